From an optimization exercise on the open Yosys and OpenROAD flow, aimed at small area and a short achievable clock period; shortcuts taken in it are not production practice.
The RTL was checked by simulation tests, not by an equivalence proof against the original design.
Runs are listed by start time; runs that overlapped did not see each other's results, and the first one shown may already differ from the original design.
The series may have gaps, and a smaller design here may also do less where the tests do not look.
Power and IR drop assume default switching activity.

[flow/config.mk]
export PLATFORM = sky130hd
export DESIGN_NAME = processador_pipeline_modular
export DESIGN_NICKNAME = processador_pipeline_modular
export VERILOG_FILES = /design/flow/design.v
export SDC_FILE = /design/flow/constraint.sdc
export NUM_CORES = 4
export LEC_CHECK = 0
export CAP_MARGIN = 20
export CORE_MARGIN = 2
export CORE_UTILIZATION = 40
export SLEW_MARGIN = 20
[flow/constraint.sdc]
create_clock -name core_clock -period 13.0 [get_ports {clock}]
set_input_delay 2.6000 -clock core_clock [delete_from_list [all_inputs] [get_ports {clock}]]
set_output_delay 2.6000 -clock core_clock [all_outputs]
set_load 0.01 [all_outputs]
[flow/design.v]
module mux2_1 #(
    parameter WIDTH = 32  
)(
    input      [WIDTH-1:0] in0,  
    input      [WIDTH-1:0] in1,  
    input                  sel,  
    output reg [WIDTH-1:0] out  
);
    always @(*) begin 
        case (sel) 
            1'b0: out = in0; 
            1'b1: out = in1;
            default: out = {WIDTH{1'b0}};  
        endcase
    end
endmodule
module mux3_1 #(
    parameter WIDTH = 32  
)(
    input      [WIDTH-1:0] in0,  
    input      [WIDTH-1:0] in1,  
    input      [WIDTH-1:0] in2,  
    input      [1:0]         sel,
    output reg [WIDTH-1:0] out
);
    always @(*) begin
        case (sel)
            2'b00:   out = in0;
            2'b01:   out = in1;
            2'b10:   out = in2;
            default: out = {WIDTH{1'b0}};  
        endcase
    end
endmodule
module Unidade_Controle_Principal (
    input  [6:0] opcode,     
    output reg    RegWrite,  
    output reg    ALUSrc,    
    output reg    MemToReg,  
    output reg    MemRead,   
    output reg    MemWrite,  
    output reg    Branch,    
    output reg [1:0] ALUOp
);
    always @(*) begin
        RegWrite = 1'b0; ALUSrc = 1'b0; MemToReg = 1'b0; MemRead  = 1'b0;
        MemWrite = 1'b0; Branch = 1'b0; ALUOp    = 2'b00;  
        case (opcode)
            7'b0110011: begin
                RegWrite = 1'b1; ALUSrc = 1'b0; MemToReg = 1'b0; MemRead = 1'b0;
                MemWrite = 1'b0; Branch = 1'b0; ALUOp    = 2'b10;  
            end
            7'b0000011: begin
                RegWrite = 1'b1; ALUSrc = 1'b1; MemToReg = 1'b1; MemRead = 1'b1;
                MemWrite = 1'b0; Branch = 1'b0; ALUOp    = 2'b00;  
            end
            7'b0010011: begin
                RegWrite = 1'b1; ALUSrc = 1'b1; MemToReg = 1'b0; MemRead = 1'b0;
                MemWrite = 1'b0; Branch = 1'b0; ALUOp    = 2'b11;  
            end
            7'b0100011: begin
                RegWrite = 1'b0; ALUSrc = 1'b1; MemToReg = 1'b0;  
                MemRead  = 1'b0; MemWrite = 1'b1; Branch = 1'b0; ALUOp    = 2'b00;  
            end
            7'b1100011: begin
                RegWrite = 1'b0; ALUSrc = 1'b0; MemToReg = 1'b0;  
                MemRead  = 1'b0; MemWrite = 1'b0; Branch = 1'b1; ALUOp    = 2'b01;  
            end
        endcase
    end
endmodule
module Unidade_Controle_ULA (
    input  [1:0]  ALUOp,                 
    input  [6:0]  funct7,                
    input  [2:0]  funct3,                
    output reg [3:0]  alu_control_out    
);
    localparam ALU_AND = 4'b0000, ALU_OR  = 4'b0001, ALU_ADD = 4'b0010, ALU_SUB = 4'b0100, ALU_SRL = 4'b0101;
    always @(*) begin
        case (ALUOp)
            2'b00: alu_control_out = ALU_ADD;  
            2'b01: alu_control_out = ALU_SUB;  
            2'b11: alu_control_out = ALU_AND;  
            2'b10: begin                       
                case (funct3)
                    3'b000: if (funct7 == 7'b0100000) alu_control_out = ALU_SUB; else alu_control_out = ALU_ADD;  
                    3'b110: alu_control_out = ALU_OR;
                    3'b101: if (funct7 == 7'b0000000) alu_control_out = ALU_SRL; else alu_control_out = ALU_AND;
                    default: alu_control_out = ALU_AND; 
                endcase
            end
            default: alu_control_out = ALU_AND;
        endcase
    end
endmodule
module ULA (
    input  [31:0] in1, in2, 
    input  [3:0]  ula_control,
    output reg [31:0] ula_result,
    output reg        zero_flag
);
    always @(*)
    begin
        case(ula_control)
            4'b0000: ula_result = in1 & in2;     
            4'b0001: ula_result = in1 | in2;     
            4'b0010: ula_result = in1 + in2;     
            4'b0100: ula_result = in1 - in2;     
            4'b0101: ula_result = in1 >> in2;    
            4'b0011: ula_result = in1 << in2;    
            4'b0110: ula_result = in1 * in2;     
            4'b0111: ula_result = in1 ^ in2;     
            4'b1000: begin                       
                if(in1 < in2)
                    ula_result = 32'd1;
                else
                    ula_result = 32'd0;
            end
            default: ula_result = 32'h00000000;  
        endcase
        if (ula_result == 32'd0)
            zero_flag = 1'b1;
        else
            zero_flag = 1'b0;
    end
endmodule
module Forwarding_Unit (
    input EX_MEM_RegWrite,
    input [4:0] EX_MEM_rd,
    input MEM_WB_RegWrite,
    input [4:0] MEM_WB_rd,
    input [4:0] ID_EX_rs1,
    input [4:0] ID_EX_rs2,
    output reg [1:0] ForwardA,
    output reg [1:0] ForwardB
);
    always @(*) begin
        if (EX_MEM_RegWrite && (EX_MEM_rd != 5'b0) && (EX_MEM_rd == ID_EX_rs1)) begin
            ForwardA = 2'b01;  
        end else if (MEM_WB_RegWrite && (MEM_WB_rd != 5'b0) && (MEM_WB_rd == ID_EX_rs1)) begin
            ForwardA = 2'b10;  
        end else begin
            ForwardA = 2'b00;  
        end
        if (EX_MEM_RegWrite && (EX_MEM_rd != 5'b0) && (EX_MEM_rd == ID_EX_rs2)) begin
            ForwardB = 2'b01;  
        end else if (MEM_WB_RegWrite && (MEM_WB_rd != 5'b0) && (MEM_WB_rd == ID_EX_rs2)) begin
            ForwardB = 2'b10;  
        end else begin
            ForwardB = 2'b00;  
        end
    end
endmodule
module Hazard_Detection_Unit (
    input [4:0] IF_ID_rs1,
    input [4:0] IF_ID_rs2,
    input ID_EX_MemRead,
    input [4:0] ID_EX_rd,
    output reg PC_Stall,      
    output reg IF_ID_Stall,   
    output reg ID_EX_Bubble   
);
    always @(*) begin
        if (ID_EX_MemRead &&  
           ( (ID_EX_rd == IF_ID_rs1) || (ID_EX_rd == IF_ID_rs2) ) &&  
           (ID_EX_rd != 5'b0) )  
        begin
            PC_Stall = 1'b1;
            IF_ID_Stall = 1'b1;
            ID_EX_Bubble = 1'b1;
        end else begin
            PC_Stall = 1'b0;
            IF_ID_Stall = 1'b0;
            ID_EX_Bubble = 1'b0;
        end
    end
endmodule
module REG_FILE(
    input  [4:0]  read_reg_num1,
    input  [4:0]  read_reg_num2,
    input  [4:0]  write_reg,
    input  [31:0] write_data,
    output [31:0] read_data1,
    output [31:0] read_data2,
    input         regwrite,
    input         clock,
    input         reset
);
    wire [1023:0] reg_flat;
    assign read_data1 = (read_reg_num1 == 5'b0) ? 32'b0 : reg_flat[32*read_reg_num1 +: 32];
    assign read_data2 = (read_reg_num2 == 5'b0) ? 32'b0 : reg_flat[32*read_reg_num2 +: 32];
    genvar g;
    generate
        for (g = 0; g < 32; g = g + 1) begin : g_reg
            reg [31:0] q;
            always @(posedge clock or posedge reset) begin
                if (reset)
                    q <= g;
                else if (regwrite && (write_reg != 5'b0) && (write_reg == g))
                    q <= write_data;
            end
            assign reg_flat[32*g +: 32] = q;
        end
    endgenerate
endmodule
module stage_if (
    input         clock,
    input         reset,
    input         pc_stall,
    input         branch_taken,
    input  [31:0] branch_target_addr,
    input  [31:0] imem_data,
    output [31:0] instruction,
    output [31:0] pc_current
);
    reg  [31:0] r_pc_current;
    wire [31:0] w_pc_next, w_pc_plus_4;
    always @(posedge clock or posedge reset) begin
        if (reset)
            r_pc_current <= 32'b0;
        else if (!pc_stall)
            r_pc_current <= w_pc_next;
    end
    assign pc_current = r_pc_current;
    assign w_pc_plus_4 = pc_current + 32'd4;
    mux2_1 #( .WIDTH(32) ) u_mux_pc (
        .in0(w_pc_plus_4),
        .in1(branch_target_addr),
        .sel(branch_taken),
        .out(w_pc_next)
    );
    assign instruction = imem_data;
endmodule
module reg_if_id (
    input         clock,
    input         reset,
    input         if_id_stall,
    input         branch_taken,
    input  [31:0] in_instruction,
    input  [31:0] in_pc,
    output reg [31:0] out_instruction,
    output reg [31:0] out_pc
);
    always @(posedge clock or posedge reset) begin
        if (reset) begin
            out_instruction <= 32'h00000013;  
            out_pc          <= 32'b0;
        end else if (!if_id_stall) begin
            out_instruction <= branch_taken ? 32'h00000013 : in_instruction;
            out_pc          <= in_pc;
        end
    end
endmodule
module stage_id (
    input         clock,
    input         reset,
    input  [31:0] if_id_instruction,
    input         mem_wb_regwrite,
    input  [4:0]  mem_wb_rd,
    input  [31:0] wb_write_data,
    output [4:0]  id_rs1,
    output [4:0]  id_rs2,
    output [31:0] id_read_data_1,
    output [31:0] id_read_data_2,
    output [31:0] id_immediate,
    output        id_regwrite,
    output        id_alusrc,
    output        id_memtoreg,
    output        id_memread,
    output        id_memwrite,
    output        id_branch,
    output [1:0]  id_aluop,
    output [4:0]  id_rd,
    output [2:0]  id_funct3,
    output [6:0]  id_funct7
);
    wire [6:0] opcode = if_id_instruction[6:0];
    assign id_rs1    = if_id_instruction[19:15];
    assign id_rs2    = if_id_instruction[24:20];
    assign id_rd     = if_id_instruction[11:7];
    assign id_funct7 = if_id_instruction[31:25];
    assign id_funct3 = if_id_instruction[14:12];
    Unidade_Controle_Principal u_main_control (
        .opcode(opcode),
        .RegWrite(id_regwrite), .ALUSrc(id_alusrc), .MemToReg(id_memtoreg),
        .MemRead(id_memread), .MemWrite(id_memwrite), .Branch(id_branch),
        .ALUOp(id_aluop)
    );
    REG_FILE u_regfile (
        .clock(clock), .reset(reset),
        .regwrite(mem_wb_regwrite),
        .read_reg_num1(id_rs1),
        .read_reg_num2(id_rs2),
        .write_reg(mem_wb_rd),
        .write_data(wb_write_data),
        .read_data1(id_read_data_1),
        .read_data2(id_read_data_2)
    );
    assign id_immediate = (opcode == 7'b0100011) ? {{20{if_id_instruction[31]}}, if_id_instruction[31:25], if_id_instruction[11:7]} :
                          (opcode == 7'b1100011) ? {{20{if_id_instruction[31]}}, if_id_instruction[7], if_id_instruction[30:25], if_id_instruction[11:8], 1'b0} :
                                                   {{20{if_id_instruction[31]}}, if_id_instruction[31:20]};
endmodule
module reg_id_ex (
    input         clock,
    input         reset,
    input         branch_taken,
    input         id_ex_bubble,
    input  [31:0] in_pc,
    input  [31:0] in_read_data_1,
    input  [31:0] in_read_data_2,
    input  [31:0] in_immediate,
    input  [4:0]  in_rs1,
    input  [4:0]  in_rs2,
    input  [4:0]  in_rd,
    input  [2:0]  in_funct3,
    input  [6:0]  in_funct7,
    input         in_regwrite,
    input         in_alusrc,
    input         in_memtoreg,
    input         in_memread,
    input         in_memwrite,
    input         in_branch,
    input  [1:0]  in_aluop,
    output reg [31:0] out_pc,
    output reg [31:0] out_read_data_1,
    output reg [31:0] out_read_data_2,
    output reg [31:0] out_immediate,
    output reg [4:0]  out_rs1,
    output reg [4:0]  out_rs2,
    output reg [4:0]  out_rd,
    output reg [2:0]  out_funct3,
    output reg [6:0]  out_funct7,
    output reg        out_regwrite,
    output reg        out_alusrc,
    output reg        out_memtoreg,
    output reg        out_memread,
    output reg        out_memwrite,
    output reg        out_branch,
    output reg [1:0]  out_aluop
);
    always @(posedge clock or posedge reset) begin
        if (reset) begin
            out_regwrite <= 0; out_alusrc <= 0; out_memtoreg <= 0;
            out_memread  <= 0; out_memwrite <= 0; out_branch <= 0;
            out_aluop    <= 0;
            out_rd <= 0;
        end else if (branch_taken || id_ex_bubble) begin
            out_regwrite <= 0; out_alusrc <= 0; out_memtoreg <= 0;
            out_memread  <= 0; out_memwrite <= 0; out_branch <= 0;
            out_aluop    <= 0;
            out_rd <= 0;
        end else begin
            out_pc            <= in_pc;
            out_read_data_1   <= in_read_data_1;
            out_read_data_2   <= in_read_data_2;
            out_immediate     <= in_immediate;
            out_rs1           <= in_rs1;
            out_rs2           <= in_rs2;
            out_rd            <= in_rd;
            out_funct3        <= in_funct3;
            out_funct7        <= in_funct7;
            out_regwrite      <= in_regwrite;
            out_alusrc        <= in_alusrc;
            out_memtoreg      <= in_memtoreg;
            out_memread       <= in_memread;
            out_memwrite      <= in_memwrite;
            out_branch        <= in_branch;
            out_aluop         <= in_aluop;
        end
    end
endmodule
module stage_ex (
    input  [31:0] id_ex_pc,
    input  [31:0] id_ex_read_data_1,
    input  [31:0] id_ex_read_data_2,
    input  [31:0] id_ex_immediate,
    input  [1:0]  forward_a,
    input  [1:0]  forward_b,
    input         id_ex_alusrc,
    input  [1:0]  id_ex_aluop,
    input  [6:0]  id_ex_funct7,
    input  [2:0]  id_ex_funct3,
    input  [31:0] ex_mem_alu_result_fwd,
    input  [31:0] wb_write_data_fwd,
    output [31:0] ex_alu_result,
    output        ex_zero_flag,
    output [31:0] ex_branch_target_addr,
    output [31:0] ex_write_data_mem
);
    wire [3:0]  final_alu_control;
    wire [31:0] alu_input_1, alu_input_2_forwarded, alu_input_2_final;
    mux3_1 #( .WIDTH(32) ) u_mux_fwd_a (
        .in0(id_ex_read_data_1),
        .in1(ex_mem_alu_result_fwd),
        .in2(wb_write_data_fwd),
        .sel(forward_a),
        .out(alu_input_1)
    );
    mux3_1 #( .WIDTH(32) ) u_mux_fwd_b (
        .in0(id_ex_read_data_2),
        .in1(ex_mem_alu_result_fwd),
        .in2(wb_write_data_fwd),
        .sel(forward_b),
        .out(alu_input_2_forwarded)
    );
    assign ex_write_data_mem = alu_input_2_forwarded;
    mux2_1 #( .WIDTH(32) ) u_mux_alusrc (
        .in0(alu_input_2_forwarded),
        .in1(id_ex_immediate),
        .sel(id_ex_alusrc),
        .out(alu_input_2_final)
    );
    Unidade_Controle_ULA u_alu_control (
        .ALUOp(id_ex_aluop),
        .funct7(id_ex_funct7),
        .funct3(id_ex_funct3),
        .alu_control_out(final_alu_control)
    );
    ULA u_alu (
        .in1(alu_input_1),
        .in2(alu_input_2_final),
        .ula_control(final_alu_control),
        .ula_result(ex_alu_result),
        .zero_flag(ex_zero_flag)
    );
    assign ex_branch_target_addr = id_ex_pc + id_ex_immediate;
endmodule
module reg_ex_mem (
    input         clock,
    input         reset,
    input  [31:0] in_alu_result,
    input  [31:0] in_write_data_mem,
    input  [4:0]  in_rd,
    input         in_zero_flag,
    input         in_regwrite,
    input         in_memtoreg,
    input         in_memread,
    input         in_memwrite,
    input         in_branch,
    output reg [31:0] out_alu_result,
    output reg [31:0] out_write_data_mem,
    output reg [4:0]  out_rd,
    output reg        out_zero_flag,
    output reg        out_regwrite,
    output reg        out_memtoreg,
    output reg        out_memread,
    output reg        out_memwrite,
    output reg        out_branch
);
    always @(posedge clock or posedge reset) begin
        if (reset) begin
            out_regwrite <= 1'b0; out_memtoreg <= 1'b0;
            out_memread  <= 1'b0; out_memwrite <= 1'b0;
            out_branch   <= 1'b0; out_rd       <= 5'b0;
        end else begin
            out_alu_result    <= in_alu_result;
            out_write_data_mem<= in_write_data_mem;
            out_rd            <= in_rd;
            out_zero_flag     <= in_zero_flag;
            out_regwrite      <= in_regwrite;
            out_memtoreg      <= in_memtoreg;
            out_memread       <= in_memread;
            out_memwrite      <= in_memwrite;
            out_branch        <= in_branch;
        end
    end
endmodule
module stage_mem (
    input         clock,
    input         ex_mem_memwrite,
    input         ex_mem_memread,
    input  [31:0] ex_mem_alu_result,
    input  [31:0] ex_mem_write_data_mem,
    input  [31:0] dmem_rdata,
    output [31:0] mem_read_data,
    output [31:0] dmem_addr,
    output [31:0] dmem_wdata,
    output        dmem_we,
    output        dmem_re
);
    assign dmem_addr     = ex_mem_alu_result;
    assign dmem_wdata    = ex_mem_write_data_mem;
    assign dmem_we       = ex_mem_memwrite;
    assign dmem_re       = ex_mem_memread;
    assign mem_read_data = dmem_rdata;
endmodule
module reg_mem_wb (
    input         clock,
    input         reset,
    input  [31:0] in_mem_read_data,
    input  [31:0] in_alu_result,
    input  [4:0]  in_rd,
    input         in_regwrite,
    input         in_memtoreg,
    output reg [31:0] out_mem_read_data,
    output reg [31:0] out_alu_result,
    output reg [4:0]  out_rd,
    output reg        out_regwrite,
    output reg        out_memtoreg
);
    always @(posedge clock or posedge reset) begin
        if (reset) begin
            out_regwrite <= 1'b0;
            out_memtoreg <= 1'b0;
            out_rd       <= 5'b0;
        end else begin
            out_mem_read_data <= in_mem_read_data;
            out_alu_result    <= in_alu_result;
            out_rd            <= in_rd;
            out_regwrite      <= in_regwrite;
            out_memtoreg      <= in_memtoreg;
        end
    end
endmodule
module stage_wb (
    input         mem_wb_memtoreg,
    input  [31:0] mem_wb_mem_read_data,
    input  [31:0] mem_wb_alu_result,
    output [31:0] wb_write_data_to_regfile
);
    mux2_1 #( .WIDTH(32) ) u_mux_wb (
        .in0(mem_wb_alu_result),
        .in1(mem_wb_mem_read_data),
        .sel(mem_wb_memtoreg),
        .out(wb_write_data_to_regfile)
    );
endmodule
module processador_pipeline_modular(
    input clock,
    input reset,
    output [31:0] imem_addr,
    input  [31:0] imem_data,
    output [31:0] dmem_addr,
    output [31:0] dmem_wdata,
    output        dmem_we,
    output        dmem_re,
    input  [31:0] dmem_rdata
);
    wire [31:0] w_if_instruction, w_if_pc;
    wire [31:0] w_if_id_instruction, w_if_id_pc;
    wire [31:0] w_id_read_data_1, w_id_read_data_2, w_id_immediate;
    wire [4:0]  w_id_rs1, w_id_rs2, w_id_rd;
    wire [2:0]  w_id_funct3;
    wire [6:0]  w_id_funct7;
    wire        w_id_regwrite, w_id_alusrc, w_id_memtoreg, w_id_memread, w_id_memwrite, w_id_branch;
    wire [1:0]  w_id_aluop;
    wire [31:0] w_id_ex_pc, w_id_ex_read_data_1, w_id_ex_read_data_2, w_id_ex_immediate;
    wire [4:0]  w_id_ex_rs1, w_id_ex_rs2, w_id_ex_rd;
    wire [2:0]  w_id_ex_funct3;
    wire [6:0]  w_id_ex_funct7;
    wire        w_id_ex_regwrite, w_id_ex_alusrc, w_id_ex_memtoreg, w_id_ex_memread, w_id_ex_memwrite, w_id_ex_branch;
    wire [1:0]  w_id_ex_aluop;
    wire [31:0] w_ex_alu_result, w_ex_branch_target_addr, w_ex_write_data_mem;
    wire        w_ex_zero_flag;
    wire [31:0] w_ex_mem_alu_result, w_ex_mem_write_data_mem;
    wire [4:0]  w_ex_mem_rd;
    wire        w_ex_mem_zero_flag;
    wire        w_ex_mem_regwrite, w_ex_mem_memtoreg, w_ex_mem_memread, w_ex_mem_memwrite, w_ex_mem_branch;
    wire [31:0] w_mem_read_data;
    wire [31:0] w_mem_wb_mem_read_data, w_mem_wb_alu_result;
    wire [4:0]  w_mem_wb_rd;
    wire        w_mem_wb_regwrite, w_mem_wb_memtoreg;
    wire [31:0] w_wb_write_data_to_regfile;
    wire w_pc_stall, w_if_id_stall, w_id_ex_bubble;
    wire w_branch_taken;
    wire [1:0] w_forward_a, w_forward_b;
    assign imem_addr = w_if_pc;
    assign w_branch_taken = w_ex_mem_branch & w_ex_mem_zero_flag;
    Hazard_Detection_Unit u_hazard_detection (
        .IF_ID_rs1(w_id_rs1), .IF_ID_rs2(w_id_rs2),
        .ID_EX_MemRead(w_id_ex_memread), .ID_EX_rd(w_id_ex_rd),
        .PC_Stall(w_pc_stall),
        .IF_ID_Stall(w_if_id_stall),
        .ID_EX_Bubble(w_id_ex_bubble)
    );
    Forwarding_Unit u_forwarding (
        .EX_MEM_RegWrite(w_ex_mem_regwrite), .EX_MEM_rd(w_ex_mem_rd),
        .MEM_WB_RegWrite(w_mem_wb_regwrite), .MEM_WB_rd(w_mem_wb_rd),
        .ID_EX_rs1(w_id_ex_rs1), .ID_EX_rs2(w_id_ex_rs2),
        .ForwardA(w_forward_a), .ForwardB(w_forward_b)
    );
    stage_if u_stage_if (
        .clock(clock), .reset(reset),
        .pc_stall(w_pc_stall),
        .branch_taken(w_branch_taken),
        .branch_target_addr(w_ex_branch_target_addr),
        .imem_data(imem_data),
        .instruction(w_if_instruction),
        .pc_current(w_if_pc)
    );
    reg_if_id u_reg_if_id (
        .clock(clock), .reset(reset),
        .if_id_stall(w_if_id_stall),
        .branch_taken(w_branch_taken),
        .in_instruction(w_if_instruction),
        .in_pc(w_if_pc),
        .out_instruction(w_if_id_instruction),
        .out_pc(w_if_id_pc)
    );
    stage_id u_stage_id (
        .clock(clock), .reset(reset),
        .if_id_instruction(w_if_id_instruction),
        .mem_wb_regwrite(w_mem_wb_regwrite),
        .mem_wb_rd(w_mem_wb_rd),
        .wb_write_data(w_wb_write_data_to_regfile),
        .id_rs1(w_id_rs1), .id_rs2(w_id_rs2),
        .id_read_data_1(w_id_read_data_1), .id_read_data_2(w_id_read_data_2),
        .id_immediate(w_id_immediate),
        .id_regwrite(w_id_regwrite), .id_alusrc(w_id_alusrc), .id_memtoreg(w_id_memtoreg),
        .id_memread(w_id_memread), .id_memwrite(w_id_memwrite), .id_branch(w_id_branch),
        .id_aluop(w_id_aluop),
        .id_rd(w_id_rd), .id_funct3(w_id_funct3), .id_funct7(w_id_funct7)
    );
    reg_id_ex u_reg_id_ex (
        .clock(clock), .reset(reset),
        .branch_taken(w_branch_taken),
        .id_ex_bubble(w_id_ex_bubble),
        .in_pc(w_if_id_pc), .in_read_data_1(w_id_read_data_1), .in_read_data_2(w_id_read_data_2),
        .in_immediate(w_id_immediate),
        .in_rs1(w_id_rs1), .in_rs2(w_id_rs2), .in_rd(w_id_rd),
        .in_funct3(w_id_funct3), .in_funct7(w_id_funct7),
        .in_regwrite(w_id_regwrite), .in_alusrc(w_id_alusrc), .in_memtoreg(w_id_memtoreg),
        .in_memread(w_id_memread), .in_memwrite(w_id_memwrite), .in_branch(w_id_branch),
        .in_aluop(w_id_aluop),
        .out_pc(w_id_ex_pc), .out_read_data_1(w_id_ex_read_data_1), .out_read_data_2(w_id_ex_read_data_2),
        .out_immediate(w_id_ex_immediate),
        .out_rs1(w_id_ex_rs1), .out_rs2(w_id_ex_rs2), .out_rd(w_id_ex_rd),
        .out_funct3(w_id_ex_funct3), .out_funct7(w_id_ex_funct7),
        .out_regwrite(w_id_ex_regwrite), .out_alusrc(w_id_ex_alusrc), .out_memtoreg(w_id_ex_memtoreg),
        .out_memread(w_id_ex_memread), .out_memwrite(w_id_ex_memwrite), .out_branch(w_id_ex_branch),
        .out_aluop(w_id_ex_aluop)
    );
    stage_ex u_stage_ex (
        .id_ex_pc(w_id_ex_pc), .id_ex_read_data_1(w_id_ex_read_data_1), .id_ex_read_data_2(w_id_ex_read_data_2),
        .id_ex_immediate(w_id_ex_immediate),
        .forward_a(w_forward_a), .forward_b(w_forward_b),
        .id_ex_alusrc(w_id_ex_alusrc), .id_ex_aluop(w_id_ex_aluop),
        .id_ex_funct7(w_id_ex_funct7), .id_ex_funct3(w_id_ex_funct3),
        .ex_mem_alu_result_fwd(w_ex_mem_alu_result),
        .wb_write_data_fwd(w_wb_write_data_to_regfile),
        .ex_alu_result(w_ex_alu_result), .ex_zero_flag(w_ex_zero_flag),
        .ex_branch_target_addr(w_ex_branch_target_addr),
        .ex_write_data_mem(w_ex_write_data_mem)
    );
    reg_ex_mem u_reg_ex_mem (
        .clock(clock), .reset(reset),
        .in_alu_result(w_ex_alu_result), .in_write_data_mem(w_ex_write_data_mem),
        .in_rd(w_id_ex_rd), .in_zero_flag(w_ex_zero_flag),
        .in_regwrite(w_id_ex_regwrite), .in_memtoreg(w_id_ex_memtoreg),
        .in_memread(w_id_ex_memread), .in_memwrite(w_id_ex_memwrite), .in_branch(w_id_ex_branch),
        .out_alu_result(w_ex_mem_alu_result), .out_write_data_mem(w_ex_mem_write_data_mem),
        .out_rd(w_ex_mem_rd), .out_zero_flag(w_ex_mem_zero_flag),
        .out_regwrite(w_ex_mem_regwrite), .out_memtoreg(w_ex_mem_memtoreg),
        .out_memread(w_ex_mem_memread), .out_memwrite(w_ex_mem_memwrite), .out_branch(w_ex_mem_branch)
    );
    stage_mem u_stage_mem (
        .clock(clock),
        .ex_mem_memwrite(w_ex_mem_memwrite),
        .ex_mem_memread(w_ex_mem_memread),
        .ex_mem_alu_result(w_ex_mem_alu_result),
        .ex_mem_write_data_mem(w_ex_mem_write_data_mem),
        .dmem_rdata(dmem_rdata),
        .mem_read_data(w_mem_read_data),
        .dmem_addr(dmem_addr),
        .dmem_wdata(dmem_wdata),
        .dmem_we(dmem_we),
        .dmem_re(dmem_re)
    );
    reg_mem_wb u_reg_mem_wb (
        .clock(clock), .reset(reset),
        .in_mem_read_data(w_mem_read_data),
        .in_alu_result(w_ex_mem_alu_result),
        .in_rd(w_ex_mem_rd),
        .in_regwrite(w_ex_mem_regwrite),
        .in_memtoreg(w_ex_mem_memtoreg),
        .out_mem_read_data(w_mem_wb_mem_read_data),
        .out_alu_result(w_mem_wb_alu_result),
        .out_rd(w_mem_wb_rd),
        .out_regwrite(w_mem_wb_regwrite),
        .out_memtoreg(w_mem_wb_memtoreg)
    );
    stage_wb u_stage_wb (
        .mem_wb_memtoreg(w_mem_wb_memtoreg),
        .mem_wb_mem_read_data(w_mem_wb_mem_read_data),
        .mem_wb_alu_result(w_mem_wb_alu_result),
        .wb_write_data_to_regfile(w_wb_write_data_to_regfile)
    );
endmodule
[flow/run.sh]
#!/bin/bash
# synth_recipe.tcl (not shown) runs the flow's synth.tcl, then flattens the netlist and writes it again
# the make line also repeats each setting of config.mk as NAME=value (left out here)
make -C /OpenROAD-flow-scripts/flow DESIGN_CONFIG=/design/flow/config.mk WORK_HOME=/design/flow/orfs CLKGATE_MAP_FILE= SYNTH_SCRIPT=/design/flow/synth_recipe.tcl finish
==> results of run 1 <==
==> power by group through the flow <==
stage                     sequential [mW]  combinational [mW]  clock, mW
final                                4.97                1.39       4.52
after global routing                 4.98                1.50       4.78
after CTS                            4.96                1.38       4.60
after detailed placement             5.04                1.37          0
after global placement               5.03                1.36          0
after floorplan                      4.93               0.911          0
==> routing by layer <==
metal | GRT usage, % | up-vias
met5 | 0.1241 | -
met4 | 12.40 | 2
li1 | - | 25410
met2 | 43.38 | 2796
met1 | 37.92 | 29720
met3 | 4.931 | 678
==> kinds of logic (layout without fill, tap and decap cells) <==
kind of cell	count (synthesis)	after routing	synth area share (%)
compound gates	1901	1901	14.70
xor+xnor	110	110	1.273
fa+ha+maj	130	130	2.169
buf+inv	831	709	4.349
flops	1399	1399	48.04
mux	788	788	18.38
other cells	0	1	0
simple gates	1962	1962	11.09
==> stage by stage <==
step / power (mW) / cells / hold slack [ps] / setup TNS, ps / util (%)
after global placement: 6.389 / 9199 / 337.1 / 0 / 42.27
after detailed placement: 6.410 / 9201 / 340.2 / 0 / 42.28
after floorplan: 5.845 / 7121 / 331.2 / -9124440 / -
final: 10.88 / 9495 / 357.2 / 0 / 45.11
after global routing: 11.26 / 9494 / 363.4 / 0 / 45.11
after CTS: 10.94 / 9490 / 351.8 / 0 / 45.07
==> layout by cell type, fill, tap and decap left out, types with 128 or more instances in the layout <==
cell                n
a21oi_1           777
edfxtp_1          251
nor2_1            735
nand2_1           763
buf_4             149
mux4_2            472
dfrtp_1          1053
ha_1              128
clkbuf_16         161
mux2i_1           192
o21ai_0           616
clkdlybuf4s50_1   163
==> state kept, by name (all words and copies together), names as in the netlist, 2 cells and up <==
| name | flops |
|---|---|
| u_stage_id.u_regfile.g.q | 1024 |
| u_reg_mem_wb.out_mem_read_data | 32 |
| u_reg_mem_wb.out_alu_result | 32 |
| u_reg_id_ex.out_read_data_2 | 32 |
| u_reg_id_ex.out_immediate | 13 |
| u_reg_id_ex.out_aluop | 2 |
| u_reg_id_ex.out_rs2 | 5 |
| u_reg_id_ex.out_rd | 5 |
| u_reg_id_ex.out_rs1 | 5 |
| u_reg_id_ex.out_funct3 | 3 |
| u_reg_ex_mem.out_rd | 5 |
| u_stage_if.r_pc_current | 32 |
| u_reg_mem_wb.out_rd | 5 |
| u_reg_id_ex.out_read_data_1 | 32 |
| u_reg_ex_mem.out_alu_result | 32 |
| u_reg_if_id.out_instruction | 32 |
| u_reg_if_id.out_pc | 32 |
| u_reg_ex_mem.out_write_data_mem | 32 |
| u_reg_id_ex.out_pc | 32 |
==> layout make-up <==
class                           instances  area, sq um
Clock inverter                         66        740.7
Sequential cell                      1399        36410
Antenna cell                            1        2.502
Tap cell                             2495         3122
Fill cell                           17320       103200
Multi-Input combinational cell       4891        36590
Timing Repair Buffer                  330         3112
Clock buffer                          223         4492
Inverter                               90        341.6
==> critical path, delay by kind of cell, from the launching register on <==
kind / cells / cell delay, ps
AO/OA/AOI/OAI: 9 / 2560
XOR/XNOR: 2 / 290
adder cells (fa/ha/maj): 2 / 680
buffers and inverters: 2 / 1060
flip-flops: 1 / 710
multiplexers: 2 / 1090
AND/OR/NAND/NOR: 7 / 2120
==> how the worst min path moves through the flow <==
| stage | from | to | slack (ps) | cells past startpoint |
|---|---|---|---|---|
| after global placement | u_reg_id_ex.out_branch | u_reg_ex_mem.out_branch | 340 | 0 |
| after CTS | u_reg_id_ex.out_branch | u_reg_ex_mem.out_branch | 350 | 0 |
| after floorplan | u_reg_id_ex.out_branch | u_reg_ex_mem.out_branch | 330 | 0 |
| after detailed placement | u_reg_id_ex.out_branch | u_reg_ex_mem.out_branch | 340 | 0 |
| final | u_reg_id_ex.out_branch | u_reg_ex_mem.out_branch | 360 | 0 |
| after global routing | u_reg_id_ex.out_branch | u_reg_ex_mem.out_branch | 360 | 0 |
==> flow_summary.json, run 1 <==
{
  "yosysTopAreaCellShare_pct": 35.21,
  "cts_made_buffers": 154,
  "cts_max_level": 4,
  "area_growth_pct": 12.04,
  "dpl.hpwl_mm": 167.5,
  "pwr-share-comb_pct": 12.8,
  "cts_tree": "built",
  "viasPerCell": 6.172,
  "required_ps": 13670,
  "stdcell_area_sq_mm": 0.08481,
  "grt_max_degree": 174,
  "dr_total_vias": 58600,
  "fin_crit_ps": 8674,
  "top_layer_used": "met5",
  "slowest_delay_ps": 920,
  "syn_nets": 7317,
  "cp_slowest_cell": "mux2i_4",
  "syn_area_sq_mm": 0.07570,
  "fin_nets": 7062,
  "yosys-top-cells-area": "dfrtp_1, mux4_2, edfxtp_1, a21oi_1, o21ai_0",
  "place_congestion": 0.9917,
  "fmax_ghz": 0.1153,
  "worst_slew_pin_slew_ps": 1178,
  "intPower_mw": 7.878,
  "relSlewSlack_pct": 21.49,
  "post-place-ws_ps": 4382,
  "post_drt_wl_per_cell_um": 28.44,
  "critical_path_peak_fanout": 39,
  "r2r_slack_ps": 4330,
  "path_cells": "buf_4 > mux2i_4 > and3_1 > o31ai_4 > mux2i_4 > buf_4 > ha_1 > nand4_1 > o21ai_0 > xnor2_1 > ha_1 > a21o_1 > a2111oi_0 > o21a_1 > nand3_1 > a31oi_1 > a21oi_1 > a311oi_1 > xor2_1 > o221ai_1 > or4_1 > nor4_1 > nand4b_1 > nor3_2",
  "drive_above_1_share_pct": 17.35,
  "fin_ws_ps": 4326,
  "switching_power_mw": 3.004,
  "grt_overflow": 0,
  "clk_pin_slew_worst_paths_ps": 60,
  "seq_area_frac_synth_pct": 48.04,
  "p_leak_nw": 35.13,
  "core-area_sq_mm": 0.1880,
  "wirelength_mm": 270.0,
  "cp_data_arrival_time_ps": 9350,
  "critPathCaptureType": "register",
  "r2r_cells": 24,
  "ys_ff_latch": 1399,
  "met3RoutedLength_mm": 22.51,
  "finClkSkew_ps": 36.98,
  "maxCapViolCount": 0,
  "power_density_mw_per_mm2": 128.3,
  "rsz0062_at_grt": "no",
  "r2r_start": "u_reg_mem_wb.out_memtoreg",
  "worstSetupEndpoint": "u_reg_ex_mem.out_zero_flag",
  "status": "complete, no violations",
  "die_w_um": 439.0,
  "rows": 159,
  "syn_inst": 7121,
  "die_y_um": 439.0,
  "cts_setup_buffers": 0,
  "r2r-end": "u_reg_ex_mem.out_zero_flag",
  "cts_hold_buf": 0,
  "avgSynthCellArea_sq_um": 10.63,
  "finalSetupViolations": 0,
  "clock_latency_ps": 820,
  "irDropWorstVdd_mv": 0.1081,
  "die_area_sq_mm": 0.1927,
  "cts.repair.resized": 0,
  "cts_root_buffer": "clkbuf_16",
  "start_util_pct": 40.27,
  "synthArstFlopShare_pct": 82.06,
  "synthTopCellsByCount": "dfrtp_1, a21oi_1, nand2_1",
  "io_pins": 164,
  "cts.sinks": 1399,
  "drt_iter0_drc": 6447,
  "p_clk_share_pct": 41.6,
  "clockBufferDepth": 3,
  "firstDrtPassIters": 8,
  "grt_pass1_wl_mm": 395.5,
  "startpoint": "u_reg_mem_wb.out_memtoreg",
  "hp-class": "register to register",
  "wl_met2_mm": 123.8,
  "cp-start-kind": "register",
  "synth_top_flop_cell": "dfrtp_1",
  "synth.distinct_cells": 102,
  "slew_viol_final": 0,
  "grt_pass1_vias": 57460,
  "synth_edf_count": 251,
  "placed_cell_area_sq_mm": 0.07950,
  "netSwitchingFraction_pct": 27.60,
  "criticalPathCategory": "register to register",
  "ys.warnings.count": 13,
  "antenna_left": 0,
  "finalHoldViolCount": 0,
  "grt.total_usage_pct": 27.79,
  "drc": 0,
  "yosysMostFrequentCell": "dfrtp_1",
  "fin_crit_sh_pct": 66.72,
  "port_buffers": 163,
  "sequentialPowerShare_pct": 45.7,
  "yosys.area.top_type": "dfrtp_1",
  "antenna_found_initial": 9,
  "drt-met1-wl_mm": 110.2
}
==> run 2, diff against run 1 <==
==> flow/design.v (replaced) <==
module processador_pipeline_modular(
    input clock,
    input reset,
    output [31:0] imem_addr,
    input  [31:0] imem_data,
    output [31:0] dmem_addr,
    output [31:0] dmem_wdata,
    output        dmem_we,
    output        dmem_re,
    input  [31:0] dmem_rdata
);
    localparam NOP = 32'h00000013;
    reg  [31:0] pc;
    reg  [31:0] ifid_inst, ifid_pc;
    reg         idex_regwrite, idex_memread, idex_memwrite, idex_branch;
    reg  [4:0]  idex_rd;
    reg  [31:0] idex_rd1, idex_rd2;
    reg  [11:0] idex_imm;
    reg         idex_imm_s;
    reg  [31:0] idex_target;
    reg         idex_a_m, idex_a_w, idex_a_r;           
    reg         idex_b_m, idex_b_w, idex_b_r, idex_b_i;  
    reg         idex_s_m, idex_s_w, idex_s_r;           
    reg         idex_add, idex_sub, idex_or, idex_srl, idex_and;
    reg  [31:0] exmem_alu, exmem_wdata;
    reg  [4:0]  exmem_rd;
    reg         exmem_regwrite, exmem_memread, exmem_memwrite, exmem_taken;
    reg  [31:0] memwb_data;
    reg  [4:0]  memwb_rd;
    reg         memwb_regwrite;
    wire        wb_we = memwb_regwrite && (memwb_rd != 5'd0);
    wire [1023:0] rf_flat;
    wire [31:0]   rf_valid;
    assign rf_flat[31:0] = 32'b0;
    assign rf_valid[0]   = 1'b0;
    genvar g;
    generate
        for (g = 1; g < 32; g = g + 1) begin : g_reg
            reg [31:0] q;
            reg        v;
            always @(posedge clock)
                if (wb_we && (memwb_rd == g))
                    q <= memwb_data;
            always @(posedge clock or posedge reset)
                if (reset)
                    v <= 1'b0;
                else if (wb_we && (memwb_rd == g))
                    v <= 1'b1;
            assign rf_flat[32*g +: 32] = q;
            assign rf_valid[g] = v;
        end
    endgenerate
    wire [6:0] opcode = ifid_inst[6:0];
    wire [4:0] rs1    = ifid_inst[19:15];
    wire [4:0] rs2    = ifid_inst[24:20];
    wire [4:0] rd     = ifid_inst[11:7];
    wire [2:0] funct3 = ifid_inst[14:12];
    wire [6:0] funct7 = ifid_inst[31:25];
    wire is_r  = (opcode == 7'b0110011);
    wire is_ld = (opcode == 7'b0000011);
    wire is_ai = (opcode == 7'b0010011);
    wire is_st = (opcode == 7'b0100011);
    wire is_br = (opcode == 7'b1100011);
    wire id_regwrite = is_r | is_ld | is_ai;
    wire id_alusrc   = is_ld | is_ai | is_st;
    reg id_add, id_sub, id_or, id_srl, id_and;
    always @(*) begin
        id_add = 1'b0; id_sub = 1'b0; id_or = 1'b0; id_srl = 1'b0; id_and = 1'b0;
        if (is_br)
            id_sub = 1'b1;
        else if (is_ai)
            id_and = 1'b1;
        else if (is_r) begin
            case (funct3)
                3'b000: if (funct7 == 7'b0100000) id_sub = 1'b1; else id_add = 1'b1;
                3'b110: id_or = 1'b1;
                3'b101: if (funct7 == 7'b0000000) id_srl = 1'b1; else id_and = 1'b1;
                default: id_and = 1'b1;
            endcase
        end else
            id_add = 1'b1;
    end
    wire [11:0] id_imm = is_st ? {ifid_inst[31:25], ifid_inst[11:7]} :
                         is_br ? {ifid_inst[7], ifid_inst[30:25], ifid_inst[11:8], 1'b0} :
                                 ifid_inst[31:20];
    wire [31:0] id_imm32 = {{20{ifid_inst[31]}}, id_imm};
    wire [31:0] sel1 = (32'b1 << rs1) & rf_valid;
    wire [31:0] sel2 = (32'b1 << rs2) & rf_valid;
    reg  [31:0] id_rd1, id_rd2;
    integer i;
    always @(*) begin
        id_rd1 = {27'b0, rs1 & {5{~|sel1}}};
        id_rd2 = {27'b0, rs2 & {5{~|sel2}}};
        for (i = 1; i < 32; i = i + 1) begin
            id_rd1 = id_rd1 | ({32{sel1[i]}} & rf_flat[32*i +: 32]);
            id_rd2 = id_rd2 | ({32{sel2[i]}} & rf_flat[32*i +: 32]);
        end
    end
    wire stall = idex_memread && (idex_rd != 5'd0) && ((idex_rd == rs1) || (idex_rd == rs2));
    wire m1 = idex_regwrite  && (idex_rd  != 5'd0) && (idex_rd  == rs1);
    wire w1 = exmem_regwrite && (exmem_rd != 5'd0) && (exmem_rd == rs1);
    wire m2 = idex_regwrite  && (idex_rd  != 5'd0) && (idex_rd  == rs2);
    wire w2 = exmem_regwrite && (exmem_rd != 5'd0) && (exmem_rd == rs2);
    wire [31:0] wb_data = memwb_data;
    wire [31:0] ex_a  = ({32{idex_a_m}} & exmem_alu) | ({32{idex_a_w}} & wb_data) | ({32{idex_a_r}} & idex_rd1);
    wire [31:0] ex_sd = ({32{idex_s_m}} & exmem_alu) | ({32{idex_s_w}} & wb_data) | ({32{idex_s_r}} & idex_rd2);
    wire [31:0] ex_b  = ({32{idex_b_m}} & exmem_alu) | ({32{idex_b_w}} & wb_data) | ({32{idex_b_r}} & idex_rd2) |
                        ({32{idex_b_i}} & {{20{idex_imm_s}}, idex_imm});
    wire [31:0] ex_sum = ex_a + (ex_b ^ {32{idex_sub}}) + {31'b0, idex_sub};
    wire [31:0] ex_shr = (|ex_b[31:5]) ? 32'b0 : (ex_a >> ex_b[4:0]);
    wire [31:0] ex_res = ({32{idex_add | idex_sub}} & ex_sum) |
                         ({32{idex_or}}  & (ex_a | ex_b)) |
                         ({32{idex_and}} & (ex_a & ex_b)) |
                         ({32{idex_srl}} & ex_shr);
    wire ex_taken = idex_branch && (ex_a == ex_sd);
    wire taken = exmem_taken;
    assign dmem_addr  = exmem_alu;
    assign dmem_wdata = exmem_wdata;
    assign dmem_we    = exmem_memwrite;
    assign dmem_re    = exmem_memread;
    wire [31:0] mem_wb_next = exmem_memread ? dmem_rdata : exmem_alu;
    assign imem_addr = pc;
    always @(posedge clock or posedge reset) begin
        if (reset)
            pc <= 32'b0;
        else if (!stall)
            pc <= taken ? idex_target : pc + 32'd4;
    end
    always @(posedge clock or posedge reset) begin
        if (reset) begin
            ifid_inst <= NOP;
            ifid_pc   <= 32'b0;
        end else if (!stall) begin
            ifid_inst <= taken ? NOP : imem_data;
            ifid_pc   <= pc;
        end
    end
    always @(posedge clock or posedge reset) begin
        if (reset) begin
            idex_regwrite <= 1'b0; idex_memread <= 1'b0;
            idex_memwrite <= 1'b0; idex_branch  <= 1'b0;
        end else if (taken || stall) begin
            idex_regwrite <= 1'b0; idex_memread <= 1'b0;
            idex_memwrite <= 1'b0; idex_branch  <= 1'b0;
        end else begin
            idex_regwrite <= id_regwrite; idex_memread <= is_ld;
            idex_memwrite <= is_st;       idex_branch  <= is_br;
        end
    end
    always @(posedge clock)
        if (!(taken || stall))
            idex_target <= ifid_pc + id_imm32;
    always @(posedge clock) begin
        idex_rd    <= rd;
        idex_rd1   <= id_rd1;
        idex_rd2   <= id_rd2;
        idex_imm   <= id_imm;
        idex_imm_s <= ifid_inst[31];
        idex_a_m   <= m1;
        idex_a_w   <= !m1 && w1;
        idex_a_r   <= !m1 && !w1;
        idex_s_m   <= m2;
        idex_s_w   <= !m2 && w2;
        idex_s_r   <= !m2 && !w2;
        idex_b_m   <= !id_alusrc && m2;
        idex_b_w   <= !id_alusrc && !m2 && w2;
        idex_b_r   <= !id_alusrc && !m2 && !w2;
        idex_b_i   <= id_alusrc;
        idex_add   <= id_add;
        idex_sub   <= id_sub;
        idex_or    <= id_or;
        idex_srl   <= id_srl;
        idex_and   <= id_and;
    end
    always @(posedge clock or posedge reset) begin
        if (reset) begin
            exmem_regwrite <= 1'b0; exmem_memread <= 1'b0;
            exmem_memwrite <= 1'b0; exmem_taken   <= 1'b0;
        end else begin
            exmem_regwrite <= idex_regwrite; exmem_memread <= idex_memread;
            exmem_memwrite <= idex_memwrite; exmem_taken   <= ex_taken;
        end
    end
    always @(posedge clock) begin
        exmem_alu   <= ex_res;
        exmem_wdata <= ex_sd;
        exmem_rd    <= idex_rd;
    end
    always @(posedge clock or posedge reset) begin
        if (reset)
            memwb_regwrite <= 1'b0;
        else
            memwb_regwrite <= exmem_regwrite;
    end
    always @(posedge clock) begin
        memwb_data <= mem_wb_next;
        memwb_rd   <= exmem_rd;
    end
endmodule
==> flow_summary.json, run 2 <==
{
  "slowest_delay_ps": 1040,
  "synthTopCellsByCount": "edfxtp_1, a22oi_1, nand2_1",
  "grt_max_degree": 85,
  "irDropWorstVdd_mv": 0.1390,
  "r2r_slack_ps": 7510,
  "cp_slowest_cell": "dfxtp_1",
  "fin_setup_tns_ps": 0,
  "die_y_um": 392.8,
  "final_common_cell": "edfxtp_1",
  "syn_nets": 4930,
  "rsz0062_at_grt": "no",
  "critical_path_peak_fanout": 39,
  "pwr-share-comb_pct": 5.9,
  "synth_edf_count": 1024,
  "drive_above_1_share_pct": 11.41,
  "largest_reg_flops": 992,
  "fin_nets": 5014,
  "r2r-end": "exmem_alu[28]",
  "intPower_mw": 7.535,
  "startpoint": "memwb_data[0]",
  "switching_power_mw": 2.338,
  "largest_register": "g.q",
  "clk_pin_slew_worst_paths_ps": 70,
  "firstDrtPassIters": 10,
  "final_core_util_pct": 46.47,
  "antenna_found_initial": 20,
  "fin_crit_ps": 5489,
  "synth_top_flop_cell": "edfxtp_1",
  "status": "complete, no violations",
  "finClkSkew_ps": 46.47,
  "required_ps": 13710,
  "fin_crit_sh_pct": 42.22,
  "fmax_ghz": 0.1822,
  "area_growth_pct": 15.23,
  "power_density_mw_per_mm2": 141.7,
  "dr_total_vias": 51120,
  "place_congestion": 0.9706,
  "avgSynthCellArea_sq_um": 12.60,
  "path_cells": "a22oi_1 > nand2_2 > buf_4 > a21oi_1 > fa_1 > a211oi_1 > nor2_1 > o31ai_1 > a211oi_1 > nor4_1 > nor4_1 > nor2_1 > o21ai_0 > a31o_1",
  "p_clk_share_pct": 44.0,
  "cts_root_buffer": "clkbuf_16",
  "io_pins": 164,
  "grt.total_usage_pct": 36.03,
  "hold_end": "exmem_memwrite",
  "cp-start-kind": "register",
  "wirelength_mm": 284.6,
  "drc": 0,
  "viasPerCell": 7.273,
  "ys_ff_latch": 1363,
  "clockBufferDepth": 3,
  "maxCapViolCount": 0,
  "post-place-ws_ps": 7688,
  "yosysTopAreaCellShare_pct": 50.85,
  "cts_setup_buffers": 0,
  "r2r_start": "memwb_data[0]",
  "grt_pass1_wl_mm": 385.1,
  "synthArstFlopShare_pct": 9.978,
  "netSwitchingFraction_pct": 23.68,
  "yosys-top-cells-area": "edfxtp_1, a22oi_1, dfxtp_1, dfrtp_1, a22o_1",
  "cts_made_buffers": 143,
  "antenna_left": 0,
  "r2r_cells": 14,
  "worst_slew_pin_slew_ps": 1255,
  "yosysMostFrequentCell": "edfxtp_1",
  "rows": 142,
  "cts_max_level": 4,
  "critPathCaptureType": "register",
  "synth.distinct_cells": 84,
  "fin_ws_ps": 7511,
  "syn_area_sq_mm": 0.06047,
  "grt_overflow": 0,
  "post_drt_wl_per_cell_um": 40.48,
  "cts_tree": "built",
  "die_area_sq_mm": 0.1543,
  "power_mw": 9.873,
  "start_util_pct": 40.33,
  "cts_hold_buf": 0,
  "yosys.area.top_type": "edfxtp_1",
  "finalHoldViolCount": 0,
  "clock_latency_ps": 820,
  "cts.sinks": 1363,
  "port_buffers": 163,
  "dpl.hpwl_mm": 155.9,
  "layout_common_cells": "edfxtp_1, a22oi_1, nand2_1, nand3_1, dfxtp_1",
  "cts.repair.resized": 0,
  "seq_area_frac_synth_pct": 63.21,
  "p_leak_nw": 25.25,
  "cp_data_arrival_time_ps": 6190,
  "relSlewSlack_pct": 16.14,
  "ys.warnings.count": 1,
  "min_from": "idex_memwrite",
  "drt_iter0_drc": 11060,
  "grt_pass1_vias": 48180,
  "hp-class": "register to register",
  "sequentialPowerShare_pct": 50.1,
  "syn_inst": 4800,
  "holdPathStages": 0,
  "die_w_um": 392.8,
  "core-area_sq_mm": 0.1500,
  "criticalPathCategory": "register to register",
  "slew_viol_final": 0,
  "finalSetupViolations": 0
}
[run 2: cell types whose count changed in the layout (fill, tap and decap cells not counted), moves of 104 or more]
cell      before   now
dfrtp_1     1053   132
edfxtp_1     251  1024
a21oi_1      777    97
a22oi_1        6   661
nor2_1       735    90
o21ai_0      616   118
mux4_2       472     0
nand2_1      763   355
dfxtp_1        0   197
nand3_1       93   250
a22o_1        14   160
mux2i_1      192    71
a221oi_1      52   159
a222oi_1       0   104
[run 2: logic make-up (layout without fill, tap and decap cells)]
kind of cell,Yosys count,after routing,share of synthesized area [%]
simple gates,1149,1149,9.537
xor+xnor,131,131,1.897
flops,1363,1363,63.21
compound gates,1525,1525,19.16
buf+inv,451,654,2.818
other cells,0,10,0
fa+ha+maj,64,64,1.349
mux,117,117,2.032
[run 2: stage by stage]
stage          hold WS (ps)  instances  instance area, sq um
2_1_floorplan         331.2       4800                 60470
3_3_place_gp          342.4       6753                 64650
3_5_place_dp          357.7       6753                 64650
4_1_cts               392.1       7017                 69620
5_1_grt               400.3       7020                 69660
6_report              381.4       7029                 69680
[run 2: area by class of cell]
| class | instances | area, sq um |
|---|---|---|
| antenna | 10 | 25.02 |
| clock buffer | 187 | 4029 |
| clock inverter | 77 | 934.6 |
| fill | 13470 | 80270 |
| inverter | 75 | 286.5 |
| multi-input combinational | 2986 | 20860 |
| sequential | 1363 | 38230 |
| tap | 2016 | 2522 |
| timing repair buffer | 315 | 2793 |
[run 2: how the worst max path moves through the flow]
stage                    end  slack, ps  cells past startpoint
6_report       exmem_alu[28]       7510                     14
5_1_grt        exmem_alu[24]       7160                     14
4_1_cts        exmem_alu[24]       7690                     14
2_1_floorplan  exmem_memread       6770                      1
3_3_place_gp   exmem_alu[24]       7670                     14
3_5_place_dp   exmem_alu[24]       7690                     14
[run 2: worst max-delay path: cells and delay by family (launching register included)]
| kind | cells | cell delay [ps] |
|---|---|---|
| and+or+nand+nor | 5 | 1490 |
| adders and majority gates | 1 | 530 |
| DFF | 1 | 1040 |
| AOI/OAI and AO/OA | 7 | 1840 |
| buffers and inverters | 1 | 480 |
[run 2: metal layers]
layer / track usage (%) / vias to the layer above / wire length [um]
met5: 0.3509 / - / 172
met4: 22.53 / 16 / 23500
met3: 15.08 / 1494 / 46990
met2: 49.91 / 5152 / 114200
met1: 46.24 / 24890 / 99690
li1: - / 19580 / -
[run 2: power groups by stage]
stage | sequential, mW | combinational, mW | clock, mW
floorplan | 5.03 | 0.281 | 0
global placement | 5.03 | 0.558 | 0
detailed placement | 5.03 | 0.562 | 0
CTS | 4.94 | 0.563 | 4.34
global route | 4.95 | 0.620 | 4.51
finish | 4.94 | 0.582 | 4.35
==> run 3, diff against run 2 <==
--- a/flow/design.v
+++ b/flow/design.v
@@ -12,6 +12,7 @@
     localparam NOP = 32'h00000013;
     reg  [31:0] pc;
     reg  [31:0] ifid_inst, ifid_pc;
+    reg         ifid_st, ifid_br;    
     reg         idex_regwrite, idex_memread, idex_memwrite, idex_branch;
     reg  [4:0]  idex_rd;
     reg  [31:0] idex_rd1, idex_rd2;
@@ -59,8 +60,8 @@
     wire is_r  = (opcode == 7'b0110011);
     wire is_ld = (opcode == 7'b0000011);
     wire is_ai = (opcode == 7'b0010011);
-    wire is_st = (opcode == 7'b0100011);
-    wire is_br = (opcode == 7'b1100011);
+    wire is_st = ifid_st;
+    wire is_br = ifid_br;
     wire id_regwrite = is_r | is_ld | is_ai;
     wire id_alusrc   = is_ld | is_ai | is_st;
     reg id_add, id_sub, id_or, id_srl, id_and;
@@ -106,7 +107,8 @@
     wire [31:0] ex_sd = ({32{idex_s_m}} & exmem_alu) | ({32{idex_s_w}} & wb_data) | ({32{idex_s_r}} & idex_rd2);
     wire [31:0] ex_b  = ({32{idex_b_m}} & exmem_alu) | ({32{idex_b_w}} & wb_data) | ({32{idex_b_r}} & idex_rd2) |
                         ({32{idex_b_i}} & {{20{idex_imm_s}}, idex_imm});
-    wire [31:0] ex_sum = ex_a + (ex_b ^ {32{idex_sub}}) + {31'b0, idex_sub};
+    wire [32:0] ex_sum33 = {ex_a, 1'b1} + {ex_b ^ {32{idex_sub}}, idex_sub};
+    wire [31:0] ex_sum = ex_sum33[32:1];
     wire [31:0] ex_shr = (|ex_b[31:5]) ? 32'b0 : (ex_a >> ex_b[4:0]);
     wire [31:0] ex_res = ({32{idex_add | idex_sub}} & ex_sum) |
                          ({32{idex_or}}  & (ex_a | ex_b)) |
@@ -130,9 +132,13 @@
         if (reset) begin
             ifid_inst <= NOP;
             ifid_pc   <= 32'b0;
+            ifid_st   <= 1'b0;
+            ifid_br   <= 1'b0;
         end else if (!stall) begin
             ifid_inst <= taken ? NOP : imem_data;
             ifid_pc   <= pc;
+            ifid_st   <= !taken && (imem_data[6:0] == 7'b0100011);
+            ifid_br   <= !taken && (imem_data[6:0] == 7'b1100011);
         end
     end
     always @(posedge clock or posedge reset) begin
==> flow/flow/run.sh (new file) <==
#!/bin/bash
# Standard ORFS flow (standard.sh) with a timing-driven repair margin,
# port buffers of a fixed drive, and a clock tree of large clusters without
# dummy loads. The full make output is kept in flow_make.log.
set -uo pipefail
bash standard.sh \
  SETUP_SLACK_MARGIN=9.0 \
  MATCH_CELL_FOOTPRINT=0 \
  "BUFFER_PORTS_ARGS=-buffer_cell sky130_fd_sc_hd__buf_2" \
  "CTS_ARGS=-sink_clustering_enable -repair_clock_nets -dont_use_dummy_load -buf_list sky130_fd_sc_hd__clkbuf_16 -sink_clustering_size 20 -sink_clustering_max_diameter 200" \
  finish > flow_make.log 2>&1
rc=$?
tail -20 flow_make.log
exit $rc
==> flow/standard.sh (new file) <==
#!/bin/bash
# synth_recipe.tcl (not shown) runs the flow's synth.tcl, then flattens the netlist and writes it again
# the make line also repeats each setting of config.mk as NAME=value (left out here)
make -C /OpenROAD-flow-scripts/flow DESIGN_CONFIG=/design/flow/config.mk WORK_HOME=/design/flow/orfs CLKGATE_MAP_FILE= SYNTH_SCRIPT=/design/flow/synth_recipe.tcl "${@:-finish}"
--- a/flow/config.mk
+++ b/flow/config.mk
@@ -7,5 +7,5 @@
 export LEC_CHECK = 0
 export CAP_MARGIN = 20
 export CORE_MARGIN = 2
-export CORE_UTILIZATION = 40
+export CORE_UTILIZATION = 45
 export SLEW_MARGIN = 20
removed: flow/run.sh
==> flow_summary.json, run 3 <==
{
  "synth.distinct_cells": 83,
  "syn_area_sq_mm": 0.06080,
  "critical_path_peak_fanout": 19,
  "power_density_mw_per_mm2": 123.5,
  "antenna_left": 0,
  "drt_iter0_drc": 12350,
  "grt_max_degree": 85,
  "grt.total_usage_pct": 39.84,
  "clk_pin_slew_worst_paths_ps": 90,
  "ys.warnings.count": 1,
  "place_congestion": 1.012,
  "irDropWorstVdd_mv": 0.08263,
  "die_area_sq_mm": 0.1381,
  "core-area_sq_mm": 0.1338,
  "grt_overflow": 0,
  "grt_pass1_wl_mm": 379.9,
  "syn_nets": 4894,
  "synthTopCellsByCount": "edfxtp_1, a22oi_1, clkbuf_1",
  "worst_slew_pin_slew_ps": 1282,
  "firstDrtPassIters": 12,
  "r2r_cells": 8,
  "io_pins": 164,
  "status": "complete, no violations",
  "cp_data_arrival_time_ps": 4730,
  "maxCapViolCount": 0,
  "antenna_found_initial": 19,
  "final_common_cell": "edfxtp_1",
  "finClkSkew_ps": 77.80,
  "drc": 0,
  "criticalPathCategory": "register to register",
  "largest_reg_flops": 992,
  "syn_inst": 4764,
  "post_drt_wl_per_cell_um": 43.04,
  "fin_nets": 4912,
  "wirelength_mm": 282.2,
  "port_buffers": 163,
  "slew_viol_final": 0,
  "fmax_ghz": 0.2410,
  "required_ps": 13580,
  "cts_tree": "built",
  "cts_max_level": 3,
  "synthArstFlopShare_pct": 10.11,
  "yosysTopAreaCellShare_pct": 50.58,
  "dr_total_vias": 50720,
  "holdPathStages": 0,
  "clockBufferDepth": 3,
  "dpl.hpwl_mm": 152.3,
  "fin_setup_tns_ps": 0,
  "synth_top_flop_cell": "edfxtp_1",
  "start_util_pct": 45.44,
  "fin_crit_sh_pct": 31.91,
  "yosys-top-cells-area": "edfxtp_1, dfxtp_1, a22oi_1, dfrtp_1, a221oi_1",
  "critPathCaptureType": "register",
  "cts_root_buffer": "clkbuf_16",
  "cts_made_buffers": 78,
  "clock_latency_ps": 750,
  "seq_area_frac_synth_pct": 62.95,
  "yosys.area.top_type": "edfxtp_1",
  "fin_crit_ps": 4149,
  "rsz0062_at_grt": "yes",
  "p_leak_nw": 23.75,
  "avgSynthCellArea_sq_um": 12.76,
  "yosysMostFrequentCell": "edfxtp_1",
  "rows": 134,
  "cts_hold_buf": 0,
  "synth_edf_count": 1024,
  "viasPerCell": 7.735,
  "ys_ff_latch": 1365,
  "largest_register": "g.q",
  "relSlewSlack_pct": 14.50,
  "hp-class": "register to register",
  "cp-start-kind": "register",
  "die_y_um": 371.6,
  "drive_above_1_share_pct": 14.39,
  "cts.sinks": 1365,
  "die_w_um": 371.6,
  "fin_cells": 6558,
  "finalSetupViolations": 0,
  "layout_common_cells": "edfxtp_1, a22oi_1, nand2_1, nand3_1",
  "area_growth_pct": 8.709,
  "finalHoldViolCount": 0,
  "dp_cells": 6463,
  "grt_pass1_vias": 47160
}
run 3: changes by cell type after synthesis, sizes merged, moves of 12 or more:
cell and change:
nor3 -21, a21oi +12, a21o +13, or3 +22
a22o +71, a22oi -145, a221oi +73, buf +35
mux2 +26, nor2b +14, clkbuf -37, nand2 -107
nor2 +45, or4 -27
run 3: metal layers:
layer | vias up | GRT usage (%) | share of wire (%)
met4 | 24 | 25.74 | 9.1
met2 | 5288 | 55.45 | 40
met1 | 24710 | 51.18 | 34
li1 | 19190 | - | -
met5 | - | 0.4895 | 0.088
met3 | 1513 | 16.00 | 17
run 3: timing repair:
| item | in CTS | in global routing |
|---|---|---|
| pin swaps | 0 | 6 |
| resized for setup | 60 | 53 |
| buffers inserted | 0 | 5 |
| endpoints found under the setup margin | 63 | 34 |
run 3: path summary, 6_finish.rpt:
kind	startpoint	to	slack, ps
worst max register to register	ifid_inst[16]	idex_rd1[1]	8850
worst max-delay path	ifid_inst[16]	idex_rd1[1]	8850
worst min register to register	idex_memwrite	exmem_memwrite	360
max in group asynchronous	reset	ifid_inst[20]	9360
worst min-delay path	idex_memwrite	exmem_memwrite	360
min in group asynchronous	reset	ifid_inst[18]	2020
run 3: metrics by stage:
stage               hold WS (ps)  util, %  worst slack [ps]  power [mW]  cell area, sq um
floorplan                  331.2        -              8681       5.457             60800
global placement           336.0    47.65              8208       5.740             63760
detailed placement         337.1    47.65              8152       5.746             63760
CTS                        359.1    49.20              9002       8.128             65820
finish                     355.9    49.40              8851       8.163             66090
global route               369.5    49.38              8990       8.358             66070
run 3: cell type report:
cell class                 count  area (sq um)
clock buffer                  78          1952
antenna                       10         25.02
sequential                  1365         38370
fill                       11700         67700
timing repair buffer         312          2042
inverter                      78         296.5
multi-input combinational   2947         21200
tap                         1768          2212
run 3: cell families after synthesis:
| group | Yosys count | synth area share, % |
|---|---|---|
| AOI/OAI and AO/OA | 1517 | 19.25 |
| DFF | 1365 | 62.95 |
| muxes | 139 | 2.437 |
| xor gates and xnor gates | 134 | 1.930 |
| and+or+nand+nor | 1093 | 9.181 |
| buffers and inverters | 452 | 2.929 |
| adders and majority gates | 64 | 1.329 |
run 3: worst max-delay path, cell delays in order, from the launching register on:
cell,delay [ps]
dfrtp_1,680
nor2b_1,420
nor2b_1,300
and3_2,1100
buf_4,580
nor4_1,130
nand4_1,120
nor2_1,180
a2111o_1,510
run 3: where the power goes:
part	switching (mW)	leakage [nW]	internal (mW)
Combinational	0.420	10.0	0.245
Sequential	0.153	12.7	4.86
Clock	1.41	0.961	1.07
Total	1.99	23.7	6.18
==> run 4, diff against run 3 <==
--- a/flow/design.v
+++ b/flow/design.v
@@ -18,7 +18,7 @@
     reg  [31:0] idex_rd1, idex_rd2;
     reg  [11:0] idex_imm;
     reg         idex_imm_s;
-    reg  [31:0] idex_target;
+    reg  [31:0] idex_pc;
     reg         idex_a_m, idex_a_w, idex_a_r;           
     reg         idex_b_m, idex_b_w, idex_b_r, idex_b_i;  
     reg         idex_s_m, idex_s_w, idex_s_r;           
@@ -84,14 +84,15 @@
     wire [11:0] id_imm = is_st ? {ifid_inst[31:25], ifid_inst[11:7]} :
                          is_br ? {ifid_inst[7], ifid_inst[30:25], ifid_inst[11:8], 1'b0} :
                                  ifid_inst[31:20];
-    wire [31:0] id_imm32 = {{20{ifid_inst[31]}}, id_imm};
+    wire        v1 = rf_valid[rs1];
+    wire        v2 = rf_valid[rs2];
     wire [31:0] sel1 = (32'b1 << rs1) & rf_valid;
     wire [31:0] sel2 = (32'b1 << rs2) & rf_valid;
     reg  [31:0] id_rd1, id_rd2;
     integer i;
     always @(*) begin
-        id_rd1 = {27'b0, rs1 & {5{~|sel1}}};
-        id_rd2 = {27'b0, rs2 & {5{~|sel2}}};
+        id_rd1 = {27'b0, rs1 & {5{~v1}}};
+        id_rd2 = {27'b0, rs2 & {5{~v2}}};
         for (i = 1; i < 32; i = i + 1) begin
             id_rd1 = id_rd1 | ({32{sel1[i]}} & rf_flat[32*i +: 32]);
             id_rd2 = id_rd2 | ({32{sel2[i]}} & rf_flat[32*i +: 32]);
@@ -126,7 +127,7 @@
         if (reset)
             pc <= 32'b0;
         else if (!stall)
-            pc <= taken ? idex_target : pc + 32'd4;
+            pc <= taken ? idex_pc + {{20{idex_imm_s}}, idex_imm} : pc + 32'd4;
     end
     always @(posedge clock or posedge reset) begin
         if (reset) begin
@@ -154,14 +155,15 @@
         end
     end
     always @(posedge clock)
-        if (!(taken || stall))
-            idex_target <= ifid_pc + id_imm32;
+        if (!(taken || stall)) begin
+            idex_pc    <= ifid_pc;
+            idex_imm   <= id_imm;
+            idex_imm_s <= ifid_inst[31];
+        end
     always @(posedge clock) begin
         idex_rd    <= rd;
         idex_rd1   <= id_rd1;
         idex_rd2   <= id_rd2;
-        idex_imm   <= id_imm;
-        idex_imm_s <= ifid_inst[31];
         idex_a_m   <= m1;
         idex_a_w   <= !m1 && w1;
         idex_a_r   <= !m1 && !w1;
--- a/flow/flow/run.sh
+++ b/flow/flow/run.sh
@@ -4,7 +4,7 @@
 # dummy loads. The full make output is kept in flow_make.log.
 set -uo pipefail
 bash standard.sh \
-  SETUP_SLACK_MARGIN=9.0 \
+  SETUP_SLACK_MARGIN=9.3 \
   MATCH_CELL_FOOTPRINT=0 \
   "BUFFER_PORTS_ARGS=-buffer_cell sky130_fd_sc_hd__buf_2" \
   "CTS_ARGS=-sink_clustering_enable -repair_clock_nets -dont_use_dummy_load -buf_list sky130_fd_sc_hd__clkbuf_16 -sink_clustering_size 20 -sink_clustering_max_diameter 200" \
==> flow_summary.json, run 4 <==
{
  "status": "complete, no violations",
  "relSlewSlack_pct": 9.906,
  "grt_pass1_wl_mm": 389.1,
  "die_area_sq_mm": 0.1390,
  "holdPathStages": 0,
  "drc": 0,
  "layout_common_cells": "edfxtp_1, a22oi_1, nand2_1, nand3_1, buf_4",
  "finalHoldViolCount": 0,
  "viasPerCell": 7.657,
  "multi_input_area_sq_mm": 0.02168,
  "maxCapViolCount": 0,
  "final_common_cell": "edfxtp_1",
  "irDropWorstVdd_mv": 0.09031,
  "startpoint": "exmem_memread",
  "synthTopCellsByCount": "edfxtp_1, a22oi_1, nand2_1",
  "syn_nets": 4952,
  "fin_crit_sh_pct": 30.36,
  "cp-start-kind": "register",
  "clockBufferDepth": 3,
  "rsz0062_at_grt": "yes",
  "synth.distinct_cells": 82,
  "clock_latency_ps": 710,
  "criticalPathCategory": "register to output pin",
  "drt_iter0_drc": 12000,
  "required_ps": 10400,
  "place_congestion": 0.9777,
  "yosys.area.top_type": "edfxtp_1",
  "antenna_left": 0,
  "intPower_mw": 6.207,
  "r2r_slack_ps": 9170,
  "fin_setup_tns_ps": 0,
  "seq_area_frac_synth_pct": 62.74,
  "synth_top_flop_cell": "edfxtp_1",
  "wirelength_mm": 288.7,
  "io_pins": 164,
  "rows": 135,
  "cts_max_level": 3,
  "p_clk_share_pct": 30.4,
  "grt_overflow": 0,
  "cts_made_buffers": 78,
  "finalSetupViolations": 0,
  "slew_viol_final": 0,
  "power_density_mw_per_mm2": 120.9,
  "fin_cells": 6744,
  "grt.total_usage_pct": 40.07,
  "synth_edf_count": 1037,
  "port_buffers": 163,
  "r2r-end": "idex_rd1[6]",
  "start_util_pct": 45.24,
  "largest_register": "g.q",
  "ys_ff_latch": 1365,
  "dr_total_vias": 51640,
  "worst_slew_pin_slew_ps": 1337,
  "placed_cell_area_sq_mm": 0.06428,
  "yosys-top-cells-area": "edfxtp_1, a22oi_1, dfxtp_1, dfrtp_1, a221oi_1",
  "largest_reg_flops": 992,
  "netSwitchingFraction_pct": 24.65,
  "hp-class": "register to register",
  "dp_cells": 6545,
  "cts.sinks": 1365,
  "firstDrtPassIters": 14,
  "avgSynthCellArea_sq_um": 12.69,
  "fin_nets": 5076,
  "cts_tree": "built",
  "syn_area_sq_mm": 0.06121,
  "synthArstFlopShare_pct": 10.11,
  "drive_above_1_share_pct": 17.01,
  "fmax_ghz": 0.2534,
  "antenna_found_initial": 18,
  "r2r_cells": 7,
  "p_leak_nw": 24.61,
  "cts_hold_buf": 0,
  "ys.warnings.count": 1,
  "area_growth_pct": 11.35,
  "cts_root_buffer": "clkbuf_16",
  "fin_crit_ps": 3947,
  "ff_latch_area_sq_mm": 0.03860,
  "yosysMostFrequentCell": "edfxtp_1",
  "grt_pass1_vias": 48290,
  "finClkSkew_ps": 93.13,
  "die_w_um": 372.8,
  "post_drt_wl_per_cell_um": 42.81,
  "yosysTopAreaCellShare_pct": 50.88,
  "min_from": "exmem_regwrite",
  "sequentialPowerShare_pct": 59.9,
  "clk_pin_slew_worst_paths_ps": 70,
  "syn_inst": 4822,
  "critical_path_peak_fanout": 2,
  "die_y_um": 372.8,
  "r2r_start": "ifid_inst[17]",
  "critPathCaptureType": "output pin",
  "core-area_sq_mm": 0.1353,
  "pwr-share-comb_pct": 9.7,
  "stdcell_area_sq_mm": 0.06816,
  "hold_end": "memwb_regwrite",
  "dpl.hpwl_mm": 157.6,
  "grt_max_degree": 80,
  "power_mw": 8.237,
  "switching_power_mw": 2.030,
  "num-fill-cells": 11780,
  "cp_data_arrival_time_ps": 1350
}
## run 4: cell types whose count changed after synthesis, sizes merged, moves of 19 or more
cell	change
a221oi	-64
a21oi	-19
nand3	+35
or3	-25
o21ai	-20
a22o	-67
nor2	-25
a22oi	+126
nand2	+120
nand4	-21
mux2	-21
inv	-22
or4	+20
## run 4: power by group through the flow
stage          logic, mW  clock network, mW  registers [mW]
2_1_floorplan      0.362                  0            5.04
3_3_place_gp       0.621                  0            5.05
3_5_place_dp       0.625                  0            5.05
4_1_cts            0.747               2.49            4.93
5_1_grt            0.847               2.62            4.94
6_report           0.800               2.51            4.93
## run 4: critical path: stages, from the launching register on
cell	delay (ps)
dfrtp_2	430
buf_12	130
buf_6	110
## run 4: layer usage
layer  track usage, %  wire length [um]  share of wire, %
met5                0               104             0.036
met4            25.18             25840               9.0
met3            14.50             46870                16
met2            56.68            115400                40
met1            52.11            100500                35
## run 4: layout make-up
class                   count  share of cell area [%]
clock buffers              78                   2.864
inverters                  56                  0.3139
repair buffers            420                   5.028
diodes                     19                 0.06976
flip-flops and latches   1365                   56.64
multi-input cells        3025                   31.81
well taps                1781                   3.270
## run 4: timing repair
action,in CTS,in global routing
cloned,1,4
endpoints found under the hold margin,0,0
pin swaps,6,13
setup endpoints to repair,205,133
setup buffers,77,20
resized for setup,212,85
## run 4: how the worst max path moves through the flow
| stage | to | slack, ps | cells past startpoint |
|---|---|---|---|
| 6_report | dmem_re | 9050 | 2 |
| 2_1_floorplan | exmem_memread | 8680 | 1 |
| 5_1_grt | dmem_re | 9030 | 2 |
| 3_5_place_dp | exmem_memread | 8390 | 4 |
| 4_1_cts | dmem_re | 9030 | 2 |
| 3_3_place_gp | exmem_memread | 8410 | 4 |
## run 4: kinds of logic after synthesis
| kind of cell | after synthesis | share of synthesized area, % |
|---|---|---|
| AO/OA/AOI/OAI | 1510 | 18.92 |
| flip-flops | 1365 | 62.74 |
| XOR/XNOR | 131 | 1.875 |
| adder cells (fa/ha/maj) | 64 | 1.321 |
| AND/OR/NAND/NOR | 1177 | 9.567 |
| buffers and inverters | 432 | 2.770 |
| multiplexers | 143 | 2.811 |
## run 4: through the flow
stage                     hold slack (ps)  setup WS, ps  util [%]
after floorplan                     331.2          8681         -
after global placement              358.5          8408     47.51
after detailed placement            360.1          8389     47.51
after CTS                           377.3          9035     49.90
after global routing                382.2          9030     50.35
final                               378.4          9053     50.38
==> run 5, diff against run 4 <==
--- a/flow/flow/run.sh
+++ b/flow/flow/run.sh
@@ -4,7 +4,7 @@
 # dummy loads. The full make output is kept in flow_make.log.
 set -uo pipefail
 bash standard.sh \
-  SETUP_SLACK_MARGIN=9.3 \
+  SETUP_SLACK_MARGIN=9.0 \
   MATCH_CELL_FOOTPRINT=0 \
   "BUFFER_PORTS_ARGS=-buffer_cell sky130_fd_sc_hd__buf_2" \
   "CTS_ARGS=-sink_clustering_enable -repair_clock_nets -dont_use_dummy_load -buf_list sky130_fd_sc_hd__clkbuf_16 -sink_clustering_size 20 -sink_clustering_max_diameter 200" \
==> flow_summary.json, run 5 <==
{
  "synthTopCellsByCount": "edfxtp_1, a22oi_1, nand2_1",
  "drt-met1-wl_mm": 100.6,
  "die_area_sq_mm": 0.1390,
  "power_mw": 8.089,
  "core-area_sq_mm": 0.1353,
  "place_congestion": 0.9537,
  "path_cells": "buf_2",
  "synthArstFlopShare_pct": 10.11,
  "criticalPathCategory": "register to output pin",
  "die_y_um": 372.8,
  "syn_inst": 4822,
  "cp_slowest_cell": "dfxtp_2",
  "cp_data_arrival_time_ps": 1400,
  "critical_path_peak_fanout": 6,
  "hp-class": "register to register",
  "avgSynthCellArea_sq_um": 12.69,
  "antenna_left": 0,
  "fin_crit_ps": 4001,
  "dpl.hpwl_mm": 155.9,
  "irDropWorstVdd_mv": 0.07887,
  "syn_area_sq_mm": 0.06121,
  "largest_register": "g.q",
  "cts_hold_buf": 0,
  "fin_crit_sh_pct": 30.78,
  "worst-path-buf-inv": 1,
  "die_w_um": 372.8,
  "cts_root_buffer": "clkbuf_16",
  "final_common_cell": "edfxtp_1",
  "finClkSkew_ps": 78.14,
  "grt.total_usage_pct": 39.74,
  "yosysTopAreaCellShare_pct": 50.88,
  "firstDrtPassIters": 11,
  "cp_top_family": "flip-flops",
  "yosys-top-cells-area": "edfxtp_1, a22oi_1, dfxtp_1, dfrtp_1, a221oi_1",
  "maxCapViolCount": 0,
  "drc": 0,
  "ys.warnings.count": 1,
  "slowest_delay_ps": 470,
  "finalSetupViolations": 0,
  "grt_overflow": 0,
  "wl_met2_mm": 112.5,
  "cts_tree": "built",
  "post_drt_wl_per_cell_um": 42.97,
  "power_density_mw_per_mm2": 121.5,
  "critPathCaptureType": "output pin",
  "rows": 135,
  "dr_total_vias": 51030,
  "clockBufferDepth": 3,
  "drt_iter0_drc": 11650,
  "met3RoutedLength_mm": 47.35,
  "top_layer_used": "met5",
  "start_util_pct": 45.24,
  "viasPerCell": 7.681,
  "cp-start-kind": "register",
  "fin_nets": 4986,
  "cts_max_level": 3,
  "yosysMostFrequentCell": "edfxtp_1",
  "required_ps": 10400,
  "grt_pass1_wl_mm": 385.6,
  "synth_top_flop_cell": "edfxtp_1",
  "area_growth_pct": 8.817,
  "yosys.area.top_type": "edfxtp_1",
  "syn_nets": 4952,
  "grt_max_degree": 73,
  "p_leak_nw": 24.00,
  "relSlewSlack_pct": 21.52,
  "drive_above_1_share_pct": 14.34,
  "antenna_found_initial": 15,
  "ys_ff_latch": 1365,
  "clk_pin_slew_worst_paths_ps": 90,
  "rsz0062_at_grt": "yes",
  "cts.sinks": 1365,
  "largest_reg_flops": 992,
  "io_pins": 164,
  "status": "complete, no violations",
  "seq_area_frac_synth_pct": 62.74,
  "synth.distinct_cells": 82,
  "worst_slew_pin_slew_ps": 1177,
  "grt_pass1_vias": 47510,
  "fin_setup_tns_ps": 0,
  "wirelength_mm": 285.5,
  "fmax_ghz": 0.2499,
  "synth_edf_count": 1037,
  "port_buffers": 163,
  "cts_made_buffers": 78,
  "layout_common_cells": "edfxtp_1, a22oi_1, nand2_1, nand3_1, a221oi_1",
  "finalHoldViolCount": 0,
  "clock_latency_ps": 740,
  "slew_viol_final": 0
}
run 5: cell counts after synthesis:
No cell type changed its count.
run 5: routing by layer:
metal / global-route usage (%) / vias to the layer above
met2: 54.78 / 5228
met1: 52.64 / 24930
li1: - / 19450
met5: 0.1048 / -
met4: 24.61 / 22
met3: 15.01 / 1389
run 5: kinds of logic after synthesis:
group | after synthesis | synth area share [%]
fa+ha+maj | 64 | 1.321
compound gates | 1510 | 18.92
buf+inv | 432 | 2.770
mux | 143 | 2.811
xor+xnor | 131 | 1.875
flops | 1365 | 62.74
simple gates | 1177 | 9.567
run 5: final cells by class:
type	instances	area (sq um)
diodes	8	20.02
clock buffers	78	1952
fillers	11770	68690
inverters	56	214.0
multi-input cells	3026	21530
flip-flops and latches	1365	38510
well taps	1781	2228
repair buffers	329	2157
run 5: timing repair:
item / 4_1_cts / 5_1_grt
buffers inserted: 5 / 7
gates cloned: 1 / 1
setup endpoints to repair: 55 / 35
pin swaps: 1 / 3
resized for setup: 63 / 27
run 5: path summary, 6_finish.rpt:
check                              start             to  slack [ps]  cells after the start
setup / recovery           exmem_alu[29]  dmem_addr[29]        9000                      1
hold / removal             ifid_inst[11]     idex_rd[4]         400                      0
setup reg to reg           ifid_inst[20]    idex_rd2[4]        9030                      9
hold reg to reg            ifid_inst[11]     idex_rd[4]         400                      0
max in group asynchronous          reset  exmem_memread        9580                      4
min in group asynchronous          reset         pc[31]        2210                      3
run 5: stage by stage:
stage / area, sq um / utilization (%) / std cells / worst slack [ps] / hold slack, ps
floorplan: 61210 / - / 4822 / 8681 / 331.2
global placement: 64260 / 47.50 / 6542 / 8317 / 377.3
detailed placement: 64280 / 47.51 / 6543 / 8358 / 382.4
CTS: 66410 / 49.09 / 6627 / 8963 / 401.8
global route: 66590 / 49.22 / 6637 / 8919 / 415.3
finish: 66600 / 49.23 / 6643 / 8999 / 397.9
run 5: where the power goes:
group	internal, mW	switching, mW	total, mW	leakage (nW)
combinational	0.228	0.398	0.626	10.3
clock	1.07	1.42	2.48	0.961
sequential	4.83	0.151	4.98	12.7
total	6.13	1.96	8.09	24.0
==> run 6, diff against run 5 <==
--- a/flow/design.v
+++ b/flow/design.v
@@ -24,6 +24,7 @@
     reg         idex_s_m, idex_s_w, idex_s_r;           
     reg         idex_add, idex_sub, idex_or, idex_srl, idex_and;
     reg  [31:0] exmem_alu, exmem_wdata;
+    reg         exmem_ld;        
     reg  [4:0]  exmem_rd;
     reg         exmem_regwrite, exmem_memread, exmem_memwrite, exmem_taken;
     reg  [31:0] memwb_data;
@@ -121,7 +122,7 @@
     assign dmem_wdata = exmem_wdata;
     assign dmem_we    = exmem_memwrite;
     assign dmem_re    = exmem_memread;
-    wire [31:0] mem_wb_next = exmem_memread ? dmem_rdata : exmem_alu;
+    wire [31:0] mem_wb_next = exmem_ld ? dmem_rdata : exmem_alu;
     assign imem_addr = pc;
     always @(posedge clock or posedge reset) begin
         if (reset)
@@ -191,6 +192,7 @@
     end
     always @(posedge clock) begin
         exmem_alu   <= ex_res;
+        exmem_ld    <= idex_memread;
         exmem_wdata <= ex_sd;
         exmem_rd    <= idex_rd;
     end
--- a/flow/flow/run.sh
+++ b/flow/flow/run.sh
@@ -4,7 +4,7 @@
 # dummy loads. The full make output is kept in flow_make.log.
 set -uo pipefail
 bash standard.sh \
-  SETUP_SLACK_MARGIN=9.0 \
+  SETUP_SLACK_MARGIN=9.3 \
   MATCH_CELL_FOOTPRINT=0 \
   "BUFFER_PORTS_ARGS=-buffer_cell sky130_fd_sc_hd__buf_2" \
   "CTS_ARGS=-sink_clustering_enable -repair_clock_nets -dont_use_dummy_load -buf_list sky130_fd_sc_hd__clkbuf_16 -sink_clustering_size 20 -sink_clustering_max_diameter 200" \
==> flow_summary.json, run 6 <==
{
  "cp-start-kind": "register",
  "worst_slew_pin_slew_ps": 1236,
  "power_mw": 8.280,
  "relSlewSlack_pct": 17.57,
  "power_density_mw_per_mm2": 120.8,
  "area_growth_pct": 12.02,
  "layout_common_cells": "edfxtp_1, a22oi_1, nand2_1, nand3_1, buf_4",
  "fin_setup_tns_ps": 0,
  "syn_nets": 4940,
  "clk_pin_slew_worst_paths_ps": 90,
  "viasPerCell": 7.640,
  "grt.total_usage_pct": 40.29,
  "synth_compound_area_share_pct": 19.13,
  "syn_inst": 4810,
  "post_drt_wl_per_cell_um": 42.69,
  "maxCapViolCount": 0,
  "criticalPathCategory": "register to output pin",
  "critical_path_peak_fanout": 5,
  "synthAdderAreaFrac_pct": 1.321,
  "firstDrtPassIters": 11,
  "finClkSkew_ps": 59.38,
  "yosys.area_share.simple_pct": 9.248,
  "synth_top_flop_cell": "edfxtp_1",
  "irDropWorstVdd_mv": 0.09376,
  "rsz0062_at_grt": "yes",
  "slowest_delay_ps": 470,
  "wirelength_mm": 288.7,
  "rows": 135,
  "pwr-share-comb_pct": 9.9,
  "fmax_ghz": 0.2564,
  "finalHoldViolCount": 0,
  "switching_power_mw": 2.033,
  "hp-class": "register to register",
  "synth_edf_count": 1037,
  "synthArstFlopShare_pct": 10.10,
  "die_area_sq_mm": 0.1390,
  "synth_top_family_by_area": "compound AO/OA/AOI/OAI gates",
  "largest_register": "g.q",
  "synth_xor_area_share_pct": 1.861,
  "port_buffers": 163,
  "yosysMostFrequentCell": "edfxtp_1",
  "p_clk_share_pct": 30.0,
  "cts.sinks": 1366,
  "yosysTopAreaCellShare_pct": 50.89,
  "synthTopCellsByCount": "edfxtp_1, a22oi_1, nand2_1",
  "drive_above_1_share_pct": 18.01,
  "grt_overflow": 0,
  "yosys.area.top_type": "edfxtp_1",
  "fin_nets": 5106,
  "die_y_um": 372.8,
  "cts_tree": "built",
  "synthMuxAreaShare_pct": 2.924,
  "dpl.hpwl_mm": 158.1,
  "synth.distinct_cells": 88,
  "path_cells": "buf_6",
  "ys.warnings.count": 1,
  "core-area_sq_mm": 0.1353,
  "worst-path-buf-inv": 1,
  "grt_max_degree": 76,
  "cts_max_level": 3,
  "yosys-top-cells-area": "edfxtp_1, a22oi_1, dfxtp_1, dfrtp_1, a22o_1",
  "largest_reg_flops": 992,
  "dr_total_vias": 51680,
  "sequentialPowerShare_pct": 60.0,
  "fin_crit_sh_pct": 30.00,
  "slew_viol_final": 0,
  "status": "complete, no violations",
  "die_w_um": 372.8,
  "clock_latency_ps": 750,
  "drt_iter0_drc": 11780,
  "placed_cell_area_sq_mm": 0.06435,
  "seq_area_frac_synth_pct": 62.78,
  "cp_data_arrival_time_ps": 1300,
  "cts_root_buffer": "clkbuf_16",
  "finalSetupViolations": 0,
  "final_common_cell": "edfxtp_1",
  "timing.hold.ws_ps": 365.7,
  "start_util_pct": 45.23,
  "intPower_mw": 6.247,
  "syn_area_sq_mm": 0.06120,
  "required_ps": 10400,
  "cp_top_family": "flip-flops",
  "place_congestion": 0.9869,
  "p_leak_nw": 25.09,
  "grt_pass1_vias": 48460,
  "critPathCaptureType": "output pin",
  "fin_ws_ps": 9100,
  "fin_crit_ps": 3900,
  "netSwitchingFraction_pct": 24.55,
  "cp_slowest_cell": "dfrtp_2",
  "drc": 0,
  "cts_made_buffers": 78,
  "fin_cells": 6764,
  "grt_pass1_wl_mm": 390.1,
  "antenna_left": 0,
  "stdcell_area_sq_mm": 0.06855,
  "io_pins": 164,
  "post-place-ws_ps": 7987,
  "avgSynthCellArea_sq_um": 12.72,
  "final_core_util_pct": 50.67,
  "antenna_found_initial": 11,
  "ys_ff_latch": 1366,
  "dp_cells": 6537,
  "clockBufferDepth": 3
}
## run 6: worst paths after layout
path	start	depth (start not counted)	slack [ps]	to
hold / removal	idex_memwrite	0	370	exmem_memwrite
setup / recovery	pc[2]	1	9100	imem_addr[2]
setup reg to reg	ifid_inst[20]	7	9200	idex_rd2[10]
hold reg to reg	idex_memwrite	0	370	exmem_memwrite
max in group asynchronous	reset	4	9710	pc[3]
min in group asynchronous	reset	3	2060	pc[30]
## run 6: power groups by stage
stage	Sequential, mW	Clock, mW	Combinational (mW)
6_report	4.97	2.49	0.823
3_5_place_dp	5.10	0	0.620
4_1_cts	4.97	2.49	0.782
2_1_floorplan	5.06	0	0.383
5_1_grt	4.98	2.62	0.874
3_3_place_gp	5.10	0	0.619
## run 6: kinds of logic after synthesis
logic type,count (synthesis)
compound gates,1527
simple gates,1135
xor+xnor,130
buf+inv,439
flops,1366
fa+ha+maj,64
mux,149
## run 6: area by class of cell
type,instances,area [sq um]
Inverter,66,251.5
Clock buffer,78,1952
Sequential cell,1366,38630
Fill cell,11620,66750
Multi-Input combinational cell,3005,21720
Timing Repair Buffer,459,3745
Antenna cell,9,22.52
Tap cell,1781,2228
## run 6: repair_timing
action | 4_1_cts | 5_1_grt
pin swaps | 26 | 22
setup buffers | 109 | 23
gates cloned | 7 | 0
setup endpoints to repair | 198 | 156
hold buffers | 0 | 0
resized for setup | 219 | 68
## run 6: metal layers
metal,global-route usage (%),up-vias,wire (um)
met1,52.67,25200,99880
li1,-,19700,-
met4,25.69,12,25210
met5,0,-,87
met2,55.17,5324,113800
met3,16.34,1445,49770
==> run 7, diff against run 6 <==
--- a/flow/design.v
+++ b/flow/design.v
@@ -11,7 +11,7 @@
 );
     localparam NOP = 32'h00000013;
     reg  [31:0] pc;
-    reg  [31:0] ifid_inst, ifid_pc;
+    reg  [31:0] ifid_inst;
     reg         ifid_st, ifid_br;    
     reg         idex_regwrite, idex_memread, idex_memwrite, idex_branch;
     reg  [4:0]  idex_rd;
@@ -133,12 +133,10 @@
     always @(posedge clock or posedge reset) begin
         if (reset) begin
             ifid_inst <= NOP;
-            ifid_pc   <= 32'b0;
             ifid_st   <= 1'b0;
             ifid_br   <= 1'b0;
         end else if (!stall) begin
             ifid_inst <= taken ? NOP : imem_data;
-            ifid_pc   <= pc;
             ifid_st   <= !taken && (imem_data[6:0] == 7'b0100011);
             ifid_br   <= !taken && (imem_data[6:0] == 7'b1100011);
         end
@@ -157,7 +155,7 @@
     end
     always @(posedge clock)
         if (!(taken || stall)) begin
-            idex_pc    <= ifid_pc;
+            idex_pc    <= pc - 32'd4;
             idex_imm   <= id_imm;
             idex_imm_s <= ifid_inst[31];
         end
==> flow_summary.json, run 7 <==
{
  "status": "complete, no violations",
  "largest_register": "g.q",
  "irDropWorstVdd_mv": 0.09332,
  "required_ps": 13530,
  "synthArstFlopShare_pct": 7.946,
  "r2r_start": "ifid_inst[16]",
  "slew_viol_final": 0,
  "p_leak_nw": 24.33,
  "wirelength_mm": 289.0,
  "io_pins": 164,
  "yosys.area.top_type": "edfxtp_1",
  "cp_slowest_cell": "and3_2",
  "finalHoldViolCount": 0,
  "fin_crit_sh_pct": 30.02,
  "sequentialPowerShare_pct": 59.8,
  "clk_pin_slew_worst_paths_ps": 90,
  "worst_slew_pin_slew_ps": 1186,
  "grt_max_degree": 103,
  "startpoint": "ifid_inst[16]",
  "yosysMostFrequentCell": "edfxtp_1",
  "criticalPathCategory": "register to register",
  "critical_path_peak_fanout": 21,
  "fin_setup_tns_ps": 0,
  "crit_top_cell": "nor2b_1",
  "fin_crit_ps": 3902,
  "port_buffers": 163,
  "relSlewSlack_pct": 20.96,
  "slowest_delay_ps": 700,
  "synth_top_flop_cell": "edfxtp_1",
  "fin_nets": 5092,
  "finalSetupViolations": 0,
  "cp-start-kind": "register",
  "ys_ff_latch": 1334,
  "switching_power_mw": 2.034,
  "rsz0062_at_grt": "yes",
  "path_cells": "nor2b_1 > nor2b_1 > and3_2 > buf_4 > a221oi_1 > nand4_1 > a2111o_1",
  "cp_data_arrival_time_ps": 4430,
  "final_common_cell": "edfxtp_1",
  "yosysTopAreaCellShare_pct": 51.38,
  "rows": 134,
  "grt.total_usage_pct": 40.72,
  "synth_edf_count": 1037,
  "area_growth_pct": 12.13,
  "intPower_mw": 6.107,
  "firstDrtPassIters": 12,
  "syn_area_sq_mm": 0.06061,
  "stdcell_area_sq_mm": 0.06796,
  "power_mw": 8.142,
  "antenna_found_initial": 17,
  "dr_total_vias": 51940,
  "critPathCaptureType": "register",
  "grt_pass1_wl_mm": 388.5,
  "die_y_um": 371.0,
  "synthTopCellsByCount": "edfxtp_1, a22oi_1, clkbuf_1",
  "cp_top_family": "simple AND/OR/NAND/NOR gates",
  "clock_latency_ps": 750,
  "seq_area_frac_synth_pct": 62.07,
  "dpl.hpwl_mm": 157.2,
  "drive_above_1_share_pct": 18.17,
  "r2r_slack_ps": 9100,
  "final_core_util_pct": 50.86,
  "power_density_mw_per_mm2": 119.8,
  "r2r-end": "idex_rd1[4]",
  "syn_nets": 4944,
  "finClkSkew_ps": 117.1,
  "die_w_um": 371.0,
  "num-fill-cells": 11530,
  "clockBufferDepth": 3,
  "worstSetupEndpoint": "idex_rd1[4]",
  "core-area_sq_mm": 0.1336,
  "grt_overflow": 0,
  "timing.hold.ws_ps": 366.9,
  "antenna_left": 0,
  "post-place-ws_ps": 8307,
  "netSwitchingFraction_pct": 24.99,
  "ys.warnings.count": 1,
  "die_area_sq_mm": 0.1376,
  "p_clk_share_pct": 29.9,
  "viasPerCell": 7.710,
  "grt_pass1_vias": 48070,
  "cts_made_buffers": 76,
  "pwr-share-comb_pct": 10.3,
  "fmax_ghz": 0.2563,
  "placed_cell_area_sq_mm": 0.06368,
  "r2r_cells": 7,
  "hp-class": "register to register",
  "yosys-top-cells-area": "edfxtp_1, a22oi_1, dfxtp_1, dfrtp_1, a22o_1",
  "cp.depth": 7,
  "cts_root_buffer": "clkbuf_16",
  "largest_reg_flops": 992,
  "syn_inst": 4813,
  "cts_max_level": 3,
  "place_congestion": 0.9492,
  "drc": 0,
  "avgSynthCellArea_sq_um": 12.59,
  "post_drt_wl_per_cell_um": 42.89,
  "cts_tree": "built",
  "synth.distinct_cells": 82,
  "maxCapViolCount": 0,
  "worst-path-buf-inv": 1,
  "drt_iter0_drc": 11180,
  "fin_ws_ps": 9098,
  "cts.sinks": 1334,
  "layout_common_cells": "edfxtp_1, a22oi_1, nand3_1, nand2_1, buf_4",
  "start_util_pct": 45.36,
  "fin_cells": 6737,
  "dp_cells": 6513
}
[run 7: routing by layer]
metal | track usage, % | wire [um] | vias to the layer above
met1 | 50.41 | 97620 | 25390
li1 | - | - | 19670
met2 | 58.04 | 118000 | 5317
met4 | 24.88 | 23510 | 17
met5 | 0.9790 | 240 | -
met3 | 18.23 | 49610 | 1546
[run 7: cell families (layout without fill, tap and decap cells)]
logic type                 after synthesis  in the layout  synth area share (%)
muxes                                  141            141                 2.775
DFF                                   1334           1334                 62.07
AOI/OAI and AO/OA                     1533           1533                 19.23
buffers and inverters                  453            599                 2.832
and+or+nand+nor                       1133           1133                 9.519
xor gates and xnor gates               154            154                 2.225
other                                    0             10                     0
adders and majority gates               65             65                 1.354
[run 7: worst min-delay path by stage]
stage,start,to,depth (start not counted)
floorplan,idex_memwrite,exmem_memwrite,0
global route,idex_memwrite,exmem_memwrite,0
detailed placement,idex_memwrite,exmem_memwrite,0
global placement,idex_memwrite,exmem_memwrite,0
CTS,idex_memwrite,exmem_memwrite,0
finish,idex_memwrite,exmem_memwrite,0
[run 7: cell type report]
class                   count  area, sq um  area share, %
flip-flops and latches   1334        37860          55.71
multi-input cells        3026        21960          32.31
repair buffers            448         3716          5.468
well taps                1768         2212          3.255
clock buffers              76         1902          2.798
inverters                  75        285.3         0.4198
diodes                     10        25.02        0.03682
[run 7: power by group through the flow]
stage	clock network, mW	logic (mW)	registers [mW]
CTS	2.43	0.795	4.86
global placement	0	0.638	5.00
global route	2.56	0.897	4.88
detailed placement	0	0.640	5.00
finish	2.43	0.842	4.87
floorplan	0	0.412	4.94
[run 7: what timing repair did]
item	in CTS	in global routing
endpoints found under the setup margin	126	116
hold buffers	0	0
cloned	4	3
gates resized for setup	269	63
pin swaps	27	33
buffers inserted	104	27
==> run 8, diff against run 7 <==
--- a/flow/design.v
+++ b/flow/design.v
@@ -9,10 +9,9 @@
     output        dmem_re,
     input  [31:0] dmem_rdata
 );
-    localparam NOP = 32'h00000013;
     reg  [31:0] pc;
     reg  [31:0] ifid_inst;
-    reg         ifid_st, ifid_br;    
+    reg         ifid_valid;          
     reg         idex_regwrite, idex_memread, idex_memwrite, idex_branch;
     reg  [4:0]  idex_rd;
     reg  [31:0] idex_rd1, idex_rd2;
@@ -58,11 +57,11 @@
     wire [4:0] rd     = ifid_inst[11:7];
     wire [2:0] funct3 = ifid_inst[14:12];
     wire [6:0] funct7 = ifid_inst[31:25];
-    wire is_r  = (opcode == 7'b0110011);
-    wire is_ld = (opcode == 7'b0000011);
-    wire is_ai = (opcode == 7'b0010011);
-    wire is_st = ifid_st;
-    wire is_br = ifid_br;
+    wire is_r  = ifid_valid && (opcode == 7'b0110011);
+    wire is_ld = ifid_valid && (opcode == 7'b0000011);
+    wire is_ai = ifid_valid && (opcode == 7'b0010011);
+    wire is_st = ifid_valid && (opcode == 7'b0100011);
+    wire is_br = ifid_valid && (opcode == 7'b1100011);
     wire id_regwrite = is_r | is_ld | is_ai;
     wire id_alusrc   = is_ld | is_ai | is_st;
     reg id_add, id_sub, id_or, id_srl, id_and;
@@ -82,7 +81,8 @@
         end else
             id_add = 1'b1;
     end
-    wire [11:0] id_imm = is_st ? {ifid_inst[31:25], ifid_inst[11:7]} :
+    wire [11:0] id_imm = !ifid_valid ? 12'b0 :
+                         is_st ? {ifid_inst[31:25], ifid_inst[11:7]} :
                          is_br ? {ifid_inst[7], ifid_inst[30:25], ifid_inst[11:8], 1'b0} :
                                  ifid_inst[31:20];
     wire        v1 = rf_valid[rs1];
@@ -99,7 +99,7 @@
             id_rd2 = id_rd2 | ({32{sel2[i]}} & rf_flat[32*i +: 32]);
         end
     end
-    wire stall = idex_memread && (idex_rd != 5'd0) && ((idex_rd == rs1) || (idex_rd == rs2));
+    wire stall = ifid_valid && idex_memread && (idex_rd != 5'd0) && ((idex_rd == rs1) || (idex_rd == rs2));
     wire m1 = idex_regwrite  && (idex_rd  != 5'd0) && (idex_rd  == rs1);
     wire w1 = exmem_regwrite && (exmem_rd != 5'd0) && (exmem_rd == rs1);
     wire m2 = idex_regwrite  && (idex_rd  != 5'd0) && (idex_rd  == rs2);
@@ -131,16 +131,14 @@
             pc <= taken ? idex_pc + {{20{idex_imm_s}}, idex_imm} : pc + 32'd4;
     end
     always @(posedge clock or posedge reset) begin
-        if (reset) begin
-            ifid_inst <= NOP;
-            ifid_st   <= 1'b0;
-            ifid_br   <= 1'b0;
-        end else if (!stall) begin
-            ifid_inst <= taken ? NOP : imem_data;
-            ifid_st   <= !taken && (imem_data[6:0] == 7'b0100011);
-            ifid_br   <= !taken && (imem_data[6:0] == 7'b1100011);
-        end
-    end
+        if (reset)
+            ifid_valid <= 1'b0;
+        else if (!stall)
+            ifid_valid <= !taken;
+    end
+    always @(posedge clock)
+        if (!stall)
+            ifid_inst <= imem_data;
     always @(posedge clock or posedge reset) begin
         if (reset) begin
             idex_regwrite <= 1'b0; idex_memread <= 1'b0;
@@ -157,7 +155,7 @@
         if (!(taken || stall)) begin
             idex_pc    <= pc - 32'd4;
             idex_imm   <= id_imm;
-            idex_imm_s <= ifid_inst[31];
+            idex_imm_s <= ifid_valid && ifid_inst[31];
         end
     always @(posedge clock) begin
         idex_rd    <= rd;
==> flow_summary.json, run 8 <==
{
  "layout_common_cells": "edfxtp_1, a22oi_1, nand3_1, buf_4",
  "cp_data_arrival_time_ps": 1230,
  "synthArstFlopShare_pct": 5.476,
  "avgSynthCellArea_sq_um": 12.96,
  "drc": 0,
  "rows": 134,
  "grt_pass1_wl_mm": 377.6,
  "fmax_ghz": 0.2608,
  "dpl.hpwl_mm": 156.3,
  "hp-class": "register to register",
  "finalSetupViolations": 0,
  "slew_viol_final": 0,
  "die_area_sq_mm": 0.1368,
  "grt_max_degree": 74,
  "yosys.area.top_type": "edfxtp_1",
  "fin_crit_ps": 3834,
  "required_ps": 10400,
  "antenna_left": 0,
  "finalHoldViolCount": 0,
  "power_density_mw_per_mm2": 119.5,
  "grt_pass1_vias": 46610,
  "port_buffers": 163,
  "clockBufferDepth": 3,
  "die_w_um": 369.8,
  "fin_setup_tns_ps": 0,
  "yosysTopAreaCellShare_pct": 53.30,
  "syn_inst": 4646,
  "dr_total_vias": 50840,
  "yosysMostFrequentCell": "edfxtp_1",
  "synth.distinct_cells": 84,
  "core-area_sq_mm": 0.1331,
  "fin_crit_sh_pct": 29.49,
  "viasPerCell": 7.739,
  "cp_slowest_cell": "dfxtp_4",
  "cts_root_buffer": "clkbuf_16",
  "p_leak_nw": 24.78,
  "rsz0062_at_grt": "yes",
  "cts_max_level": 3,
  "grt.total_usage_pct": 39.70,
  "fin_nets": 4921,
  "firstDrtPassIters": 10,
  "seq_area_frac_synth_pct": 62.68,
  "cts_tree": "built",
  "area_growth_pct": 12.23,
  "largest_register": "g.q",
  "cts_made_buffers": 76,
  "synthTopCellsByCount": "edfxtp_1, a22oi_1, clkbuf_1",
  "num-fill-cells": 11430,
  "die_y_um": 369.8,
  "io_pins": 164,
  "criticalPathCategory": "register to output pin",
  "irDropWorstVdd_mv": 0.08305,
  "cts.sinks": 1333,
  "wirelength_mm": 283.3,
  "yosys-top-cells-area": "edfxtp_1, a22oi_1, dfxtp_1, dfrtp_1, a221oi_1",
  "worst-path-buf-inv": 1,
  "relSlewSlack_pct": 17.26,
  "final_common_cell": "edfxtp_1",
  "grt_overflow": 0,
  "maxCapViolCount": 0,
  "drt_iter0_drc": 11430,
  "cp-start-kind": "register",
  "syn_area_sq_mm": 0.06023,
  "status": "complete, no violations",
  "synth_edf_count": 1069,
  "place_congestion": 0.9942,
  "post-place-ws_ps": 8154,
  "drive_above_1_share_pct": 18.92,
  "syn_nets": 4777,
  "clk_pin_slew_worst_paths_ps": 100,
  "ys.warnings.count": 1,
  "critical_path_peak_fanout": 2,
  "clock_latency_ps": 720,
  "path_cells": "buf_6",
  "critPathCaptureType": "output pin",
  "worst_slew_pin_slew_ps": 1228,
  "start_util_pct": 45.24,
  "slowest_delay_ps": 400,
  "synth_top_flop_cell": "edfxtp_1",
  "antenna_found_initial": 21,
  "finClkSkew_ps": 86.77,
  "ys_ff_latch": 1333,
  "fin_ws_ps": 9166,
  "cp_top_family": "flip-flops",
  "post_drt_wl_per_cell_um": 43.13,
  "largest_reg_flops": 992
}
==> run 8: repair_timing <==
action,4_1_cts,5_1_grt
endpoints found under the setup margin,172,115
pin swaps,22,37
setup buffers,89,37
gates resized for setup,265,101
cloned,2,5
hold endpoints to repair,0,0
hold buffers,0,0
==> run 8: logic make-up after synthesis <==
kind of cell | share of synthesized area, %
compound gates | 19.23
xor+xnor | 2.254
fa+ha+maj | 1.363
simple gates | 8.742
flops | 62.68
mux | 2.877
buf+inv | 2.852
==> run 8: worst paths after layout <==
kind	start	endpoint	slack (ps)	cells past startpoint
max	exmem_alu[31]	dmem_addr[31]	9170	1
min	idex_memwrite	exmem_memwrite	360	0
max reg2reg	ifid_inst[22]	idex_rd2[19]	9330	8
min reg2reg	idex_memwrite	exmem_memwrite	360	0
max in group asynchronous	reset	g_reg[11].v	10270	4
min in group asynchronous	reset	pc[29]	2110	3
==> run 8: final cells by class <==
type / count / area (sq um) / area share [%]
antenna: 13 / 32.53 / 0.04813
clock buffer: 76 / 1902 / 2.814
inverter: 78 / 299.0 / 0.4424
multi-input combinational: 2865 / 21400 / 31.66
sequential: 1333 / 38010 / 56.24
tap: 1768 / 2212 / 3.273
timing repair buffer: 436 / 3735 / 5.526
==> run 8: metal layers <==
metal | share of wire, % | vias up | global-route usage, %
met5 | 0.10 | - | 0.4895
met4 | 8.9 | 20 | 24.27
met3 | 17 | 1594 | 17.54
met2 | 41 | 5391 | 57.67
met1 | 33 | 24680 | 48.43
li1 | - | 19160 | -
==> run 8: report_power, final <==
group / total (mW) / leakage [nW] / internal [mW] / switching, mW
logic: 0.797 / 11.0 / 0.322 / 0.475
clock network: 2.42 / 0.937 / 1.04 / 1.38
registers: 4.86 / 12.9 / 4.73 / 0.125
==> run 8: through the flow <==
| step | total power, mW | cells | area (sq um) | hold WS [ps] | util, % |
|---|---|---|---|---|---|
| after floorplan | 5.327 | 4646 | 60260 | 331.2 | - |
| after global placement | 5.592 | 6345 | 63210 | 348.2 | 47.48 |
| after detailed placement | 5.598 | 6346 | 63210 | 344.1 | 47.48 |
| after CTS | 8.001 | 6513 | 66700 | 362.7 | 50.10 |
| after global routing | 8.265 | 6556 | 67560 | 382.3 | 50.75 |
| final | 8.076 | 6569 | 67590 | 359.6 | 50.77 |
==> run 9, diff against run 8 <==
--- a/flow/design.v
+++ b/flow/design.v
@@ -12,6 +12,8 @@
     reg  [31:0] pc;
     reg  [31:0] ifid_inst;
     reg         ifid_valid;          
+    reg  [3:0]  ifid_h1, ifid_h2;    
+    reg  [7:0]  ifid_l1, ifid_l2;    
     reg         idex_regwrite, idex_memread, idex_memwrite, idex_branch;
     reg  [4:0]  idex_rd;
     reg  [31:0] idex_rd1, idex_rd2;
@@ -87,8 +89,13 @@
                                  ifid_inst[31:20];
     wire        v1 = rf_valid[rs1];
     wire        v2 = rf_valid[rs2];
-    wire [31:0] sel1 = (32'b1 << rs1) & rf_valid;
-    wire [31:0] sel2 = (32'b1 << rs2) & rf_valid;
+    reg  [31:0] sel1, sel2;
+    integer j;
+    always @(*)
+        for (j = 0; j < 32; j = j + 1) begin
+            sel1[j] = ifid_h1[j / 8] & ifid_l1[j % 8] & rf_valid[j];
+            sel2[j] = ifid_h2[j / 8] & ifid_l2[j % 8] & rf_valid[j];
+        end
     reg  [31:0] id_rd1, id_rd2;
     integer i;
     always @(*) begin
@@ -137,8 +144,13 @@
             ifid_valid <= !taken;
     end
     always @(posedge clock)
-        if (!stall)
+        if (!stall) begin
             ifid_inst <= imem_data;
+            ifid_h1   <= 4'b1 << imem_data[19:18];
+            ifid_l1   <= 8'b1 << imem_data[17:15];
+            ifid_h2   <= 4'b1 << imem_data[24:23];
+            ifid_l2   <= 8'b1 << imem_data[22:20];
+        end
     always @(posedge clock or posedge reset) begin
         if (reset) begin
             idex_regwrite <= 1'b0; idex_memread <= 1'b0;
==> flow_summary.json, run 9 <==
{
  "die_w_um": 371.1,
  "port_buffers": 163,
  "maxCapViolCount": 0,
  "post_drt_wl_per_cell_um": 43.11,
  "synth.distinct_cells": 72,
  "post-place-ws_ps": 8344,
  "place_congestion": 0.9517,
  "yosys.area.top_type": "edfxtp_1",
  "layout_common_cells": "edfxtp_1, a22oi_1, buf_4, nand3_1, nand2_1",
  "criticalPathCategory": "register to output pin",
  "yosysMostFrequentCell": "edfxtp_1",
  "finClkSkew_ps": 97.65,
  "syn_area_sq_mm": 0.06063,
  "clk_pin_slew_worst_paths_ps": 110,
  "dpl.hpwl_mm": 149.5,
  "start_util_pct": 45.37,
  "grt_pass1_vias": 46740,
  "ys_ff_latch": 1357,
  "synth_top_flop_cell": "edfxtp_1",
  "slew_viol_final": 0,
  "antenna_found_initial": 15,
  "status": "complete, no violations",
  "yosys-top-cells-area": "edfxtp_1, a22oi_1, dfxtp_1, dfrtp_1, clkbuf_1",
  "finalSetupViolations": 0,
  "cp_top_family": "flip-flops",
  "rsz0062_at_grt": "yes",
  "firstDrtPassIters": 11,
  "pwr-share-comb_pct": 9.6,
  "final_common_cell": "edfxtp_1",
  "fin_setup_tns_ps": 0,
  "core-area_sq_mm": 0.1336,
  "power_density_mw_per_mm2": 120.5,
  "cts_root_buffer": "clkbuf_16",
  "netSwitchingFraction_pct": 24.62,
  "wirelength_mm": 284.3,
  "r2r_slack_ps": 9300,
  "r2r_cells": 10,
  "drt_iter0_drc": 11370,
  "synthTopCellsByCount": "edfxtp_1, a22oi_1, clkbuf_1",
  "grt_pass1_wl_mm": 379.4,
  "r2r_start": "pc[9]",
  "critical_path_peak_fanout": 4,
  "cts.sinks": 1357,
  "viasPerCell": 7.641,
  "fin_ws_ps": 9038,
  "fin_crit_sh_pct": 30.48,
  "synth_edf_count": 1093,
  "slowest_delay_ps": 460,
  "die_area_sq_mm": 0.1377,
  "antenna_left": 0,
  "hp-class": "register to register",
  "synthArstFlopShare_pct": 5.380,
  "grt_max_degree": 71,
  "drive_above_1_share_pct": 18.47,
  "ys.warnings.count": 1,
  "clock_latency_ps": 760,
  "fin_crit_ps": 3962,
  "dr_total_vias": 50390,
  "cts_tree": "built",
  "worst_slew_pin_slew_ps": 1262,
  "required_ps": 10400,
  "hold_end": "exmem_memwrite",
  "cp_data_arrival_time_ps": 1360,
  "fin_nets": 4952,
  "grt_overflow": 0,
  "cts_hold_buf": 0,
  "timing.hold.ws_ps": 356.8,
  "syn_nets": 4805,
  "p_clk_share_pct": 30.2,
  "avgSynthCellArea_sq_um": 12.97,
  "yosysTopAreaCellShare_pct": 54.14,
  "sequentialPowerShare_pct": 60.2,
  "relSlewSlack_pct": 15.65,
  "cts_max_level": 3,
  "r2r-end": "idex_pc[31]",
  "intPower_mw": 6.185,
  "cp-start-kind": "register",
  "grt.total_usage_pct": 39.98,
  "largest_register": "g.q",
  "fmax_ghz": 0.2524,
  "finalHoldViolCount": 0,
  "drc": 0,
  "switching_power_mw": 2.020,
  "largest_reg_flops": 992,
  "worst-path-buf-inv": 1,
  "die_y_um": 371.1,
  "path_cells": "buf_6",
  "cp_slowest_cell": "dfxtp_4",
  "rows": 134,
  "min_from": "idex_memwrite",
  "clockBufferDepth": 3,
  "syn_inst": 4674,
  "cts_made_buffers": 77,
  "holdPathStages": 0,
  "p_leak_nw": 24.70,
  "io_pins": 164,
  "stdcell_area_sq_mm": 0.06807,
  "placed_cell_area_sq_mm": 0.06366,
  "seq_area_frac_synth_pct": 63.46,
  "critPathCaptureType": "output pin",
  "irDropWorstVdd_mv": 0.1170,
  "area_growth_pct": 12.28
}
-- run 9: cell count changes after synthesis, sizes merged, moves of 26 or more --
cell / delta
a221oi: -55
nand4: +36
buf: -34
o21ai: +26
clkbuf: +26
a22oi: +109
a22o: -55
-- run 9: cells by family after synthesis --
logic type	count (synthesis)	synth area share [%]
AO/OA/AOI/OAI	1483	18.55
AND/OR/NAND/NOR	1047	9.120
XOR/XNOR	162	2.340
multiplexers	121	2.456
flip-flops	1357	63.46
buffers and inverters	439	2.724
adder cells (fa/ha/maj)	65	1.354
-- run 9: final cells by class --
cell class | instances | area, sq um
Inverter | 77 | 299.0
Multi-Input combinational cell | 2878 | 21280
Tap cell | 1768 | 2212
Clock buffer | 77 | 1927
Fill cell | 11400 | 65560
Timing Repair Buffer | 430 | 3603
Antenna cell | 8 | 20.02
Sequential cell | 1357 | 38720
-- run 9: power groups by stage --
stage	sequential, mW	combinational (mW)	clock, mW
after global placement	5.07	0.591	0
after floorplan	5.01	0.371	0
after CTS	4.94	0.729	2.46
final	4.94	0.788	2.48
after global routing	4.95	0.831	2.61
after detailed placement	5.07	0.591	0
-- run 9: worst max-delay path by stage --
stage	depth (start not counted)	to	slack, ps	from
2_1_floorplan	19	exmem_alu[30]	9060	idex_b_m
3_3_place_gp	15	exmem_alu[30]	8330	memwb_data[1]
6_report	1	dmem_addr[28]	9040	exmem_alu[28]
5_1_grt	1	dmem_addr[28]	9040	exmem_alu[28]
3_5_place_dp	15	exmem_alu[30]	8340	memwb_data[1]
4_1_cts	1	dmem_addr[28]	9020	exmem_alu[28]
-- run 9: repair_timing --
action                     4_1_cts  5_1_grt
pin swaps                       20       39
setup endpoints to repair      123      164
resized for setup              275       84
hold endpoints to repair         0        0
gates cloned                     7        0
buffers inserted                89       39
-- run 9: through the flow --
stage	total power [mW]	utilization [%]	cells
after floorplan	5.385	-	4674
after global placement	5.658	47.64	6375
after detailed placement	5.661	47.64	6375
after CTS	8.125	50.39	6548
after global routing	8.384	50.93	6588
final	8.204	50.94	6595
-- run 9: routing by layer --
layer | track usage (%) | vias to the layer above | share of wire [%]
met1 | 48.35 | 24430 | 33
met2 | 59.58 | 5181 | 42
met4 | 25.59 | 8 | 8.7
met5 | 0.2448 | - | 0.036
li1 | - | 19220 | -
met3 | 15.61 | 1550 | 16
==> run 10, diff against run 9 <==
--- a/flow/design.v
+++ b/flow/design.v
@@ -12,8 +12,6 @@
     reg  [31:0] pc;
     reg  [31:0] ifid_inst;
     reg         ifid_valid;          
-    reg  [3:0]  ifid_h1, ifid_h2;    
-    reg  [7:0]  ifid_l1, ifid_l2;    
     reg         idex_regwrite, idex_memread, idex_memwrite, idex_branch;
     reg  [4:0]  idex_rd;
     reg  [31:0] idex_rd1, idex_rd2;
@@ -89,13 +87,8 @@
                                  ifid_inst[31:20];
     wire        v1 = rf_valid[rs1];
     wire        v2 = rf_valid[rs2];
-    reg  [31:0] sel1, sel2;
-    integer j;
-    always @(*)
-        for (j = 0; j < 32; j = j + 1) begin
-            sel1[j] = ifid_h1[j / 8] & ifid_l1[j % 8] & rf_valid[j];
-            sel2[j] = ifid_h2[j / 8] & ifid_l2[j % 8] & rf_valid[j];
-        end
+    wire [31:0] sel1 = (32'b1 << rs1) & rf_valid;
+    wire [31:0] sel2 = (32'b1 << rs2) & rf_valid;
     reg  [31:0] id_rd1, id_rd2;
     integer i;
     always @(*) begin
@@ -144,13 +137,8 @@
             ifid_valid <= !taken;
     end
     always @(posedge clock)
-        if (!stall) begin
+        if (!stall)
             ifid_inst <= imem_data;
-            ifid_h1   <= 4'b1 << imem_data[19:18];
-            ifid_l1   <= 8'b1 << imem_data[17:15];
-            ifid_h2   <= 4'b1 << imem_data[24:23];
-            ifid_l2   <= 8'b1 << imem_data[22:20];
-        end
     always @(posedge clock or posedge reset) begin
         if (reset) begin
             idex_regwrite <= 1'b0; idex_memread <= 1'b0;
--- a/flow/flow/run.sh
+++ b/flow/flow/run.sh
@@ -4,7 +4,7 @@
 # dummy loads. The full make output is kept in flow_make.log.
 set -uo pipefail
 bash standard.sh \
-  SETUP_SLACK_MARGIN=9.3 \
+  SETUP_SLACK_MARGIN=9.15 \
   MATCH_CELL_FOOTPRINT=0 \
   "BUFFER_PORTS_ARGS=-buffer_cell sky130_fd_sc_hd__buf_2" \
   "CTS_ARGS=-sink_clustering_enable -repair_clock_nets -dont_use_dummy_load -buf_list sky130_fd_sc_hd__clkbuf_16 -sink_clustering_size 20 -sink_clustering_max_diameter 200" \
==> flow_summary.json, run 10 <==
{
  "seq_area_frac_synth_pct": 62.68,
  "fin_crit_sh_pct": 30.05,
  "drive_above_1_share_pct": 16.76,
  "yosysMostFrequentCell": "edfxtp_1",
  "dr_total_vias": 50320,
  "critPathCaptureType": "output pin",
  "layout_common_cells": "edfxtp_1, a22oi_1, nand3_1, buf_4, nand2_1",
  "finalSetupViolations": 0,
  "die_y_um": 369.8,
  "synth_edf_count": 1069,
  "busiest_layer": "met2",
  "cp-start-kind": "register",
  "grt_max_degree": 68,
  "criticalPathCategory": "register to output pin",
  "fin_crit_ps": 3907,
  "fmax_ghz": 0.2559,
  "yosys-top-cells-area": "edfxtp_1, a22oi_1, dfxtp_1, dfrtp_1, a221oi_1",
  "path_cells": "buf_6",
  "timing.hold.ws_ps": 351.4,
  "place_congestion": 1.007,
  "cts_hold_buf": 0,
  "largest_reg_flops": 992,
  "required_ps": 10400,
  "synth.distinct_cells": 84,
  "cts.sinks": 1333,
  "synthArstFlopShare_pct": 5.476,
  "use_met3_pct": 16.81,
  "cts_made_buffers": 76,
  "cp_slowest_cell": "dfxtp_4",
  "post_drt_wl_per_cell_um": 42.66,
  "cts_max_level": 3,
  "avgSynthCellArea_sq_um": 12.96,
  "io_pins": 164,
  "fin_setup_tns_ps": 0,
  "viasPerCell": 7.697,
  "grt_overflow": 0,
  "cts_root_buffer": "clkbuf_16",
  "synth_top_flop_cell": "edfxtp_1",
  "grt_pass1_wl_mm": 375.3,
  "globalRouteMet1Util_pct": 47.76,
  "p_leak_nw": 24.46,
  "drc": 0,
  "grt.total_usage_pct": 39.40,
  "num-fill-cells": 11590,
  "cp_top_family": "flip-flops",
  "slowest_delay_ps": 450,
  "drt_iter0_drc": 10600,
  "ys_ff_latch": 1333,
  "dpl.hpwl_mm": 157.9,
  "clock_latency_ps": 720,
  "power_density_mw_per_mm2": 121.1,
  "yosysTopAreaCellShare_pct": 53.30,
  "fin_cells": 6537,
  "relSlewSlack_pct": 12.61,
  "clk_pin_slew_worst_paths_ps": 100,
  "dp_cells": 6355,
  "worst-path-buf-inv": 1,
  "ys.warnings.count": 1,
  "placed_cell_area_sq_mm": 0.06327,
  "final_common_cell": "edfxtp_1",
  "fin_nets": 4887,
  "syn_nets": 4777,
  "clockBufferDepth": 3,
  "wirelength_mm": 278.9,
  "slew_viol_final": 0,
  "grt_use_met2_pct": 58.08,
  "synthTopCellsByCount": "edfxtp_1, a22oi_1, clkbuf_1",
  "finClkSkew_ps": 74.72,
  "syn_inst": 4646,
  "maxCapViolCount": 0,
  "status": "complete, no violations",
  "critical_path_peak_fanout": 5,
  "area_growth_pct": 10.36,
  "stdcell_area_sq_mm": 0.06647,
  "antenna_found_initial": 16,
  "syn_area_sq_mm": 0.06023,
  "largest_register": "g.q",
  "die_w_um": 369.8,
  "firstDrtPassIters": 11,
  "antenna_left": 0,
  "rsz0062_at_grt": "yes",
  "irDropWorstVdd_mv": 0.09361,
  "cts_tree": "built",
  "hp-class": "register to register",
  "yosys.area.top_type": "edfxtp_1",
  "rows": 134,
  "finalHoldViolCount": 0,
  "grt_pass1_vias": 46750,
  "worst_slew_pin_slew_ps": 1297,
  "cp_data_arrival_time_ps": 1310,
  "start_util_pct": 45.24,
  "port_buffers": 163,
  "die_area_sq_mm": 0.1368,
  "core-area_sq_mm": 0.1331
}
run 10: through the flow:
step	utilization [%]	setup WS [ps]	power, mW
6_report	49.93	9093	8.046
3_5_place_dp	47.53	8086	5.592
4_1_cts	49.70	9076	7.981
5_1_grt	49.92	8933	8.233
3_3_place_gp	47.52	8056	5.587
2_1_floorplan	-	9166	5.327
run 10: layer usage:
| layer | vias to the layer above | wire length (um) |
|---|---|---|
| met5 | - | 455 |
| met4 | 12 | 23360 |
| met3 | 1546 | 46230 |
| met2 | 5142 | 116100 |
| met1 | 24510 | 92740 |
| li1 | 19110 | - |
run 10: cell type report:
cell class | instances | area [sq um] | share of cell area [%]
Multi-Input combinational cell | 2865 | 21170 | 31.86
Tap cell | 1768 | 2212 | 3.328
Sequential cell | 1333 | 37940 | 57.08
Clock buffer | 76 | 1902 | 2.861
Timing Repair Buffer | 402 | 2900 | 4.364
Antenna cell | 15 | 37.54 | 0.05647
Inverter | 78 | 299.0 | 0.4499
run 10: worst paths after layout:
kind | start | end | slack, ps | cells past startpoint
worst min register to register | idex_memwrite | exmem_memwrite | 350 | 0
min in group asynchronous | reset | g_reg[11].v | 2040 | 2
max in group asynchronous | reset | pc[4] | 9850 | 3
worst max register to register | idex_imm_s | exmem_alu[23] | 9110 | 13
worst min-delay path | idex_memwrite | exmem_memwrite | 350 | 0
worst max-delay path | exmem_alu[31] | dmem_addr[31] | 9090 | 1
run 10: power by group:
group / internal [mW] / total (mW) / leakage, nW / switching [mW]
registers: 4.73 / 4.84 / 12.9 / 0.114
logic: 0.292 / 0.753 / 10.7 / 0.462
clock network: 1.04 / 2.45 / 0.937 / 1.41
run 10: kinds of logic (layout without fill, tap and decap cells):
kind of cell / Yosys count / count (layout) / synth area share [%]
multiplexers: 143 / 143 / 2.877
flip-flops: 1333 / 1333 / 62.68
AND/OR/NAND/NOR: 1008 / 1008 / 8.742
adder cells (fa/ha/maj): 65 / 65 / 1.363
XOR/XNOR: 155 / 155 / 2.254
buffers and inverters: 448 / 556 / 2.852
AO/OA/AOI/OAI: 1494 / 1494 / 19.23
other: 0 / 15 / 0
run 10: what timing repair did:
action                                  CTS  global route
pin swaps                                10             6
gates resized for setup                 146            45
endpoints found under the setup margin  132            40
setup buffers                            78            11
gates cloned                              1             1

re-timing with driven ports:
No port has a modelled driver above. Below, the same layouts with a new extraction and two added sets of constraints.
Step 1: set_driving_cell puts a clkbuf_16 on clock and a buf_2 on each other input, an assumption about the parent block.
Step 2 moves the port delays by t, midway between the first and last clock arrival at a register: inputs arrive t later, outputs are due t later. That takes back most of the time a late clock gives input paths.
a / b / c = ideal / step 1 / step 2; a / b = the first two.
| run | t (ns) | setup slack, ns | worst setup path after step 2 |
|---|---|---|---|
| run 1 | 0.892 | 4.326 / 4.326 / 4.326 | register to register |
| run 2 | 0.877 | 7.511 / 7.511 / 7.511 | register to register |
| run 3 | 0.771 | 8.851 / 8.851 / 8.649 | input, reset recovery |
| run 4 | 0.761 | 9.053 / 8.976 / 9.036 | input, reset recovery |
| run 5 | 0.780 | 8.999 / 8.915 / 8.859 | input, reset recovery |
| run 6 | 0.778 | 9.100 / 9.021 / 8.997 | input, reset recovery |
| run 7 | 0.764 | 9.098 / 9.054 / 8.903 | input, reset recovery |
| run 8 | 0.752 | 9.166 / 9.089 / 9.331 | register to register |
| run 9 | 0.792 | 9.038 / 8.957 / 9.065 | input, reset recovery |
| run 10 | 0.764 | 9.093 / 9.015 / 9.107 | register to register |
After both steps setup and hold are still met in every run listed. For run 3, which loses most, drivers alone change the setup slack by 0.000 ns; drivers and shift together by -0.202 ns. Setup slack includes reset recovery checks.
